This is an optimization exercise on Yosys and OpenROAD, whose aim is small area, not a production implementation. In this exercise RTL edits were held to simulation tests only and were not proved equivalent to the original. Order is by start time. A run may have started before the one above it ended, and the first run may already hold edits. Some runs may be left out. An edit can pass the tests and still lose a function that they never use. The clock cells of runs 5 and 7 to 11 come from the design's own scripts or RTL, not from TritonCTS. The flow treats the clock pin as an ideal source. Dropping or thinning the clock tree relies on that and would not hold on a real chip.

## design/flow/design.v

```verilog
module SmartParkingSystem(
    input clk,
    input reset_n,
    input echo,
    input [3:0] ir_sensors,
    output reg trigger,
    output reg servo_pwm,
    output reg red_led,
    output reg green_led
);
localparam CLK_FREQ = 50_000_000;
localparam TRIGGER_PULSE_US = 10;
localparam MEASURE_INTERVAL = 3_000_000;
localparam DISTANCE_THRESHOLD = 25;
localparam CM_CONVERSION = 58;
localparam PWM_PERIOD = 1_000_000;
localparam PWM_MIN = 50_000;
localparam PWM_MAX = 100_000;
localparam IDLE           = 3'b000;
localparam CHECK_SLOTS    = 3'b001;
localparam OPEN_GATE      = 3'b010;
localparam HOLD_GATE_OPEN = 3'b011;
localparam CLOSE_GATE     = 3'b100;
reg [31:0] ultrasonic_counter;
reg [31:0] echo_counter;
reg [2:0] state;
reg vehicle_detected;
reg [3:0] slot_status;
reg [31:0] pwm_counter;
reg [31:0] gate_timer;
reg [31:0] pwm_duty_cycle;
reg [31:0] next_pwm_duty_cycle;
always @(posedge clk or negedge reset_n) begin
    if (!reset_n) begin
        ultrasonic_counter <= 0;
        trigger <= 0;
        echo_counter <= 0;
        vehicle_detected <= 0;
    end else begin
        if (ultrasonic_counter < MEASURE_INTERVAL) begin
            ultrasonic_counter <= ultrasonic_counter + 1;
            trigger <= (ultrasonic_counter < (TRIGGER_PULSE_US * (CLK_FREQ/1_000_000)));
        end else begin
            ultrasonic_counter <= 0;
        end
        if (echo) begin
            echo_counter <= echo_counter + 1;
        end else if (echo_counter > 0) begin
            vehicle_detected <= (echo_counter < (DISTANCE_THRESHOLD * CM_CONVERSION));
            echo_counter <= 0;
        end
    end
end
always @(posedge clk or negedge reset_n) begin
    if (!reset_n) begin
        pwm_counter <= 0;
        servo_pwm <= 0;
        pwm_duty_cycle <= PWM_MIN;
    end else begin
        pwm_duty_cycle <= next_pwm_duty_cycle;
        if (pwm_counter < PWM_PERIOD) begin
            pwm_counter <= pwm_counter + 1;
            servo_pwm <= (pwm_counter < pwm_duty_cycle);
        end else begin
            pwm_counter <= 0;
        end
    end
end
always @(posedge clk or negedge reset_n) begin
    if (!reset_n) begin
        state <= IDLE;
        green_led <= 0;
        red_led <= 0;
        slot_status <= 4'b1111;
        gate_timer <= 0;
        next_pwm_duty_cycle <= PWM_MIN;
    end else begin
        slot_status <= ir_sensors;
        case (state)
            IDLE: begin
                red_led <= (slot_status == 4'b1111);
                green_led <= (slot_status != 4'b1111);
                next_pwm_duty_cycle <= PWM_MIN;
                if (vehicle_detected) begin
                    state <= CHECK_SLOTS;
                end
            end
            CHECK_SLOTS: begin
                if (slot_status != 4'b1111) begin
                    state <= OPEN_GATE;
                    green_led <= 1;
                    red_led <= 0;
                end else begin
                    state <= IDLE;
                    red_led <= 1;
                    green_led <= 0;
                end
            end
            OPEN_GATE: begin
                next_pwm_duty_cycle <= PWM_MAX;
                state <= HOLD_GATE_OPEN;
                gate_timer <= 0;
            end
            HOLD_GATE_OPEN: begin
                if (gate_timer < 2_500_000) begin
                    gate_timer <= gate_timer + 1;
                end else begin
                    state <= CLOSE_GATE;
                end
            end
            CLOSE_GATE: begin
                next_pwm_duty_cycle <= PWM_MIN;
                state <= IDLE;
                green_led <= 0;
                red_led <= (slot_status == 4'b1111);
            end
            default: state <= IDLE;
        endcase
    end
end
endmodule
```

## design/flow/run.sh

```bash
#!/bin/bash
# synth_recipe.tcl (not shown) runs the flow's synth.tcl, then flattens the netlist and writes it again
# the make line also repeats each setting of config.mk as NAME=value (left out here)
make -C /OpenROAD-flow-scripts/flow DESIGN_CONFIG=/design/flow/config.mk WORK_HOME=/design/flow/orfs CLKGATE_MAP_FILE= SYNTH_SCRIPT=/design/flow/synth_recipe.tcl finish
```

## design/flow/config.mk

```make
export PLATFORM = sky130hd
export DESIGN_NAME = SmartParkingSystem
export DESIGN_NICKNAME = SmartParkingSystem
export VERILOG_FILES = /design/flow/design.v
export SDC_FILE = /design/flow/constraint.sdc
export NUM_CORES = 4
export LEC_CHECK = 0
export CAP_MARGIN = 20
export CORE_MARGIN = 2
export CORE_UTILIZATION = 40
export PLACE_DENSITY = 0.6
export SLEW_MARGIN = 20
```

## design/flow/constraint.sdc

```tcl
create_clock -name core_clock -period 10.0 [get_ports {clk}]
set_input_delay 2.0000 -clock core_clock [delete_from_list [all_inputs] [get_ports {clk}]]
set_output_delay 2.0000 -clock core_clock [all_outputs]
set_load 0.01 [all_outputs]
```

==> results.txt, run 1 <==
Worst-Margin Slew around 0.9 ns; status finished clean; slew margin rel. 40.3%; Top FF cell, synth dfrtp_1; Hold-fix buffers, CTS 0; Die Footprint between 15000 and 20000 um2; reg2reg setup slack ~7.7 ns; DP HPWL 8360 um; Setup crit start kind input port; Area Overhead vs Synth 14.9%; Seq cells post-synth about 140; number of setup violations in the final report 0; Die W 132 um; global placement routability congestion ~0.83; Reg clk slew, reported paths 0.06 ns; largest net degree at the start of global routing 74; commonest non-fill, non-tap cell in the layout dfrtp_1; residual DRC count 0; crit path DAT slightly above 4 ns; clk buf depth 2; Starting Density 41.2%; crit-path cells clkdlybuf4s50_1, nand3_1, nor4_2, nand2_2, o311ai_1, o41ai_1; post-synth cell types 58; fin crit share 38.3%; CTS tree done; top cells by area, synth dfrtp_1, nand3_1, nor2_1, xnor2_1, o21ai_0; R2R cell count 5; worst flop-to-flop path startpoint gate_timer[22]; slowest stage delay, CP 0.64 ns; Post-Syn Instances 643; commonest non-fill, non-tap cells in the layout dfrtp_1, nor2_1, nand3_1; io pins 11; synth warn 1; Worst Setup EP echo_counter[31]; CORE AREA between 15000 and 20000 um2; Req. time, crit path 10.29 ns; Worst Skew 0.00970 ns; capturing point of the worst reg2reg path gate_timer[17]; Die H 132 um; Tmin final 3.83 ns; DR iter-0 viols between 300 and 400; Max Freq 261 MHz; global route total overflow 0; final hold viol count 0; endpoint class of the critical path flip-flop; post-cts sizing count 0; Clock Latency Late Sink 0.43 ns; Final Max Tran Viols 0; clock root buffer clkbuf_16; slowest CP cell clkdlybuf4s50_1; Worst Setup SP echo; total CTS buffers 17; top cell type by total area after synthesis dfrtp_1; Hold Path Cell Cnt 0; GRT Util Overall 15.6%; Seq/Total Area, Yosys 55.0%; number of flops mapped to enable cells by yosys 0; maxcap violations 0; WS Path Type input port to flip-flop; port bufs 10; Routed WL 12800 um; first-pass GRT wire length 22200 um; routed len/inst 14.1 um; first-pass iteration count of the detailed router 4; Clock Sinks 144; Synth top area share 52.6%; initial antenna violation count 0; Avg Cell Area, Syn 10.2 um2; RSZ-0062 raised after global routing false; fraction of layout cells with a size suffix above 1 6.81%; final setup TNS 0 ns; Hold/Removal Path Class flip-flop to flip-flop; via count about 5000; Routed Antenna Nets 0; site row count 46; Setup Buffers After CTS 0; number of H-tree levels 4; CP Max Fanout 10; NumNets Final 696; FFs w/ async S/R, synth 100%; synthesized cell area 6570 um2; Diodes inserted 0; vias per cell 5.42; vias in the first global route around 4700
## critical path, delay by kind of cell
family | cells | cell delay, ns
buffers and inverters | 1 | 0.64
AND/OR/NAND/NOR | 3 | 1.04
AO/OA/AOI/OAI | 2 | 0.43
## layout make-up
class	count	area (um2)
Tap cell	216	270
Sequential cell	144	3610
Multi-Input combinational cell	483	2890
Timing Repair Buffer	11	109
Clock buffer	25	475
Fill cell	1481	8400
Clock inverter	7	110
Inverter	20	75.1
## state kept, by name, indices dropped and copies added, names as in the netlist
name,cells
echo_counter,32
gate_timer,32
green_led,1
next_pwm_duty_cycle,2
pwm_counter,32
pwm_duty_cycle,2
red_led,1
servo_pwm,1
slot_status,4
state,3
trigger,1
ultrasonic_counter,32
vehicle_detected,1
## cells by family (layout without fill, tap and decap cells)
logic type / count (synthesis) / in the layout / synth area share (%)
other cells: 1 / 22 / 0.0571
fa+ha+maj: 12 / 12 / 2.29
compound gates: 120 / 120 / 11.6
buf+inv: 37 / 63 / 2.38
flops: 144 / 144 / 55.0
mux: 4 / 4 / 0.648
simple gates: 288 / 288 / 23.1
xor+xnor: 37 / 37 / 4.93
## routing by layer
layer	global-route usage, %	wire length, um
met1	20.6	6140
met2	24.9	6100
met3	4.42	403
met4	5.07	132
met5	0	0
## worst min path at each step
stage / slack (ns) / startpoint / end
after floorplan: 0.35 / next_pwm_duty_cycle[14] / pwm_duty_cycle[14]
after global placement: 0.36 / next_pwm_duty_cycle[14] / pwm_duty_cycle[14]
after detailed placement: 0.36 / next_pwm_duty_cycle[14] / pwm_duty_cycle[14]
after CTS: 0.36 / next_pwm_duty_cycle[14] / pwm_duty_cycle[14]
after global routing: 0.37 / next_pwm_duty_cycle[14] / pwm_duty_cycle[14]
final: 0.36 / next_pwm_duty_cycle[14] / pwm_duty_cycle[14]
## through the flow
| stage | area, um2 | std cells | utilization (%) | hold WS [ns] | setup WS (ns) |
|---|---|---|---|---|---|
| 2_1_floorplan | 6650 | 664 | - | 0.352 | 6.56 |
| 3_3_place_gp | 6950 | 874 | 43.6 | 0.356 | 5.85 |
| 3_5_place_dp | 6950 | 874 | 43.6 | 0.356 | 5.75 |
| 4_1_cts | 7530 | 906 | 47.2 | 0.365 | 6.22 |
| 5_1_grt | 7540 | 906 | 47.3 | 0.369 | 5.98 |
| 6_report | 7540 | 906 | 47.3 | 0.364 | 6.17 |
## cell usage after synthesis, drive strengths merged (2+ instances only)
library cell  count
ha               12
a31oi             3
nand4            23
dfrtp           138
and4              4
and2             15
xor2             12
or4b              2
nand3            61
nor3             20
a21oi            23
and3             13
o21ai            43
inv              20
dfstp             6
a311oi            2
a22o              2
nand3b            2
a2111oi           2
a311o             2
xnor2            25
nor4             25
o31ai            13
or4               4
clkbuf           11
o21a              4
o211ai           11
nor2             62
buf               6
nand2            36
a21o              4
mux2i             2
mux2              2
a211oi            2
or3              16
Power of run 1 is not shown: the default activity estimate is doubtful for this run.
==> run 2: changes to the inputs <==
==> design/flow/design.v (replaced) <==
module SmartParkingSystem(
    input clk,
    input reset_n,
    input echo,
    input [3:0] ir_sensors,
    output reg trigger,
    output reg servo_pwm,
    output reg red_led,
    output reg green_led
);
localparam [21:0] U_POS0 = 22'h20ef50;    
reg  [21:0] u;
reg         u_wrap_d;    
wire u_wrap = (~u[21] & u[20] & ~u[19] & ~u[18] & ~u[17] & ~u[16] & ~u[15] & u[14] & u[13] & ~u[11] & u[10] & u[9] & u[8] & u[7] & ~u[6] & u[5] & ~u[4] & u[3] & ~u[2] & ~u[1] & ~u[0]);
wire u_500  = (u[15] & ~u[10] & ~u[8] & ~u[6] & u[5] & u[1] & ~u[0]);
always @(posedge clk or negedge reset_n) begin
    if (!reset_n) begin
        u        <= U_POS0;
        u_wrap_d <= 1'b1;
        trigger  <= 1'b0;
    end else begin
        u        <= {u[20:0], u[21] ^ u[20] ^ u_wrap};
        u_wrap_d <= u_wrap;
        trigger  <= u_wrap_d | (trigger & ~u_500);
    end
end
localparam [10:0] E_ZERO = 11'h525;   
localparam [10:0] EPOL   = 11'h2aa;
reg  [10:0] e_r;
reg         vehicle_detected;
wire [10:0] e = e_r ^ EPOL;
wire        e_low  = &e[9:0];
wire        e_sat  = e_low & e[10];           
wire        e_nz   = (e_r != (E_ZERO ^ EPOL));  
wire [10:0] e_next = echo ? {e[9:0], ~(e[10] ^ e[8]) | e_low} : E_ZERO;
always @(posedge clk or negedge reset_n) begin
    if (!reset_n) begin
        e_r <= E_ZERO ^ EPOL;
        vehicle_detected <= 1'b0;
    end else begin
        e_r <= e_next ^ EPOL;
        if (!echo && e_nz)
            vehicle_detected <= ~e_sat;
    end
end
reg not_full;    
always @(posedge clk or negedge reset_n) begin
    if (!reset_n) not_full <= 1'b0;
    else          not_full <= ~&ir_sensors;
end
wire full = ~not_full;
localparam [21:0] CPOL = 22'h2aaaaa;
reg  [21:0] c_r;
wire [21:0] c = c_r ^ CPOL;
wire c_low    = ~|c[21:2];                  
wire c_idchk  = c_low & ~c[1];             
wire c_idle   = c_idchk & ~c[0];
wire c_check  = c_idchk & c[0];
wire c_close  = (c[20] & ~c[19] & c[18] & ~c[17] & c[16] & ~c[15] & ~c[14] & c[13] & ~c[11] & ~c[10] & ~c[9] & c[8] & c[7] & ~c[6] & ~c[5] & c[4] & c[3] & ~c[2] & ~c[1] & ~c[0]);
wire c_clr    = (c_check & full) | c_close;
wire [21:0] c_next = c_clr ? 22'd0 :
                     {c[20:0], (c[21] ^ c[0]) | (c_idle & vehicle_detected)};
reg duty_open;   
always @(posedge clk or negedge reset_n) begin
    if (!reset_n) begin
        c_r       <= CPOL;
        duty_open <= 1'b0;
        red_led   <= 1'b0;
        green_led <= 1'b0;
    end else begin
        c_r       <= c_next ^ CPOL;
        duty_open <= ~c_low;
        if (c_idchk | c_close)
            red_led <= full;
        if (c_idchk)
            green_led <= ~full;
        else if (c_close)
            green_led <= 1'b0;
    end
end
localparam [19:0] P_POS0 = 20'hc7652;
reg  [19:0] p;
reg         p_lt50k;     
reg         p_lt100k;    
wire p_wrap  = (p[19] & p[18] & p[17] & ~p[16] & ~p[15] & ~p[14] & p[13] & p[12] & p[11] & ~p[10] & p[9] & p[8] & ~p[7] & ~p[6] & p[5] & ~p[4] & p[3] & ~p[2] & ~p[1] & p[0]);
wire p_49999 = (p[17] & p[14] & ~p[13] & ~p[12] & p[11] & ~p[10] & p[9] & p[7] & ~p[6] & ~p[5] & ~p[4] & ~p[3] & p[2] & ~p[0]);
wire p_99999 = (~p[16] & ~p[15] & p[14] & ~p[13] & ~p[11] & p[10] & ~p[9] & p[8] & p[7] & p[6] & ~p[5] & ~p[4] & p[3] & p[2] & p[1] & ~p[0]);
always @(posedge clk or negedge reset_n) begin
    if (!reset_n) begin
        p         <= P_POS0;
        p_lt50k   <= 1'b1;
        p_lt100k  <= 1'b1;
        servo_pwm <= 1'b0;
    end else begin
        p         <= {p[18:0], p[19] ^ p[16] ^ p_wrap};
        p_lt50k   <= p_wrap | (p_lt50k & ~p_49999);
        p_lt100k  <= p_wrap | (p_lt100k & ~p_99999);
        servo_pwm <= duty_open ? p_lt100k : p_lt50k;
    end
end
endmodule
==> run 2 against run 1 <==
Effect of this change:
- synthesized cell count shrank 70%
- via count fell by 71%
- register-to-register slack better by 0.29 ns
- non-clock buffer count down 1
- clock skew fell by 0.0032 ns
- still clean on timing, DRC and antenna
- utilization grew 0.91 points
- routed wire length fell by 67%
==> results.txt, run 2 <==
final hold viol count 0 (unchanged); residual DRC count 0 (unchanged); largest registers c_r (22), u (22), p (20); fraction of layout cells with a size suffix above 1 32.1% (+25 points); endpoint class of the critical path output port; commonest non-fill, non-tap cell in the layout dfrtp_1; Buffers & Inverters on Critical Path 1 (unchanged); slowest stage delay, CP 0.54 ns (-0.10 ns); post-synth cell types 40 (-31%); Worst Skew 0.00655 ns (-0.00315 ns); Max Freq 310 MHz (+18%); CP Max Fanout 2 (-8); via count 1448 (-71%); Worst Hold Launch u[12]; Reg clk slew, reported paths 0.07 ns (about the same); global route total overflow 0 (unchanged); site row count 30 (-35%); WS Path Type flip-flop to output port; port bufs 10 (unchanged); Clock Latency Late Sink 0.34 ns (-0.09 ns); io pins 11 (unchanged); Fill cells 610 (-59%); Tmin final 3.23 ns (-0.597 ns); clock root buffer clkbuf_8; number of flops mapped to enable cells by yosys 0 (unchanged); Area Overhead vs Synth 15.4%; NumNets Final 221 (-68%); commonest non-fill, non-tap cells in the layout dfrtp_1, dfstp_2, nand2_1; Clock Sinks 85 (-41%); vias in the first global route 1485 (-68%); synthesized cell area 2870 um2 (-56%); number of setup violations in the final report 0 (unchanged); area of the multi-input gates 639 um2 (-78%); Storage cell area 2180 um2 (-40%); Diodes inserted 0 (unchanged); Top FF cell, synth dfrtp_1; RSZ-0062 raised after global routing false; first-pass GRT wire length 7310 um (-67%); largest net degree at the start of global routing 86 (+16%); Setup crit start kind flip-flop; most frequent cells after synthesis dfrtp_1, dfstp_2, nand2_1; DR iter-0 viols 86 (-72%); CP top delay family buffers and inverters; global placement routability congestion 0.748 (-10%); post-cts sizing count 0 (unchanged); Worst Setup SP red_led; Die H 88.7 um (-33%); Seq/Total Area, Yosys 75.9% (+21 points); Hold-fix buffers, CTS 0 (unchanged); slew margin rel. 52.3% (+12 points); synth warn 1 (unchanged); Final Max Tran Viols 0 (unchanged); Synth top area share 38.4% (-14 points); Req. time, crit path 8.00 ns (-2.29 ns); total CTS buffers 9 (-8); crit path DAT 1.23 ns (-2.89 ns); Avg Cell Area, Syn 14.9 um2 (+46%); fin crit share 32.3% (-6.0 points); final setup TNS 0 ns (unchanged); Worst-Margin Slew 0.716 ns (-0.177 ns); Starting Density 41.8% (+0.60 points); GRT Util Overall 12.7% (-2.9 points); CTS tree done; top cell type by total area after synthesis dfstp_2; routed len/inst 13.5 um (-4.6%); FFs w/ async S/R, synth 100% (unchanged); Hold/Removal Path Class flip-flop to flip-flop; Die W 88.7 um (-33%); number of H-tree levels 3 (-1); DP HPWL 2790 um (-67%); Die Footprint 7870 um2 (-55%); initial antenna violation count 0 (unchanged); maxcap violations 0 (unchanged); Post-Syn Instances 193 (-70%); top cells by area, synth dfstp_2, dfrtp_1, nand3_1, nand2_1, inv_1; CORE AREA 6870 um2 (-57%); cell with the most instances after synthesis dfrtp_1; worst flop-to-flop path startpoint c_r[19]; crit-path cells clkdlybuf4s50_1; status finished clean; vias per cell 4.61 (-15%); Seq cells post-synth 85 (-41%); placement-stage worst setup slack 6.73 ns (+0.986 ns); Routed WL 4220 um (-67%); fin worst setup slack 6.77 ns (+0.597 ns); clk buf depth 2 (unchanged); Setup Buffers After CTS 0 (unchanged); first-pass iteration count of the detailed router 4 (unchanged); slowest CP cell clkdlybuf4s50_1; Routed Antenna Nets 0 (unchanged)
-- run 2: area by class of cell --
| class | instances | area share (%) |
|---|---|---|
| Clock inverter | 6 | 2.61 |
| Multi-Input combinational cell | 94 | 19.3 |
| Sequential cell | 85 | 65.8 |
| Clock buffer | 10 | 4.15 |
| Timing Repair Buffer | 10 | 3.06 |
| Tap cell | 96 | 3.63 |
| Inverter | 13 | 1.47 |
-- run 2: stage by stage --
| step | hold slack (ns) | area (um2) | utilization [%] | cells |
|---|---|---|---|---|
| final | 0.355 | 3310 | 48.2 | 314 |
| after global routing | 0.363 | 3310 | 48.2 | 314 |
| after CTS | 0.360 | 3310 | 48.2 | 314 |
| after detailed placement | 0.341 | 3090 | 44.9 | 298 |
| after global placement | 0.339 | 3090 | 44.9 | 298 |
| after floorplan | 0.333 | 2870 | - | 193 |
-- run 2: kinds of logic after synthesis --
kind of cell	Yosys count	synth area share (%)
flip-flops	85	75.9
AND/OR/NAND/NOR	76	16.9
buffers and inverters	14	1.83
AO/OA/AOI/OAI	11	2.70
XOR/XNOR	3	0.915
multiplexers	3	1.31
adder cells (fa/ha/maj)	1	0.436
-- run 2: final timing paths --
check                               end  slack, ns  cells after the start
worst max-delay path            red_led       6.77                      1
worst min-delay path              u[13]       0.35                      0
worst max register to register   c_r[0]       7.99                      4
worst min register to register    u[13]       0.35                      0
max in group asynchronous          u[7]       7.82                      1
min in group asynchronous       trigger       1.67                      1
-- run 2: routing by layer --
layer | part of all wire [%] | global-route usage, %
met5 | 0 | 0
met4 | 1.4 | 4.55
met3 | 4.9 | 5.88
met2 | 44 | 17.8
met1 | 50 | 17.4
Power of run 2 is not shown: the default activity estimate is doubtful for this run.
==> run 3: changes to the inputs <==
==> design/flow/flow/run.sh (new file) <==
#!/bin/bash
# Standard ORFS layout (standard.sh) with different clock-tree and
# port-buffer options. Each tool's output goes to standard.log.
set -e
export CTS_ARGS="-sink_clustering_enable -repair_clock_nets -dont_use_dummy_load -buf_list {sky130_fd_sc_hd__clkbuf_4 sky130_fd_sc_hd__clkbuf_8} -sink_clustering_size 30 -sink_clustering_max_diameter 200"
export BUFFER_PORTS_ARGS="-buffer_cell sky130_fd_sc_hd__buf_1"
bash standard.sh > standard.log 2>&1
==> design/flow/standard.sh (new file) <==
#!/bin/bash
# synth_recipe.tcl (not shown) runs the flow's synth.tcl, then flattens the netlist and writes it again
# the make line also repeats each setting of config.mk as NAME=value (left out here)
make -C /OpenROAD-flow-scripts/flow DESIGN_CONFIG=/design/flow/config.mk WORK_HOME=/design/flow/orfs CLKGATE_MAP_FILE= SYNTH_SCRIPT=/design/flow/synth_recipe.tcl "${@:-finish}"
--- a/design/flow/config.mk
+++ b/design/flow/config.mk
@@ -5,8 +5,9 @@
 export SDC_FILE = /design/flow/constraint.sdc
 export NUM_CORES = 4
 export LEC_CHECK = 0
+export ABC_AREA = 1
 export CAP_MARGIN = 20
 export CORE_MARGIN = 2
-export CORE_UTILIZATION = 40
-export PLACE_DENSITY = 0.6
+export CORE_UTILIZATION = 70
+export PLACE_DENSITY = 0.8
 export SLEW_MARGIN = 20
removed: design/flow/run.sh
==> run 3 against run 2 <==
Effect of this change:
- fmax up 13%
- die area down 40%
- largest cell class unchanged
- synthesized cell count increased by 32%
- via count is 21% higher
- global-route usage increased by 12 points
- critical path depth is the same
- clock skew rose by 0.0040 ns
- cell count up 2.5%
- routed wire length rose by 11%
- utilization increased by 30 points
==> results.txt, run 3 <==
WP depth 1 (unchanged); Top FF cell, synth dfrtp_1; commonest non-fill, non-tap cells in the layout nand2_1, nor2_1, dfrtp_1; Buffers & Inverters on Critical Path 1 (unchanged); Die H 68.8 um (-22%); global route total overflow 0 (unchanged); Hold-fix buffers, CTS 0 (unchanged); slowest CP cell dfrtp_1; commonest non-fill, non-tap cell in the layout nand2_1; Seq/Total Area, Yosys 74.2% (-1.7 points); RSZ-0062 raised after global routing false; Setup Buffers After CTS 0 (unchanged); fin crit share 28.6% (-3.7 points); Avg Cell Area, Syn 11.6 um2 (-22%); cell with the most instances after synthesis nand2_1; endpoint class of the critical path output port; crit path DAT 0.86 ns (-0.37 ns); worst flop-to-flop path startpoint c_r[19]; Clock Sinks 85 (unchanged); Die Footprint 4730 um2 (-40%); Seq cells post-synth 85 (unchanged); Worst Setup EP red_led; routed len/inst 14.6 um (+8.3%); GR Layer Usage met3 10.6% (+4.7 points); Setup crit start kind flip-flop; DP HPWL 3270 um (+17%); CTS tree done; number of flops mapped to enable cells by yosys 0 (unchanged); slowest stage delay, CP 0.39 ns (-0.15 ns); port bufs 10 (unchanged); number of H-tree levels 3 (unchanged); Worst-Margin Slew 0.700 ns (-0.0156 ns); io pins 11 (unchanged); synth warn 1 (unchanged); post-cts sizing count 0 (unchanged); met2 Use GR 39.1% (+21 points); site row count 23 (-23%); reg2reg setup slack 8.41 ns (+0.42 ns); Die W 68.8 um (-22%); post-synth cell types 24 (-40%); number of setup violations in the final report 0 (unchanged); clk buf depth 2 (unchanged); final hold viol count 0 (unchanged); met1 Use GR 31.1% (+14 points); top cell type by total area after synthesis dfstp_2; GRT Util Overall 25.1% (+12 points); Diodes inserted 0 (unchanged); top cells by area, synth dfstp_2, dfrtp_1, nand2_1, nor2_1, inv_1; CP top delay family flip-flops; via count 1756 (+21%); clock root buffer clkbuf_8; Tmin final 2.86 ns (-0.371 ns); CORE AREA 4030 um2 (-41%); Clock Latency Late Sink 0.34 ns (about the same); slew margin rel. 53.3% (+1.0 points); largest net degree at the start of global routing 86 (unchanged); final setup TNS 0 ns (unchanged); first-pass iteration count of the detailed router 4 (unchanged); Area Overhead vs Synth 7.71%; CP Max Fanout 2 (unchanged); synthesized cell area 2940 um2 (+2.4%); maxcap violations 0 (unchanged); Post-Syn Instances 254 (+32%); WS Path Type flip-flop to output port; global route hottest layer met2; total CTS buffers 9 (unchanged); vias per cell 5.45 (+18%); FFs w/ async S/R, synth 100% (unchanged); Routed WL 4690 um (+11%); DR iter-0 viols 123 (+43%); largest registers c_r (22), u (22), p (20); Worst Skew 0.0106 ns (+0.00401 ns); Max Freq 350 MHz (+13%); Worst Setup SP red_led; R2R cell count 8 (+4); crit-path cells buf_1; status finished clean; initial antenna violation count 0 (unchanged); Starting Density 73.0% (+31 points); first-pass GRT wire length 8140 um (+11%); most frequent cells after synthesis nand2_1, dfrtp_1, nor2_1; Routed Antenna Nets 0 (unchanged); Synth top area share 37.5% (-0.88 points); NumNets Final 282 (+28%); vias in the first global route 1831 (+23%); residual DRC count 0 (unchanged); Final Max Tran Viols 0 (unchanged); Hold/Removal Path Class flip-flop to flip-flop; capturing point of the worst reg2reg path c_r[17]; Req. time, crit path 8.00 ns (about the same); Reg clk slew, reported paths 0.07 ns (about the same); fraction of layout cells with a size suffix above 1 21.3% (-11 points); global placement routability congestion 0.797 (+6.5%)
## run 3: cell types whose count changed after synthesis, moves of 3 or more
cell	change
nand3_1	-5
nand2b_1	-3
inv_1	+18
nand4_1	+5
nor2_1	+40
nand2_1	+28
o21ai_0	+4
nor2b_1	-3
nor4_1	-4
## run 3: kinds of logic after synthesis
kind of cell | count (synthesis) | synth area share, %
compound gates | 9 | 2.00
xor+xnor | 2 | 0.596
fa+ha+maj | 1 | 0.426
buf+inv | 33 | 4.26
flops | 85 | 74.2
simple gates | 124 | 18.6
## run 3: through the flow
stage | cell area [um2] | hold WS, ns | setup WS (ns) | cells | util (%)
2_1_floorplan | 2940 | 0.333 | 7.24 | 254 | -
3_3_place_gp | 3040 | 0.340 | 7.06 | 313 | 75.4
3_5_place_dp | 3040 | 0.337 | 6.97 | 313 | 75.4
4_1_cts | 3160 | 0.354 | 7.12 | 322 | 78.5
5_1_grt | 3170 | 0.361 | 7.08 | 322 | 78.6
6_report | 3170 | 0.353 | 7.14 | 322 | 78.6
## run 3: per-layer routing
metal / part of all wire (%) / vias up
li1: - / 832
met1: 42 / 870
met2: 51 / 46
met3: 4.9 / 8
met4: 1.5 / 0
met5: 0 / -
## run 3: worst min-delay path by stage
stage / startpoint / endpoint / slack [ns] / depth (start not counted)
after floorplan: u[12] / u[13] / 0.33 / 0
after global routing: u[9] / u[10] / 0.36 / 0
after CTS: u[12] / u[13] / 0.35 / 0
after detailed placement: u[12] / u[13] / 0.34 / 0
final: u[12] / u[13] / 0.35 / 0
after global placement: u[12] / u[13] / 0.34 / 0
## run 3: cell type report
class,count,area [um2]
clock buffers,9,124
fillers,247,863
inverters,32,120
multi-input cells,136,634
flip-flops and latches,85,2180
well taps,50,62.6
repair buffers,10,45.0
Power of run 3 is not shown: the default activity estimate is doubtful for this run.
==> run 4: changes to the inputs <==
==> design/flow/flow/run.sh (replaced) <==
#!/bin/bash
# Standard ORFS layout (standard.sh) with different clock-tree and
# port-buffer options. Each tool's output goes to standard.log.
set -e
export CTS_ARGS="-sink_clustering_enable -repair_clock_nets -dont_use_dummy_load -buf_list sky130_fd_sc_hd__clkbuf_16 -sink_clustering_size 100 -sink_clustering_max_diameter 500"
export BUFFER_PORTS_ARGS="-buffer_cell sky130_fd_sc_hd__buf_1"
bash standard.sh > standard.log 2>&1
--- a/design/flow/config.mk
+++ b/design/flow/config.mk
@@ -8,6 +8,6 @@
 export ABC_AREA = 1
 export CAP_MARGIN = 20
 export CORE_MARGIN = 2
-export CORE_UTILIZATION = 70
-export PLACE_DENSITY = 0.8
+export CORE_UTILIZATION = 40
+export PLACE_DENSITY = 0.6
 export SLEW_MARGIN = 20
==> run 4 against run 3 <==
Effect of this change:
- still clean
- area after synthesis did not move
- critical path depth did not move
- sequential share of layout area fell by 4.0 points
- die area rose by 70%
- via count fell by 2.0%
- first-iteration DRC count rose by 5.7%
- synthesized cell count did not move
- non-clock buffer count rose by 2
- worst setup slack improved by 0.029 ns
- largest cell class unchanged
==> results.txt, run 4 <==
cell with the most instances after synthesis nand2_1; Routed Antenna Nets 0 (unchanged); status finished clean; final setup TNS 0 ns (unchanged); GRT Util Overall 12.6% (-13 points); Worst Skew 0.0116 ns (+0.00101 ns); routed len/inst 12.0 um (-18%); Seq/Total Area, Yosys 74.2% (unchanged); post-cts sizing count 0 (unchanged); Top FF cell, synth dfrtp_1; Req. time, crit path 8.00 ns (about the same); slew margin rel. 75.1% (+22 points); Area Overhead vs Synth 14.3%; CTS tree done; reg2reg setup slack 8.45 ns (+0.04 ns); highest metal used met4; largest net degree at the start of global routing 86 (unchanged); clk buf depth 2 (unchanged); clock root buffer clkbuf_16; Hold-fix buffers, CTS 0 (unchanged); Reg clk slew, reported paths 0.05 ns (-0.02 ns); synth warn 1 (unchanged); slowest stage delay, CP 0.38 ns (about the same); port bufs 10 (unchanged); Post-Synth XOR/XNOR Area 0.596% (unchanged); fin crit share 28.3% (-0.29 points); endpoint class of the critical path output port; crit path DAT 0.83 ns (-0.03 ns); vias per cell 4.61 (-15%); Synth Area in Simple Gates 18.6% (unchanged); Seq cells post-synth 85 (unchanged); DP HPWL 3010 um (-8.0%); io pins 11 (unchanged); Post-Syn Instances 254 (unchanged); Clock Sinks 85 (unchanged); number of setup violations in the final report 0 (unchanged); top cells by area, synth dfstp_2, dfrtp_1, nand2_1, nor2_1, inv_1; RSZ-0062 raised after global routing false; global route total overflow 0 (unchanged); Tmin final 2.83 ns (-0.0294 ns); Die Footprint 8050 um2 (+70%); commonest non-fill, non-tap cells in the layout nand2_1, nor2_1, dfrtp_1; Util after Layout 46.8% (-32 points); vias in the first global route 1759 (-3.9%); Routed WL 4470 um (-4.7%); CORE AREA 7180 um2 (+78%); fin worst setup slack 7.17 ns (+0.0294 ns); Starting Density 41.0% (-32 points); Hold/Removal Path Class flip-flop to flip-flop; Worst-Margin Slew 0.374 ns (-0.326 ns); residual DRC count 0 (unchanged); Die W 89.7 um (+30%); first-pass iteration count of the detailed router 4 (unchanged); largest family of logic cells by synthesized area simple AND/OR/NAND/NOR gates; non-filler instance count after layout 373 (+16%); metal3 WL 187 um (-19%); CP top delay family flip-flops; FFs w/ async S/R, synth 100% (unchanged); via count 1721 (-2.0%); Setup crit start kind flip-flop; first-pass GRT wire length 7960 um (-2.2%); crit-path cells buf_1; number of H-tree levels 3 (unchanged); NumNets Final 284 (+0.71%); WS Path Type flip-flop to output port; synthesized cell area 2940 um2 (unchanged); Die H 89.7 um (+30%); total CTS buffers 9 (unchanged); Buffers & Inverters on Critical Path 1 (unchanged); mux contribution to synthesized area 0% (unchanged); initial antenna violation count 0 (unchanged); Setup Buffers After CTS 0 (unchanged); commonest non-fill, non-tap cell in the layout nand2_1; Clock Latency Late Sink 0.32 ns (-0.02 ns); DR iter-0 viols 130 (+5.7%); most frequent cells after synthesis nand2_1, dfrtp_1, nor2_1; site row count 31 (+35%); global placement routability congestion 0.824 (+3.3%); Compound-Gate Fraction of Synth Area 2.00% (unchanged); Diodes inserted 0 (unchanged); DP Cell Count 363 (+16%); final hold viol count 0 (unchanged); maxcap violations 0 (unchanged); metal1 wirelength 2190 um (+10%); post-synth cell types 24 (unchanged); top cell type by total area after synthesis dfstp_2; WL met2 2000 um (-16%); Synth Area in Adders 0.426% (unchanged); slowest CP cell dfrtp_1; Final Max Tran Viols 0 (unchanged); number of flops mapped to enable cells by yosys 0 (unchanged); largest registers c_r (22), u (22), p (20); Avg Cell Area, Syn 11.6 um2 (unchanged); CP Max Fanout 2 (unchanged); placement-stage worst setup slack 6.99 ns (+0.0252 ns); fraction of layout cells with a size suffix above 1 21.9% (+0.57 points); Max Freq 354 MHz (+1.0%); Synth top area share 37.5% (unchanged)
-- run 4: layout make-up --
class	count	area, um2
Clock buffer	9	225
Fill cell	674	3820
Inverter	32	120
Multi-Input combinational cell	136	634
Sequential cell	85	2180
Tap cell	99	124
Timing Repair Buffer	12	76.3
-- run 4: routing by layer --
layer / up-vias / GRT usage [%]
met5: - / 0
met4: 0 / 7.95
met3: 9 / 2.85
met2: 35 / 18.1
met1: 840 / 17.4
li1: 837 / -
-- run 4: cell families (layout without fill, tap and decap cells) --
family | count (synthesis) | after routing
XOR/XNOR | 2 | 2
flip-flops | 85 | 85
AO/OA/AOI/OAI | 9 | 9
buffers and inverters | 33 | 53
adder cells (fa/ha/maj) | 1 | 1
AND/OR/NAND/NOR | 124 | 124
-- run 4: per-stage QoR --
stage                     hold WS (ns)  area (um2)
after floorplan                  0.333        2940
after detailed placement         0.340        3110
after global placement           0.338        3110
final                            0.355        3360
after global routing             0.359        3360
after CTS                        0.358        3330
-- run 4: final timing paths --
path                            startpoint        to  cells past startpoint
worst max-delay path               red_led   red_led                      1
worst min-delay path                 u[12]     u[13]                      0
worst max register to register     c_r[17]    c_r[9]                      8
worst min register to register       u[12]     u[13]                      0
max in group asynchronous          reset_n  u_wrap_d                      3
min in group asynchronous          reset_n     p[11]                      2
Power of run 4 is not shown: the default activity estimate is doubtful for this run.
==> run 5: changes to the inputs <==
==> design/flow/flow/run.sh (replaced) <==
#!/bin/bash
# The standard ORFS layout with a hand-made one-level clock tree
# (flow/cts_pre.tcl, run as the PRE_CTS_TCL hook) and buf_1 port buffers.
# All tool output goes to standard.log in this folder.
set -e
export PRE_CTS_TCL=$PWD/flow/cts_pre.tcl
export HAND_CTS_BUF=${HAND_CTS_BUF:-sky130_fd_sc_hd__clkbuf_8}
export HAND_CTS_NX=${HAND_CTS_NX:-2}
export HAND_CTS_NY=${HAND_CTS_NY:-2}
export BUFFER_PORTS_ARGS="-buffer_cell sky130_fd_sc_hd__buf_1"
bash standard.sh > standard.log 2>&1
==> design/flow/flow/cts_pre.tcl (new file) <==
# Hand-made clock tree, run by ORFS's cts.tcl as its PRE_CTS hook: the clock
# port drives a few clock buffers, each driving the flip-flops of one region
# of the placement directly. clock_tree_synthesis is then skipped.
set cts_buf $::env(HAND_CTS_BUF)
set nx $::env(HAND_CTS_NX)
set ny $::env(HAND_CTS_NY)
set db [ord::get_db]
set block [ord::get_db_block]
set master [$db findMaster $cts_buf]
set clk_net [$block findNet clk]
set sinks {}
foreach it [$clk_net getITerms] {
  set inst [$it getInst]
  lassign [$inst getLocation] x y
  lappend sinks [list $x $y $it]
}
set n [llength $sinks]
puts "hand CTS: $n sinks, ${nx}x${ny} buffers of $cts_buf"
set sinks [lsort -integer -index 0 $sinks]
set per_col [expr {int(ceil(double($n) / $nx))}]
set k 0
for {set c 0} {$c < $nx} {incr c} {
  set col [lrange $sinks [expr {$c * $per_col}] [expr {($c + 1) * $per_col - 1}]]
  set col [lsort -integer -index 1 $col]
  set m [llength $col]
  set per_cell [expr {int(ceil(double($m) / $ny))}]
  for {set r 0} {$r < $ny} {incr r} {
    set grp [lrange $col [expr {$r * $per_cell}] [expr {($r + 1) * $per_cell - 1}]]
    if {[llength $grp] == 0} { continue }
    set sx 0; set sy 0
    foreach s $grp { set sx [expr {$sx + [lindex $s 0]}]; set sy [expr {$sy + [lindex $s 1]}] }
    set cx [expr {$sx / [llength $grp]}]
    set cy [expr {$sy / [llength $grp]}]
    set buf [odb::dbInst_create $block $master "clkbuf_hand_$k"]
    $buf setLocation $cx $cy
    $buf setPlacementStatus PLACED
    set net [odb::dbNet_create $block "clknet_hand_$k"]
    $net setSigType CLOCK
    [$buf findITerm A] connect $clk_net
    [$buf findITerm X] connect $net
    foreach s $grp {
      set it [lindex $s 2]
      $it disconnect
      $it connect $net
    }
    puts "hand CTS: buffer $k at ($cx, $cy) drives [llength $grp] sinks"
    incr k
  }
}
$clk_net setSigType CLOCK
set_propagated_clock [all_clocks]
proc clock_tree_synthesis {args} { puts "clock_tree_synthesis skipped: hand-made tree" }
==> design/flow/config.mk (replaced) <==
export PLATFORM = sky130hd
export DESIGN_NAME = SmartParkingSystem
export DESIGN_NICKNAME = SmartParkingSystem
export VERILOG_FILES = /design/flow/design.v
export SDC_FILE = /design/flow/constraint.sdc
export NUM_CORES = 4
export LEC_CHECK = 0
export CAP_MARGIN = 20
export CORE_MARGIN = 2
export CORE_UTILIZATION = 70
export PLACE_DENSITY = 0.8
export SLEW_MARGIN = 20
==> run 5 against run 4 <==
Effect of this change:
- critical path depth did not move
- worst setup slack improved by 0.11 ns
- area after synthesis fell by 2.3%
- largest cell class unchanged
==> results.txt, run 5 <==
final hold viol count 0 (unchanged); Die W 68.1 um (-24%); Storage cell area 2180 um2 (unchanged); NumNets Final 216 (-24%); Top FF cell, synth dfrtp_1; number of flops mapped to enable cells by yosys 0 (unchanged); status finished clean; io pins 11 (unchanged); Max Freq 368 MHz (+4.1%); cell with the most instances after synthesis dfrtp_1; fin worst setup slack 7.28 ns (+0.111 ns); Synth top area share 38.4% (+0.88 points); post-synth cell types 40 (+67%); global route total overflow 0 (unchanged); Worst Hold End u[13]; Setup crit start kind flip-flop; top cell type by total area after synthesis dfstp_2; fraction of layout cells with a size suffix above 1 28.2% (+6.3 points); Post-Syn Instances 193 (-24%); Seq cells post-synth 85 (unchanged); residual DRC count 0 (unchanged); Hold Path Cell Cnt 0 (unchanged); vias in the first global route 1571 (-11%); Setup Buffers After CTS 0 (unchanged); Worst-Margin Slew 0.973 ns (+0.599 ns); Avg Cell Area, Syn 14.9 um2 (+29%); Final Max Tran Viols 0 (unchanged); Req. time, crit path 8.00 ns (about the same); RSZ-0062 raised after global routing false; Die H 68.1 um (-24%); Hold-fix buffers, CTS 0 (unchanged); DP HPWL 3230 um (+7.3%); Buffers & Inverters on Critical Path 1 (unchanged); post-cts sizing count 0 (unchanged); initial antenna violation count 0 (unchanged); GRT Util Overall 22.0% (+9.4 points); endpoint class of the critical path output port; global placement routability congestion 0.843 (+2.2%); area of the multi-input gates 639 um2 (+0.79%); FFs w/ async S/R, synth 100% (unchanged); crit path DAT 0.72 ns (-0.11 ns); WS Path Type flip-flop to output port; site row count 23 (-26%); CP Max Fanout 2 (unchanged); reg2reg setup slack 7.98 ns (-0.47 ns); Diodes inserted 0 (unchanged); Fill cells 243 (-64%); placed cell areas 2970 um2 (-4.3%); synth warn 1 (unchanged); Hold/Removal Path Class flip-flop to flip-flop; slowest CP cell dfrtp_1; first-pass iteration count of the detailed router 4 (unchanged); Worst Hold Launch u[12]; R2R cell count 4 (-4); Die Footprint 4630 um2 (-42%); Final Cell Area 3030 um2 (-9.9%); DR iter-0 viols 192 (+48%); Area Overhead vs Synth 5.40%; largest registers c_r (22), u (22), p (20); slowest stage delay, CP 0.42 ns (+0.04 ns); port bufs 10 (unchanged); capturing point of the worst reg2reg path c_r[0]; Tmin final 2.72 ns (-0.111 ns); crit-path cells buf_1; number of setup violations in the final report 0 (unchanged); first-pass GRT wire length 7650 um (-3.8%); Worst Setup SP red_led; CP top delay family flip-flops; synthesized cell area 2870 um2 (-2.3%); maxcap violations 0 (unchanged); Routed Antenna Nets 0 (unchanged); Starting Density 72.3% (+31 points); Routed WL 4620 um (+3.3%); largest net degree at the start of global routing 86 (unchanged); Worst Skew 0.00831 ns (-0.00326 ns); Seq/Total Area, Yosys 75.9% (+1.7 points); Hold Worst Slack 0.371 ns (+0.0162 ns); fin crit share 27.2% (-1.1 points); Clock Latency Late Sink 0.17 ns (-0.15 ns); worst flop-to-flop path startpoint c_r[19]; CORE AREA 3970 um2 (-45%); final setup TNS 0 ns (unchanged); routed len/inst 18.0 um (+50%); via count 1534 (-11%); most frequent cells after synthesis dfrtp_1, dfstp_2, nand2_1; vias per cell 5.99 (+30%); commonest non-fill, non-tap cells in the layout dfrtp_1, dfstp_2, nand2_1; slew margin rel. 35.2% (-40 points); top cells by area, synth dfstp_2, dfrtp_1, nand3_1, nand2_1, inv_1; commonest non-fill, non-tap cell in the layout dfrtp_1; Reg clk slew, reported paths 0.11 ns (+0.06 ns); placement-stage worst setup slack 7.05 ns (+0.0604 ns)
run 5: changes by cell type after synthesis, sizes merged, moves of 6 or more:
cell	delta
inv	-19
nand2	-28
nor2	-42
nor4	+6
run 5: layout make-up:
type,instances,share of cell area (%)
buffer,4,1.82
multi-input combinational,94,21.1
tap,50,2.07
inverter,13,1.61
timing repair buffer,10,1.36
sequential,85,72.0
run 5: logic make-up (layout without fill, tap and decap cells):
group	after synthesis	count (layout)	synth area share (%)
DFF	85	85	75.9
and+or+nand+nor	76	76	16.9
buffers and inverters	14	27	1.83
AOI/OAI and AO/OA	11	11	2.70
xor gates and xnor gates	3	3	0.915
muxes	3	3	1.31
adders and majority gates	1	1	0.436
run 5: worst max-delay path by stage:
stage	end	cells past startpoint	slack, ns
final	red_led	1	7.28
after global routing	c_r[16]	1	7.21
after CTS	c_r[12]	1	7.26
after detailed placement	c_r[12]	1	7.05
after global placement	c_r[14]	1	7.14
after floorplan	vehicle_detected	2	7.44
run 5: per-layer routing:
layer,GRT usage [%],share of wire [%],vias up
met1,31.8,44,794
met5,0,0,-
li1,-,-,701
met2,38.0,51,32
met3,1.97,3.2,7
met4,3.25,1.6,0
run 5: stage by stage:
stage / util, % / std cells
floorplan: - / 193
global placement: 74.8 / 252
detailed placement: 74.8 / 252
CTS: 76.2 / 256
global route: 76.2 / 256
finish: 76.2 / 256
Power of run 5 is not shown: the default activity estimate is doubtful for this run.
==> run 6: changes to the inputs <==
--- a/design/flow/design.v
+++ b/design/flow/design.v
@@ -49,26 +49,26 @@
     else          not_full <= ~&ir_sensors;
 end
 wire full = ~not_full;
-localparam [21:0] CPOL = 22'h2aaaaa;
-reg  [21:0] c_r;
-wire [21:0] c = c_r ^ CPOL;
-wire c_low    = ~|c[21:2];                  
-wire c_idchk  = c_low & ~c[1];             
+reg  [21:0] c;
+wire c_mid0   = ~|c[20:2];
+wire c_low    = c_mid0 & ~c[21];            
+wire c_idchk  = c_low & ~c[1];              
 wire c_idle   = c_idchk & ~c[0];
 wire c_check  = c_idchk & c[0];
-wire c_close  = (c[20] & ~c[19] & c[18] & ~c[17] & c[16] & ~c[15] & ~c[14] & c[13] & ~c[11] & ~c[10] & ~c[9] & c[8] & c[7] & ~c[6] & ~c[5] & c[4] & c[3] & ~c[2] & ~c[1] & ~c[0]);
-wire c_clr    = (c_check & full) | c_close;
-wire [21:0] c_next = c_clr ? 22'd0 :
-                     {c[20:0], (c[21] ^ c[0]) | (c_idle & vehicle_detected)};
+wire c_close  = c_mid0 & c[21] & ~c[1] & ~c[0];    
+wire c_jump   = (~c[21] & ~c[20] & c[19] & ~c[18] & ~c[17] & c[14] & c[13] & ~c[12] & ~c[11] & c[10] & ~c[9] & c[8] & ~c[7] & c[6] & ~c[5] & c[4] & c[3] & c[2] & c[1] & ~c[0]);
+wire c_back   = c_check & full;             
+wire c_fb     = (c_idle & vehicle_detected) |
+                (~c_close & ~c_back & (c[21] ^ c[20] ^ c[8] ^ c[0] ^ c_jump));
 reg duty_open;   
 always @(posedge clk or negedge reset_n) begin
     if (!reset_n) begin
-        c_r       <= CPOL;
+        c         <= 22'd0;
         duty_open <= 1'b0;
         red_led   <= 1'b0;
         green_led <= 1'b0;
     end else begin
-        c_r       <= c_next ^ CPOL;
+        c         <= {c[20:1], c[0] & ~c_back, c_fb};
         duty_open <= ~c_low;
         if (c_idchk | c_close)
             red_led <= full;
--- a/design/flow/config.mk
+++ b/design/flow/config.mk
@@ -5,8 +5,9 @@
 export SDC_FILE = /design/flow/constraint.sdc
 export NUM_CORES = 4
 export LEC_CHECK = 0
+export ABC_CLOCK_PERIOD_IN_PS = 100000
 export CAP_MARGIN = 20
 export CORE_MARGIN = 2
-export CORE_UTILIZATION = 70
-export PLACE_DENSITY = 0.8
+export CORE_UTILIZATION = 85
+export PLACE_DENSITY = 0.92
 export SLEW_MARGIN = 20
==> run 6 against run 5 <==
Effect of this change:
- area after synthesis decreased by 4.8%
- synthesized cell count is 11% lower
- the run now fails in 3_5_place_dp
==> results.txt, run 6 <==
Starting Density 89.5% (+17 points); synth warn 1 (unchanged); failing step 3_5_place_dp; Seq/Total Area, Yosys 79.3% (+3.4 points); FFs w/ async S/R, synth 100% (unchanged); Top FF cell, synth dfrtp_1; Die H 60.7 um (-11%); cell with the most instances after synthesis dfrtp_1; global placement routability congestion 0.919 (+9.1%); Die W 60.7 um (-11%); port bufs 10 (unchanged); top cells by area, synth dfrtp_1, dfstp_2, nand2_1, nand4_1, nor4_1; Post-Syn Instances 172 (-11%); post-synth cell types 37 (-7.5%); status did not finish; DP HPWL 4080 um (+26%); Synth top area share 49.5% (+11 points); Error [ERROR DPL-0033] detailed placement checks failed during check placement.; site row count 20 (-13%); most frequent cells after synthesis dfrtp_1, dfstp_2, nand2_1; top cell type by total area after synthesis dfrtp_1; synthesized cell area 2730 um2 (-4.8%); Avg Cell Area, Syn 15.9 um2 (+6.8%); Seq cells post-synth 85 (unchanged); io pins 11 (unchanged); number of flops mapped to enable cells by yosys 0 (unchanged)
run 6: changes by cell type after synthesis, sizes merged, moves of 2 or more:
cell,delta
dfstp,-11
mux2,-2
nand3,-7
dfrtp,+11
a21oi,-2
inv,-8
nand2,-3
nand2b,-3
and4b,-2
nor2,+3
run 6: metrics by stage:
step	instances	area (um2)	hold WS, ns
after global placement	225	2830	0.339
after floorplan	172	2730	0.333
run 6: how the worst max path moves through the flow:
stage	slack (ns)	cells past startpoint	endpoint	start
global placement	7.14	1	green_led	reset_n
floorplan	7.55	2	e_r[4]	echo
run 6: kinds of logic after synthesis:
logic type | count (synthesis) | share of synthesized area (%)
flip-flops | 85 | 79.3
XOR/XNOR | 4 | 1.28
buffers and inverters | 6 | 0.824
AND/OR/NAND/NOR | 62 | 13.6
adder cells (fa/ha/maj) | 2 | 0.916
multiplexers | 2 | 0.778
AO/OA/AOI/OAI | 11 | 3.39
==> run 7: changes to the inputs <==
--- a/design/flow/config.mk
+++ b/design/flow/config.mk
@@ -8,6 +8,6 @@
 export ABC_CLOCK_PERIOD_IN_PS = 100000
 export CAP_MARGIN = 20
 export CORE_MARGIN = 2
-export CORE_UTILIZATION = 85
-export PLACE_DENSITY = 0.92
+export CORE_UTILIZATION = 70
+export PLACE_DENSITY = 0.8
 export SLEW_MARGIN = 20
==> run 7 against run 6 <==
Effect of this change:
- the run now finishes clean
- area after synthesis unchanged
- synthesized cell count unchanged
==> results.txt, run 7 <==
maxcap violations 0; Avg Cell Area, Syn 15.9 um2 (unchanged); routed len/inst 17.1 um; Routed Antenna Nets 0; Util after Layout 77.6%; worst flop-to-flop path startpoint p[9]; Compound-Gate Fraction of Synth Area 3.39% (unchanged); via count 1419; crit path DAT 0.69 ns; Buffers & Inverters on Critical Path 1; synthesized cell area 2730 um2 (unchanged); Reg clk slew, reported paths 0.12 ns; global placement routability congestion 0.874 (-4.9%); number of flops mapped to enable cells by yosys 0 (unchanged); slowest stage delay, CP approximately 0.4 ns; DR iter-0 viols about 190; Die Footprint 4420 um2; Post-Synth XOR/XNOR Area 1.28% (unchanged); Max Freq approximately 370 MHz; Setup crit start kind flip-flop; Starting Density 73.5% (-16 points); status finished clean; global route total overflow 0; vias per cell 6.09; fin worst setup slack around 7.3 ns; vias in the first global route 1494; Die H 66.5 um (+9.5%); largest family of logic cells by synthesized area simple AND/OR/NAND/NOR gates; site row count 22 (+10%); port bufs 10 (unchanged); DP HPWL 2790 um (-32%); post-synth cell types 37 (unchanged); final hold viol count 0; largest net degree at the start of global routing 86; io pins 11 (unchanged); CP Max Fanout 2; Synth Area in Adders 0.916% (unchanged); fin crit share 26.9%; largest registers c (22), u (22), p (20); Worst-Margin Slew 0.942 ns; Area Overhead vs Synth 5.59%; Storage cell area approximately 2200 um2; first-pass GRT wire length between 7000 and 8000 um; CP top delay family flip-flops; Routed WL 3980 um; GRT Util Overall 20.6%; slowest CP cell dfrtp_1; slew margin rel. between 30% and 40%; synth warn 1 (unchanged); Fill cells 228; number of setup violations in the final report 0; Clock Latency Late Sink between 0.15 and 0.2 ns; crit-path cells buf_1; RSZ-0062 raised after global routing false; commonest non-fill, non-tap cell in the layout dfrtp_1; area of the multi-input gates 544 um2; Worst Setup SP red_led; post-cts sizing count 0; final setup TNS 0 ns; Synth Area in Simple Gates 13.6% (unchanged); Seq/Total Area, Yosys 79.3% (unchanged); FFs w/ async S/R, synth 100% (unchanged); placement-stage worst setup slack approximately 7 ns; Worst Skew ~0.0064 ns; reg2reg setup slack 8.07 ns; cell with the most instances after synthesis dfrtp_1; commonest non-fill, non-tap cells in the layout dfrtp_1, dfstp_2, nand2_1; top cells by area, synth dfrtp_1, dfstp_2, nand2_1, nand4_1, nor4_1; Diodes inserted 0; most frequent cells after synthesis dfrtp_1, dfstp_2, nand2_1; WS Path Type flip-flop to output port; Top FF cell, synth dfrtp_1; Req. time, crit path 8.00 ns; NumNets Final 196; Synth top area share 49.5% (unchanged); Die W 66.5 um (+9.5%); endpoint class of the critical path output port; top cell type by total area after synthesis dfrtp_1; fraction of layout cells with a size suffix above 1 23.8%; mux contribution to synthesized area 0.778% (unchanged); Post-Syn Instances 172 (unchanged); Setup Buffers After CTS 0; Hold-fix buffers, CTS 0; initial antenna violation count 0; Seq cells post-synth 85 (unchanged); first-pass iteration count of the detailed router 4; Tmin final 2.69 ns; Final Max Tran Viols 0; CORE AREA 3720 um2; residual DRC count 0; Hold/Removal Path Class flip-flop to flip-flop; Worst Hold Launch u[14]
run 7: cell counts after synthesis:
No cell type changed its count.
run 7: logic make-up (layout without fill, tap and decap cells):
group | after synthesis | in the layout
buf+inv | 6 | 19
fa+ha+maj | 2 | 2
simple gates | 62 | 62
flops | 85 | 85
mux | 2 | 2
xor+xnor | 4 | 4
compound gates | 11 | 11
run 7: final cells by class:
class	instances	area share [%]
sequential	85	75.1
multi-input combinational	81	18.9
tap	48	2.08
buffer	4	1.91
timing repair buffer	10	1.43
inverter	5	0.650
run 7: worst paths after layout:
check | endpoint | cells after the start
min reg2reg | u[15] | 0
max in group asynchronous | c[4] | 1
max reg2reg | p[0] | 4
max | red_led | 1
min | u[15] | 0
min in group asynchronous | trigger | 1
run 7: metrics by stage:
step / hold slack, ns / instances / instance area [um2]
3_5_place_dp: 0.345 / 229 / 2830
3_3_place_gp: 0.340 / 229 / 2830
5_1_grt: 0.381 / 233 / 2890
2_1_floorplan: 0.333 / 172 / 2730
4_1_cts: 0.377 / 233 / 2890
6_report: 0.368 / 233 / 2890
run 7: worst register-to-register path, cell delays in order, from the launching register on:
cell and delay (ns):
dfstp_2 0.57, nand2_1 0.06, or4b_4 0.49, or4_4 0.56, and2_4 0.15
run 7: routing by layer:
layer / track usage (%) / up-vias / wire [um]
met5: 0 / - / 0
met4: 4.85 / 0 / 93
met3: 1.18 / 11 / 100
met2: 34.9 / 29 / 2000
met1: 30.1 / 741 / 1780
li1: - / 638 / -
Power of run 7 is not shown: the default activity estimate is doubtful for this run.
==> run 8: changes to the inputs <==
--- a/design/flow/flow/run.sh
+++ b/design/flow/flow/run.sh
@@ -4,6 +4,7 @@
 # All tool output goes to standard.log in this folder.
 set -e
 export PRE_CTS_TCL=$PWD/flow/cts_pre.tcl
+export PRE_FLOORPLAN_TCL=$PWD/flow/pre_fp.tcl
 export HAND_CTS_BUF=${HAND_CTS_BUF:-sky130_fd_sc_hd__clkbuf_8}
 export HAND_CTS_NX=${HAND_CTS_NX:-2}
 export HAND_CTS_NY=${HAND_CTS_NY:-2}
==> design/flow/flow/pre_fp.tcl (new file) <==
# PRE_FLOORPLAN hook: give every combinational cell from synthesis the smallest
# drive strength of its type (same function and pins); ORFS's repair_design
# later sizes up whatever needs it for slew and capacitance.
set db [ord::get_db]
set block [ord::get_db_block]
set bytype {}
foreach lib [$db getLibs] {
  foreach m [$lib getMasters] {
    set n [$m getName]
    if {[regexp {^(sky130_fd_sc_hd__[a-z0-9]+)_([0-9]+)$} $n -> base drive]} {
      dict lappend bytype $base $m
    }
  }
}
set dont_use [expr {[info exists ::env(DONT_USE_CELLS)] ? $::env(DONT_USE_CELLS) : ""}]
set nswap 0
foreach inst [$block getInsts] {
  set m [$inst getMaster]
  set n [$m getName]
  if {![regexp {^(sky130_fd_sc_hd__[a-z0-9]+)_([0-9]+)$} $n -> base drive]} { continue }
  if {[regexp {^sky130_fd_sc_hd__(df|sdf|edf|sedf|dl|sdl|clk|conb|tap|fill|decap|lpflow)} $n]} { continue }
  if {![dict exists $bytype $base]} { continue }
  set best $m
  foreach c [dict get $bytype $base] {
    if {[lsearch -exact $dont_use [$c getName]] >= 0} { continue }
    set a [expr {[$c getWidth] * [$c getHeight]}]
    set ab [expr {[$best getWidth] * [$best getHeight]}]
    if {$a < $ab} { set best $c }
  }
  if {$best ne $m} {
    $inst swapMaster $best
    incr nswap
  }
}
puts "pre_floorplan: downsized $nswap cells"
--- a/design/flow/config.mk
+++ b/design/flow/config.mk
@@ -8,6 +8,6 @@
 export ABC_CLOCK_PERIOD_IN_PS = 100000
 export CAP_MARGIN = 20
 export CORE_MARGIN = 2
-export CORE_UTILIZATION = 70
-export PLACE_DENSITY = 0.8
+export CORE_UTILIZATION = 78
+export PLACE_DENSITY = 0.88
 export SLEW_MARGIN = 20
==> run 8 against run 7 <==
Effect of this change:
- synthesized cell count stayed put
- worst setup slack worse by 0.023 ns
- critical endpoint is now green_led
- via count is 7.9% higher
- largest cell class unchanged
- design area hardly changed
==> results.txt, run 8 <==
Diodes inserted 0 (unchanged); slowest CP cell dfrtp_1; Setup Buffers After CTS 0 (unchanged); WS Path Type flip-flop to output port; non-filler instance count after layout 232 (-0.43%); capturing point of the worst reg2reg path green_led; Worst Skew 0.00350 ns (-0.00290 ns); FFs w/ async S/R, synth 100% (unchanged); Seq/Total Area, Yosys 79.3% (unchanged); Die Footprint 3960 um2 (-10%); Final Max Tran Viols 0 (unchanged); vias per cell 6.60 (+8.4%); first-pass GRT wire length 8160 um (+16%); global route total overflow 0 (unchanged); Hold-fix buffers, CTS 0 (unchanged); DP HPWL 3340 um (+20%); crit path DAT 0.72 ns (+0.03 ns); Die W 62.9 um (-5.4%); DR iter-0 viols 137 (-27%); Clock Latency Late Sink 0.17 ns (about the same); fin crit share 27.2% (+0.23 points); first-pass iteration count of the detailed router 4 (unchanged); Top FF cell, synth dfrtp_1; Final Cell Area 2880 um2 (about the same); Hold/Removal Path Class flip-flop to flip-flop; Buffers & Inverters on Critical Path 1 (unchanged); largest registers c (22), u (22), p (20); GRT Util Overall 26.6% (+6.0 points); vias in the first global route 1626 (+8.8%); Routed Antenna Nets 0 (unchanged); Max Freq 368 MHz (-0.85%); maxcap violations 0 (unchanged); R2R cell count 5 (+1); CP Max Fanout 2 (unchanged); status finished clean; Die H 62.9 um (-5.4%); worst flop-to-flop path startpoint c[3]; via count 1531 (+7.9%); top cell type by total area after synthesis dfrtp_1; Tmin final 2.72 ns (+0.0230 ns); Worst-Margin Slew 0.572 ns (-0.370 ns); residual DRC count 0 (unchanged); Fill cells 128 (-44%); Routed WL 5230 um (+32%); RSZ-0062 raised after global routing false; synth warn 1 (unchanged); initial antenna violation count 0 (unchanged); Worst Setup SP green_led; Worst Setup EP green_led; global placement routability congestion 0.866 (-0.96%); endpoint class of the critical path output port; fraction of layout cells with a size suffix above 1 21.0% (-2.8 points); post-synth cell types 37 (unchanged); final hold viol count 0 (unchanged); commonest non-fill, non-tap cells in the layout dfrtp_1, dfstp_2, nand2_1; commonest non-fill, non-tap cell in the layout dfrtp_1; NumNets Final 197 (+0.51%); routed len/inst 22.5 um (+32%); top cells by area, synth dfrtp_1, dfstp_2, nand2_1, nand4_1, nor4_1; CORE AREA 3340 um2 (-10%); slew margin rel. 61.6% (+24 points); Yosys chip area 2730 um2; cell with the most instances after synthesis dfrtp_1; Starting Density 81.1% (+7.6 points); io pins 11 (unchanged); final setup TNS 0 ns (unchanged); most frequent cells after synthesis dfrtp_1, dfstp_2, nand2_1; Synth top area share 49.5% (unchanged); site row count 21 (-4.5%); reg2reg setup slack 7.69 ns (-0.38 ns); DP Cell Count 227 (-0.87%); WP depth 1 (unchanged); CP top delay family flip-flops; post-cts sizing count 0 (unchanged); port bufs 10 (unchanged); crit-path cells buf_1; Post-Syn Instances 172 (unchanged); number of setup violations in the final report 0 (unchanged); Req. time, crit path 8.00 ns (about the same); Reg clk slew, reported paths 0.11 ns (about the same); number of flops mapped to enable cells by yosys 0 (unchanged); largest net degree at the start of global routing 86 (unchanged); slowest stage delay, CP 0.42 ns (+0.02 ns); Setup crit start kind flip-flop; Seq cells post-synth 85 (unchanged); placed cell areas 2800 um2 (-1.0%)
-- run 8: cell count changes in the layout (fill, tap and decap cells not counted) --
cell and delta:
o41ai_2 -1, or4_1 +2, nor3_2 -1, o41ai_1 +1, or4b_4 -1, and2_4 -1, nor3_1 +1, buf_16 +1
or4b_1 +1, and2_0 +1, or4_4 -2
-- run 8: worst min path at each step --
stage               startpoint  cells after the start  slack [ns]  endpoint
floorplan                u[12]                      0        0.33     u[13]
global placement         u[12]                      0        0.34     u[13]
detailed placement       u[12]                      0        0.34     u[13]
CTS                      u[12]                      0        0.37     u[13]
global route             u[12]                      0        0.38     u[13]
finish                   u[12]                      0        0.37     u[13]
-- run 8: cell families after synthesis --
| group | Yosys count | synth area share, % |
|---|---|---|
| xor+xnor | 4 | 1.28 |
| simple gates | 62 | 13.6 |
| mux | 2 | 0.778 |
| compound gates | 11 | 3.39 |
| flops | 85 | 79.3 |
| buf+inv | 6 | 0.824 |
| fa+ha+maj | 2 | 0.916 |
-- run 8: area by class of cell --
| type | instances | area [um2] | share of cell area [%] |
|---|---|---|---|
| Tap cell | 46 | 57.6 | 2.00 |
| Buffer | 4 | 55.1 | 1.91 |
| Sequential cell | 85 | 2170 | 75.1 |
| Inverter | 5 | 18.8 | 0.651 |
| Timing Repair Buffer | 11 | 68.8 | 2.39 |
| Multi-Input combinational cell | 81 | 518 | 18.0 |
-- run 8: metrics by stage --
step                      hold slack [ns]  util [%]  worst slack (ns)
after detailed placement            0.342      84.0              7.07
after CTS                           0.371      85.6              7.27
after global placement              0.339      84.0              7.12
after floorplan                     0.333         -              7.55
after global routing                0.384      86.4              7.26
final                               0.368      86.4              7.28
-- run 8: layer usage --
| layer | wire, um | GRT usage (%) |
|---|---|---|
| met5 | 0 | 0 |
| met4 | 112 | 6.67 |
| met3 | 204 | 1.26 |
| met2 | 2870 | 45.9 |
| met1 | 2050 | 38.5 |
Power of run 8 is not shown: the default activity estimate is doubtful for this run.
==> run 9: changes to the inputs <==
--- a/design/flow/flow/run.sh
+++ b/design/flow/flow/run.sh
@@ -5,6 +5,8 @@
 set -e
 export PRE_CTS_TCL=$PWD/flow/cts_pre.tcl
 export PRE_FLOORPLAN_TCL=$PWD/flow/pre_fp.tcl
+export PRE_RESIZE_TCL=$PWD/flow/pre_rsz.tcl
+export RESET_BUF_CELL=${RESET_BUF_CELL:-sky130_fd_sc_hd__buf_2}
 export HAND_CTS_BUF=${HAND_CTS_BUF:-sky130_fd_sc_hd__clkbuf_8}
 export HAND_CTS_NX=${HAND_CTS_NX:-2}
 export HAND_CTS_NY=${HAND_CTS_NY:-2}
==> design/flow/flow/pre_rsz.tcl (new file) <==
# PRE_RESIZE hook: the reset port's input buffer drives every flip-flop's
# reset pin; make it a buf_2 (enough for the slew limit there) and keep
# repair_design from resizing it.
set block [ord::get_db_block]
set master [[ord::get_db] findMaster $::env(RESET_BUF_CELL)]
set bt [$block findBTerm reset_n]
foreach it [[$bt getNet] getITerms] {
  set inst [$it getInst]
  if {[string match "sky130_fd_sc_hd__buf_*" [[$inst getMaster] getName]]} {
    $inst swapMaster $master
    set_dont_touch [get_cells [$inst getName]]
    puts "pre_resize: reset buffer [$inst getName] is $::env(RESET_BUF_CELL)"
  }
}
==> run 9 against run 8 <==
Effect of this change:
- highest routed layer unchanged
- synthesized cell count unchanged
- largest cell class unchanged
- first-iteration DRC count unchanged
- hold slack unchanged
- still clean on timing, DRC and antenna
==> results.txt, run 9 <==
status finished clean; NumNets Final 197 (unchanged); Req. time, crit path 8.00 ns (about the same); FFs w/ async S/R, synth 100% (unchanged); Setup Buffers After CTS 0 (unchanged); DP Cell Count 227 (unchanged); Reg clk slew, reported paths 0.11 ns (about the same); global route total overflow 0 (unchanged); RSZ-0062 raised after global routing false; Buffers & Inverters on Critical Path 1 (unchanged); Clock Latency Late Sink 0.17 ns (about the same); number of flops mapped to enable cells by yosys 0 (unchanged); global placement routability congestion 0.866 (unchanged); mux contribution to synthesized area 0.778% (unchanged); io pins 11 (unchanged); crit path DAT 0.72 ns (about the same); top cells by area, synth dfrtp_1, dfstp_2, nand2_1, nand4_1, nor4_1; most frequent cells after synthesis dfrtp_1, dfstp_2, nand2_1; Yosys chip area 2730 um2 (unchanged); Worst-Margin Slew 0.572 ns (unchanged); Synth Area in Simple Gates 13.6% (unchanged); Post-Synth XOR/XNOR Area 1.28% (unchanged); endpoint class of the critical path output port; Tmin final 2.72 ns (unchanged); Routed Antenna Nets 0 (unchanged); commonest non-fill, non-tap cell in the layout dfrtp_1; Die W 62.9 um (unchanged); Hold-fix buffers, CTS 0 (unchanged); DP HPWL 3340 um (unchanged); Seq/Total Area, Yosys 79.3% (unchanged); fin crit share 27.2% (unchanged); Top FF cell, synth dfrtp_1; Hold/Removal Path Class flip-flop to flip-flop; Die H 62.9 um (unchanged); first-pass iteration count of the detailed router 4 (unchanged); post-cts sizing count 0 (unchanged); maxcap violations 0 (unchanged); Compound-Gate Fraction of Synth Area 3.39% (unchanged); via count 1531 (unchanged); Seq cells post-synth 85 (unchanged); Synth Area in Adders 0.916% (unchanged); crit-path cells buf_1; port bufs 10 (unchanged); slowest stage delay, CP 0.42 ns (about the same); final hold viol count 0 (unchanged); Final Max Tran Viols 0 (unchanged); Die Footprint 3960 um2 (unchanged); final setup TNS 0 ns (unchanged); DR iter-0 viols 137 (unchanged); Post-Syn Instances 172 (unchanged); CP Max Fanout 2 (unchanged); Worst Skew 0.00350 ns (unchanged); routed len/inst 22.5 um (unchanged); first-pass GRT wire length 8160 um (unchanged); Synth top area share 49.5% (unchanged); commonest non-fill, non-tap cells in the layout dfrtp_1, dfstp_2, nand2_1; largest registers c (22), u (22), p (20); top cell type by total area after synthesis dfrtp_1; vias per cell 6.60 (unchanged); largest family of logic cells by synthesized area simple AND/OR/NAND/NOR gates; non-filler instance count after layout 232 (unchanged); WS Path Type flip-flop to output port; fraction of layout cells with a size suffix above 1 21.0% (unchanged); post-synth cell types 37 (unchanged); initial antenna violation count 0 (unchanged); Max Freq 368 MHz (unchanged); CORE AREA 3340 um2 (unchanged); synth warn 1 (unchanged); vias in the first global route 1626 (unchanged); slew margin rel. 61.6% (unchanged); GRT Util Overall 26.6% (unchanged); number of setup violations in the final report 0 (unchanged); largest net degree at the start of global routing 86 (unchanged); Routed WL 5230 um (unchanged); Diodes inserted 0 (unchanged); residual DRC count 0 (unchanged); cell with the most instances after synthesis dfrtp_1; Setup crit start kind flip-flop; Starting Density 81.1% (unchanged); CP top delay family flip-flops; site row count 21 (unchanged); slowest CP cell dfrtp_1
run 9: cell counts in the layout (fill, tap and decap cells not counted):
Identical to the previous run, type by type.
run 9: per-stage QoR:
step	instance area, um2	worst slack, ns	util [%]	hold WS [ns]
finish	2880	7.28	86.4	0.368
detailed placement	2800	7.07	84.0	0.342
CTS	2860	7.27	85.6	0.371
global placement	2800	7.12	84.0	0.339
global route	2880	7.26	86.4	0.384
floorplan	2710	7.55	-	0.333
run 9: logic make-up after synthesis:
family,count (synthesis)
DFF,85
and+or+nand+nor,62
xor gates and xnor gates,4
adders and majority gates,2
muxes,2
AOI/OAI and AO/OA,11
buffers and inverters,6
run 9: layout make-up:
cell class,instances,area [um2]
fillers,128,453
repair buffers,11,68.8
flip-flops and latches,85,2170
plain buffers,4,55.1
inverters,5,18.8
multi-input cells,81,518
well taps,46,57.6
run 9: worst paths after layout:
kind | from | end | slack, ns | depth (start not counted)
max reg2reg | c[3] | green_led | 7.69 | 5
max in group asynchronous | reset_n | u[10] | 7.70 | 2
min reg2reg | u[12] | u[13] | 0.37 | 0
max | green_led | green_led | 7.28 | 1
min | u[12] | u[13] | 0.37 | 0
min in group asynchronous | reset_n | u[0] | 1.68 | 1
run 9: worst register-to-register path, cell delays in order (launching register included):
cell and delay [ns]:
dfrtp_1 0.43, nor4_1 0.37, nand4_1 0.19, nor3_1 0.52
o21ai_0 0.39, a32o_1 0.31
run 9: metal layers:
metal	GRT usage [%]	up-vias	share of wire (%)
met2	45.9	73	55
met3	1.26	14	3.9
met4	6.67	0	2.1
li1	-	645	-
met1	38.5	799	39
met5	0	-	0
Power of run 9 is not shown: the default activity estimate is doubtful for this run.
==> run 10: changes to the inputs <==
--- a/design/flow/flow/pre_rsz.tcl
+++ b/design/flow/flow/pre_rsz.tcl
@@ -6,7 +6,7 @@
 set bt [$block findBTerm reset_n]
 foreach it [[$bt getNet] getITerms] {
   set inst [$it getInst]
-  if {[string match "sky130_fd_sc_hd__buf_*" [[$inst getMaster] getName]]} {
+  if {[string match "sky130_fd_sc_hd__*buf_*" [[$inst getMaster] getName]]} {
     $inst swapMaster $master
     set_dont_touch [get_cells [$inst getName]]
     puts "pre_resize: reset buffer [$inst getName] is $::env(RESET_BUF_CELL)"
--- a/design/flow/config.mk
+++ b/design/flow/config.mk
@@ -9,5 +9,6 @@
 export CAP_MARGIN = 20
 export CORE_MARGIN = 2
 export CORE_UTILIZATION = 78
+export GPL_TIMING_DRIVEN = 0
 export PLACE_DENSITY = 0.88
 export SLEW_MARGIN = 20
==> run 10 against run 9 <==
Effect of this change:
- still clean
- register-to-register slack better by 0.19 ns
- fmax rose by 0.31%
- hold slack gained 0.0062 ns
- synthesized cell count unchanged
- worst setup slack gained 0.0083 ns
- cell count increased by 0.86%
- largest cell class unchanged
==> results.txt, run 10 <==
top cells by area, synth dfrtp_1, dfstp_2, nand2_1, nand4_1, nor4_1; Buffers & Inverters on Critical Path 1 (unchanged); first-pass iteration count of the detailed router 4 (unchanged); io pins 11 (unchanged); crit-path cells buf_1; maxcap violations 0 (unchanged); Diodes inserted 0 (unchanged); slowest CP cell dfrtp_1; GRT Util Overall 26.3% (-0.36 points); Starting Density 81.1% (unchanged); R2R cell count 4 (-1); via count 1479 (-3.4%); Post-Syn Instances 172 (unchanged); fraction of layout cells with a size suffix above 1 21.3% (+0.31 points); first-pass GRT wire length 8050 um (-1.3%); RSZ-0062 raised after global routing false; number of setup violations in the final report 0 (unchanged); final hold viol count 0 (unchanged); Fill cells 158 (+23%); endpoint class of the critical path output port; Worst Skew 0.00556 ns (+0.00206 ns); Yosys chip area 2730 um2 (unchanged); Die Footprint 3960 um2 (unchanged); Storage cell area 2170 um2 (unchanged); Final Max Tran Viols 0 (unchanged); largest registers c (22), u (22), p (20); Routed WL 4760 um (-8.9%); Req. time, crit path 8.00 ns (about the same); Hold-fix buffers, CTS 0 (unchanged); capturing point of the worst reg2reg path green_led; commonest non-fill, non-tap cell in the layout dfrtp_1; NumNets Final 199 (+1.0%); Max Freq 369 MHz (+0.31%); reg2reg setup slack 7.88 ns (+0.19 ns); CP top delay family flip-flops; routed len/inst 20.4 um (-9.7%); post-cts sizing count 0 (unchanged); largest net degree at the start of global routing 34 (-60%); Post-Synth XOR/XNOR Area 1.28% (unchanged); Setup Buffers After CTS 0 (unchanged); Top FF cell, synth dfrtp_1; port bufs 10 (unchanged); status finished clean; area of the multi-input gates 518 um2 (unchanged); Reg clk slew, reported paths 0.11 ns (about the same); post-synth cell types 37 (unchanged); Worst Hold Launch u[14]; vias per cell 6.32 (-4.2%); Synth Area in Simple Gates 13.6% (unchanged); final setup TNS 0 ns (unchanged); initial antenna violation count 0 (unchanged); Die W 62.9 um (unchanged); DP HPWL 3320 um (-0.68%); residual DRC count 0 (unchanged); CP Max Fanout 2 (unchanged); top cell type by total area after synthesis dfrtp_1; number of flops mapped to enable cells by yosys 0 (unchanged); site row count 21 (unchanged); Synth top area share 49.5% (unchanged); Synth Area in Adders 0.916% (unchanged); Compound-Gate Fraction of Synth Area 3.39% (unchanged); Worst-Margin Slew 0.520 ns (-0.0515 ns); synth warn 1 (unchanged); Tmin final 2.71 ns (-0.00833 ns); crit path DAT 0.71 ns (about the same); commonest non-fill, non-tap cells in the layout dfrtp_1, dfstp_2, nand2_1; vias in the first global route 1627 (+0.062%); mux contribution to synthesized area 0.778% (unchanged); fin crit share 27.1% (-0.083 points); Routed Antenna Nets 0 (unchanged); Worst Hold End u[15]; Hold Path Cell Cnt 0 (unchanged); Die H 62.9 um (unchanged); most frequent cells after synthesis dfrtp_1, dfstp_2, nand2_1; CORE AREA 3340 um2 (unchanged); WS Path Type flip-flop to output port; global route total overflow 0 (unchanged); Worst Setup SP green_led; DR iter-0 viols 125 (-8.8%); Seq cells post-synth 85 (unchanged); cell with the most instances after synthesis dfrtp_1; Clock Latency Late Sink 0.17 ns (about the same); Hold/Removal Path Class flip-flop to flip-flop; slew margin rel. 65.0% (+3.4 points); worst flop-to-flop path startpoint c[11]; Setup crit start kind flip-flop; global placement routability congestion 0.906 (+4.6%); FFs w/ async S/R, synth 100% (unchanged); slowest stage delay, CP 0.41 ns (about the same); Seq/Total Area, Yosys 79.3% (unchanged); largest family of logic cells by synthesized area simple AND/OR/NAND/NOR gates
==> run 10: cell types whose count changed in the layout (fill, tap and decap cells not counted), sizes merged <==
cell | before | now
buf | 11 | 12
clkbuf | 4 | 5
==> run 10: worst max path at each step <==
stage | end | slack, ns | depth (start not counted)
global route | p[14] | 7.24 | 3
floorplan | e_r[4] | 7.55 | 2
global placement | c[11] | 4.26 | 1
detailed placement | p[18] | 7.15 | 3
finish | green_led | 7.29 | 1
CTS | green_led | 7.29 | 1
==> run 10: routing by layer <==
layer,share of wire [%],wire [um],up-vias,GRT usage [%]
met2,50,2400,45,44.3
met4,2.6,126,0,6.67
met3,3.4,163,13,1.98
met1,44,2070,775,38.5
met5,0,0,-,0
li1,-,-,646,-
==> run 10: kinds of logic (layout without fill, tap and decap cells) <==
group,count (synthesis),count (layout)
compound gates,11,11
xor+xnor,4,4
fa+ha+maj,2,2
buf+inv,6,22
flops,85,85
mux,2,2
simple gates,62,62
==> run 10: cell type report <==
cell class | count | share of cell area, %
multi-input cells | 81 | 17.9
repair buffers | 12 | 2.72
well taps | 46 | 1.99
inverters | 5 | 0.648
flip-flops and latches | 85 | 74.7
plain buffers | 5 | 2.03
==> run 10: per-stage QoR <==
stage | utilization [%] | cells | hold slack, ns | setup slack (ns) | area [um2]
detailed placement | 85.2 | 230 | 0.353 | 7.15 | 2840
floorplan | - | 172 | 0.333 | 7.55 | 2710
global route | 86.8 | 234 | 0.378 | 7.24 | 2900
global placement | 84.0 | 228 | 0.339 | 4.26 | 2800
finish | 86.8 | 234 | 0.374 | 7.29 | 2900
CTS | 86.8 | 234 | 0.378 | 7.29 | 2900
Power of run 10 is not shown: the default activity estimate is doubtful for this run.
==> run 11: changes to the inputs <==
--- a/design/flow/flow/run.sh
+++ b/design/flow/flow/run.sh
@@ -6,7 +6,7 @@
 export PRE_CTS_TCL=$PWD/flow/cts_pre.tcl
 export PRE_FLOORPLAN_TCL=$PWD/flow/pre_fp.tcl
 export PRE_RESIZE_TCL=$PWD/flow/pre_rsz.tcl
-export RESET_BUF_CELL=${RESET_BUF_CELL:-sky130_fd_sc_hd__buf_2}
+export RESET_BUF_CELL=${RESET_BUF_CELL:-sky130_fd_sc_hd__buf_4}
 export HAND_CTS_BUF=${HAND_CTS_BUF:-sky130_fd_sc_hd__clkbuf_8}
 export HAND_CTS_NX=${HAND_CTS_NX:-2}
 export HAND_CTS_NY=${HAND_CTS_NY:-2}
==> run 11 against run 10 <==
Effect of this change:
- design area is 1.3% lower
- critical path type unchanged
- worst setup slack worse by 0.0099 ns
- still clean on timing, DRC and antenna
- fmax is 0.37% lower
==> results.txt, run 11 <==
status finished clean; most frequent cells after synthesis dfrtp_1, dfstp_2, nand2_1; Worst-Margin Slew 0.955 ns (+0.434 ns); fraction of layout cells with a size suffix above 1 20.4% (-0.85 points); NumNets Final 197 (-1.0%); residual DRC count 0 (unchanged); number of setup violations in the final report 0 (unchanged); initial antenna violation count 0 (unchanged); site row count 21 (unchanged); DR iter-0 viols 90 (-28%); slowest stage delay, CP 0.42 ns (about the same); Starting Density 81.1% (unchanged); vias per cell 6.21 (-1.7%); largest net degree at the start of global routing 86 (+150%); first-pass GRT wire length 8120 um (+0.94%); first-pass iteration count of the detailed router 4 (unchanged); vias in the first global route 1537 (-5.5%); io pins 11 (unchanged); global placement routability congestion 0.906 (unchanged); fin crit share 27.2% (+0.099 points); routed len/inst 20.6 um (+1.1%); Seq/Total Area, Yosys 79.3% (unchanged); Routed WL 4780 um (+0.27%); largest registers c (22), u (22), p (20); Buffers & Inverters on Critical Path 1 (unchanged); FFs w/ async S/R, synth 100% (unchanged); top cells by area, synth dfrtp_1, dfstp_2, nand2_1, nand4_1, nor4_1; final hold viol count 0 (unchanged); Reg clk slew, reported paths 0.12 ns (about the same); Die W 62.9 um (unchanged); Seq cells post-synth 85 (unchanged); Diodes inserted 0 (unchanged); global route total overflow 0 (unchanged); Hold/Removal Path Class flip-flop to flip-flop; Top FF cell, synth dfrtp_1; Die Footprint 3960 um2 (unchanged); Clock Latency Late Sink 0.17 ns (about the same); Util after Layout 85.7% (-1.1 points); final setup TNS 0 ns (unchanged); Req. time, crit path 8.00 ns (about the same); Routed Antenna Nets 0 (unchanged); reg2reg setup slack 7.79 ns (-0.09 ns); post-synth cell types 37 (unchanged); cell with the most instances after synthesis dfrtp_1; via count 1441 (-2.6%); post-cts sizing count 0 (unchanged); top cell type by total area after synthesis dfrtp_1; Setup crit start kind flip-flop; number of flops mapped to enable cells by yosys 0 (unchanged); Worst Skew 0.00859 ns (+0.00303 ns); CP Max Fanout 2 (unchanged); port bufs 10 (unchanged); slowest CP cell dfrtp_1; Setup Buffers After CTS 0 (unchanged); Hold-fix buffers, CTS 0 (unchanged); commonest non-fill, non-tap cells in the layout dfrtp_1, dfstp_2, nand2_1; slew margin rel. 36.3% (-29 points); RSZ-0062 raised after global routing false; Post-Syn Instances 172 (unchanged); placed cell areas 2810 um2 (-1.3%); crit path DAT 0.72 ns (about the same); WS Path Type flip-flop to output port; Max Freq 368 MHz (-0.37%); Final Cell Area 2860 um2 (-1.3%); Die H 62.9 um (unchanged); maxcap violations 0 (unchanged); Tmin final 2.72 ns (+0.00993 ns); CORE AREA 3340 um2 (unchanged); GRT Util Overall 26.7% (+0.44 points); endpoint class of the critical path output port; crit-path cells buf_1; DP HPWL 3150 um (-5.2%); Yosys chip area 2730 um2 (unchanged); Fill cells 139 (-12%); commonest non-fill, non-tap cell in the layout dfrtp_1; CP top delay family flip-flops; Synth top area share 49.5% (unchanged); Final Max Tran Viols 0 (unchanged); synth warn 1 (unchanged)
-- run 11: metrics by stage --
stage	hold slack (ns)	worst slack, ns	cells
detailed placement	0.354	7.18	228
global route	0.385	7.21	232
floorplan	0.333	7.55	172
global placement	0.339	4.26	228
finish	0.379	7.28	232
CTS	0.379	7.28	232
-- run 11: final timing paths --
path	from	cells after the start	endpoint
worst max register to register	c[11]	4	green_led
min in group asynchronous	reset_n	1	duty_open
worst max-delay path	red_led	1	red_led
worst min register to register	c[12]	0	c[13]
worst min-delay path	c[12]	0	c[13]
max in group asynchronous	reset_n	1	u[5]
-- run 11: cell type report --
| cell class | count | area, um2 | share of cell area [%] |
|---|---|---|---|
| plain buffers | 5 | 58.8 | 2.06 |
| inverters | 5 | 18.8 | 0.656 |
| multi-input cells | 81 | 518 | 18.1 |
| flip-flops and latches | 85 | 2170 | 75.7 |
| well taps | 46 | 57.6 | 2.01 |
| repair buffers | 10 | 41.3 | 1.44 |
-- run 11: kinds of logic (layout without fill, tap and decap cells) --
group / after synthesis / after routing / share of synthesized area, %
flops: 85 / 85 / 79.3
simple gates: 62 / 62 / 13.6
fa+ha+maj: 2 / 2 / 0.916
buf+inv: 6 / 20 / 0.824
mux: 2 / 2 / 0.778
xor+xnor: 4 / 4 / 1.28
compound gates: 11 / 11 / 3.39
-- run 11: routing by layer --
metal  up-vias  global-route usage [%]  wire (um)
li1        641                       -          -
met1       743                    39.0       2010
met2        48                    46.4       2510
met3         9                    1.44        167
met4         0                    4.72         81
met5         -                       0          0
Power of run 11 is not shown: the default activity estimate is doubtful for this run.

==> separate check: timing with driven ports <==
No port has a modelled driver above. Below, the same layouts with a new extraction and two added sets of constraints. Step 1: set_driving_cell puts a clkbuf_16 on clk and a buf_2 on each other input, an assumption about the parent block. Step 2 also shifts input and output timing later by t, the mid clock arrival at the registers, as if the neighbouring blocks saw the same clock. Slacks: ideal / step 1 / step 2; pairs: ideal / step 1.
run | shift t [ns] | setup slack, ns | hold WS [ns] | worst setup path at the end
run 1 | 0.458 | 6.174 / 6.191 / 5.733 | 0.364 / 0.364 / 0.364 | input to register
run 2 | 0.369 | 6.771 / 6.742 / 6.716 | 0.355 / 0.355 / 0.355 | input to register
run 3 | 0.356 | 7.142 / 7.116 / 6.979 | 0.353 / 0.353 / 0.353 | input to register
run 4 | 0.350 | 7.171 / 7.137 / 7.020 | 0.355 / 0.355 / 0.355 | input to register
run 5 | 0.220 | 7.282 / 7.227 / 7.105 | 0.371 / 0.371 / 0.371 | input to register
run 7 | 0.220 | 7.306 / 7.251 / 7.235 | 0.368 / 0.368 / 0.368 | input to register
run 8 | 0.219 | 7.283 / 7.230 / 7.163 | 0.368 / 0.368 / 0.368 | input to register
run 9 | 0.219 | 7.283 / 7.230 / 7.163 | 0.368 / 0.368 / 0.368 | input to register
run 10 | 0.218 | 7.291 / 7.236 / 7.200 | 0.374 / 0.374 / 0.374 | input, reset recovery
run 11 | 0.216 | 7.281 / 7.229 / 7.211 | 0.379 / 0.379 / 0.379 | input to register
After both steps setup and hold are still met in every run listed. For run 1, which loses most, drivers alone change the setup slack by +0.017 ns; drivers and shift together by -0.441 ns. Setup slack includes reset recovery checks.
